This is an optimization exercise on Yosys and OpenROAD, whose aim is a short achievable clock period and few clock cycles, not a production implementation. In this exercise RTL edits were held to simulation tests only and were not proved equivalent to the original. The runs stand in the order in which they began. Some may have run side by side, so a run need not build on the results above it, and the first need not be the original design. Not every run is shown, and edits may drop behaviour that the tests do not exercise. Power and IR drop assume default switching activity.

==> flow/design.v <==
`timescale 1ns / 1ps
module alu(
    output reg [15:0] out,
    output reg cout,
    input [3:0] op,
    input [3:0] logic_func,
    input [15:0] ina,
    input [15:0] inb,
    input [15:0] inc,
    input cin
    );
    integer i;
    always @(*) begin
        out = 16'b0;
        cout = cin;
        case(op)
            4'b0000 : {cout, out} = ina + inb + cin;
            4'b0001 : out = (ina << inb[3:0]) | ({16{cin}} >> -inb[3:0]);
            4'b0010 : {cout, out} = {1'b1, ina} - inb - ~cin;
            4'b0011 : out = (ina << inb[3:0]) | (ina >> -inb[3:0]);
            4'b0100 : for(i = 0; i < 16; i = i + 1) out[i] = logic_func[{ina[i], inb[i]}];
            4'b0101 : out = (|inc)    ? (ina) : (ina + inb);
            4'b0110 : out = (~|inc)   ? (ina) : (ina + inb);
            4'b0111 : out = (inc[15]) ? (ina) : (ina + inb);
        endcase
    end
endmodule
`timescale 1ns / 1ps
module reg16(
    output [15:0] outa,
    output [15:0] outb,
    output [15:0] outc,
    input [15:0] in,
    input [2:0] output_en,
    input write_en,
    input clk,
    input reset
    );
    reg [15:0] value;
    assign outa = output_en[0] ? value : 16'b0;
    assign outb = output_en[1] ? value : 16'b0;
    assign outc = output_en[2] ? value : 16'b0;
    always @(posedge clk) begin
        if(reset) begin
            value <= 16'b0;
        end else if(write_en) begin
            value <= in;
        end
    end
endmodule
`timescale 1ns / 1ps
module mem(
    output reg [7:0] data_out,
    output reg [31:0] io_outputs,
    input [7:0] data_in,
    input [31:0] io_inputs,
    input [15:0] addr,
    input write_en,
    input [7:0] mem_rdata,
    input clk,
    input reset
    );
    always @(posedge clk) begin
        if(reset) begin
            io_outputs <= 32'b0;
        end else if(write_en) begin
            case(addr)
                16'hfff8 : io_outputs[7:0] <= data_in;
                16'hfff9 : io_outputs[15:8] <= data_in;
                16'hfffa : io_outputs[23:16] <= data_in;
                16'hfffb : io_outputs[31:24] <= data_in;
                default : ;
            endcase
        end
    end
    always @(*) begin
        case(addr)
            16'hfff8 : data_out = io_outputs[7:0];
            16'hfff9 : data_out = io_outputs[15:8];
            16'hfffa : data_out = io_outputs[23:16];
            16'hfffb : data_out = io_outputs[31:24];
            16'hfffc : data_out = io_inputs[7:0];
            16'hfffd : data_out = io_inputs[15:8];
            16'hfffe : data_out = io_inputs[23:16];
            16'hffff : data_out = io_inputs[31:24];
            default  : data_out = mem_rdata;
        endcase
    end
endmodule
`timescale 1ns / 1ps
module cpu_ctl(
    output reg data_write_en,
    output reg [3:0] alu_op,
    output [3:0] alu_logic_func,
    output reg alu_cin,
    output reg [10:0] ctl_out,
    output reg [15:0] immediate,
    output reg [15:0] immediate2,
    output reg [15:0] write_en,
    output reg [47:0] output_en,
    input [7:0] data_in,
    input alu_cout,
    input clk,
    input reset
    );
    reg [31:0] insn;
    reg [15:0] mem_read_scratch;
    reg [7:0] insn_cycle;
    reg carry;
    assign alu_logic_func = insn[11:8];
    wire [15:0] reg_1, reg_2, reg_3;
    wire [47:0] out_1, out_2, out_3;
    wire insn_len_1, insn_len_2, insn_len_3, insn_len_4;
    assign reg_1 = 16'b1 << insn[3:0];
    assign reg_2 = 16'b1 << insn[15:12];
    assign reg_3 = 16'b1 << insn[11:8];
    assign out_1 = 48'b1 << (insn[3:0] * 3);
    assign out_2 = 48'b1 << (insn[15:12] * 3);
    assign out_3 = 48'b1 << (insn[11:8] * 3);
    function [1:0] insn_len;
        input [3:0] opcode;
        case(opcode)
            4'b0000: insn_len = 2'b00;
            4'b0001: insn_len = 2'b00;
            4'b0010: insn_len = 2'b01;
            4'b0011: insn_len = 2'b01;
            4'b0100: insn_len = 2'b01;
            4'b0101: insn_len = 2'b01;
            4'b0110: insn_len = 2'b01;
            4'b0111: insn_len = 2'b10;
            4'b1000: insn_len = 2'b10;
            4'b1001: insn_len = 2'b10;
            4'b1010: insn_len = 2'b11;
            4'b1011: insn_len = 2'b11;
            4'b1100: insn_len = 2'b11;
            4'b1101: insn_len = 2'b11;
            4'b1110: insn_len = 2'b11;
            4'b1111: insn_len = 2'b11;
        endcase
    endfunction
    reg [31:0] n_insn;
    reg [15:0] n_scratch;
    reg [7:0] n_cycle;
    reg n_carry;
    always @(*) begin
        n_insn = insn;
        n_cycle = insn_cycle;
        n_scratch = mem_read_scratch;
        n_carry = carry;
        case(n_cycle)
            8'b00 : begin
                n_insn[7:0] = data_in;
                n_cycle = (insn_len(n_insn[7:4]) == 2'b00) ? 8'b100 : 8'b01;
            end
            8'b01 : begin
                n_insn[15:8] = data_in;
                n_cycle = (insn_len(n_insn[7:4]) == 2'b01) ? 8'b100 : 8'b10;
            end
            8'b10 : begin
                n_insn[23:16] = data_in;
                n_cycle = (insn_len(n_insn[7:4]) == 2'b10) ? 8'b100 : 8'b11;
            end
            8'b11 : begin
                n_insn[31:24] = data_in;
                n_cycle = 8'b100;
            end
            default : case(n_insn[7:4])
                4'b0000 : begin
                    case(n_cycle)
                        8'b100  : n_cycle = 8'b101;
                        8'b101  : n_cycle = 8'b110;
                        default : n_cycle = 8'b00;
                    endcase
                end
                4'b0001 : begin
                    case(n_cycle)
                        8'b100  : n_cycle = 8'b111;
                        8'b111  : begin
                            n_scratch[7:0] = data_in;
                            n_cycle = 8'b1000;
                        end
                        8'b1000 : begin
                            n_scratch[15:8] = data_in;
                            n_cycle = 8'b1001;
                        end
                        default : n_cycle = 8'b00;
                    endcase
                end
                4'b0010 : begin
                    case(n_cycle)
                        8'b100  : n_cycle = 8'b1010;
                        default : n_cycle = 8'b00;
                    endcase
                end
                4'b0011 : begin
                    case(n_cycle)
                        8'b100  : n_cycle = 8'b1011;
                        default : begin
                            n_carry = alu_cout;
                            n_cycle = 8'b00;
                        end
                    endcase
                end
                4'b0100 : begin
                    case(n_cycle)
                        8'b100  : n_cycle = 8'b1100;
                        default : begin
                            n_carry = alu_cout;
                            n_cycle = 8'b00;
                        end
                    endcase
                end
                4'b0101 : begin
                    case(n_cycle)
                        8'b100  : n_cycle = 8'b1101;
                        default : n_cycle = 8'b00;
                    endcase
                end
                4'b0110 : begin
                    case(n_cycle)
                        8'b100  : n_cycle = 8'b1110;
                        default : n_cycle = 8'b00;
                    endcase
                end
                4'b0111 : begin
                    case(n_cycle)
                        8'b100  : n_cycle = 8'b1111;
                        default : n_cycle = 8'b00;
                    endcase
                end
                4'b1000 : begin
                    case(n_cycle)
                        8'b100  : n_cycle = 8'b10000;
                        default : n_cycle = 8'b00;
                    endcase
                end
                4'b1001 : begin
                    case(n_cycle)
                        8'b100   : n_cycle = 8'b10001;
                        8'b10001 : n_cycle = 8'b10010;
                        default  : n_cycle = 8'b00;
                    endcase
                end
                4'b1010 : begin
                    case(n_cycle)
                        8'b100  : n_cycle = 8'b10011;
                        default : n_cycle = 8'b00;
                    endcase
                end
                4'b1011 : begin
                    case(n_cycle)
                        8'b100  : n_cycle = 8'b10100;
                        default : n_cycle = 8'b00;
                    endcase
                end
                4'b1100 : begin
                    case(n_cycle)
                        8'b100  : n_cycle = 8'b10101;
                        default : n_cycle = 8'b00;
                    endcase
                end
                4'b1101 : begin
                    case(n_cycle)
                        8'b100  : n_cycle = 8'b10110;
                        default : n_cycle = 8'b00;
                    endcase
                end
                4'b1110 : begin
                    case(n_cycle)
                        8'b100   : n_cycle = 8'b10111;
                        8'b10111 : begin
                            n_scratch[7:0] = data_in;
                            n_cycle = 8'b11000;
                        end
                        8'b11000 : begin
                            n_scratch[15:8] = data_in;
                            n_cycle = 8'b11001;
                        end
                        default  : n_cycle = 8'b00;
                    endcase
                end
                4'b1111 : begin
                    case(n_cycle)
                        8'b100   : n_cycle = 8'b11010;
                        8'b11010 : n_cycle = 8'b11011;
                        default  : n_cycle = 8'b00;
                    endcase
                end
            endcase
        endcase
    end
    always @(posedge clk) begin
        if(reset) begin
            insn <= 32'b0;
            insn_cycle <= 8'b0;
            mem_read_scratch <= 16'b0;
            carry <= 1'b0;
        end else begin
            insn <= n_insn;
            insn_cycle <= n_cycle;
            mem_read_scratch <= n_scratch;
            carry <= n_carry;
        end
    end
    always @(*) begin
        write_en = 16'b0;
        data_write_en = 1'b0;
        alu_op = 4'b0;
        alu_cin = 1'b0;
        output_en = 48'b0;
        ctl_out = 11'b0;
        immediate = 16'b0;
        immediate2 = 16'b0;
        case(insn_cycle)
            8'b00, 8'b01, 8'b10, 8'b11 : begin
                write_en = 16'b1;
                data_write_en = 1'b0;
                alu_op = 4'b000;
                alu_cin = 1'b0;
                output_en = 48'b1;
                ctl_out = 11'b00010010101;
                immediate = 16'b1;
            end
            8'b100 : begin
                write_en = 16'b0;
                data_write_en = 1'b0;
            end
            8'b101 : begin
                write_en = 16'b0;
                data_write_en = 1'b1;
                alu_op = 4'b000;
                alu_cin = 1'b0;
                output_en = 48'b1000 | (out_1 << 1);
                ctl_out = 11'b01000100101;
                immediate = 16'hffff;
            end
            8'b110 : begin
                write_en = 16'b10;
                data_write_en = 1'b1;
                alu_op = 4'b000;
                alu_cin = 1'b0;
                output_en = 48'b1000 | (out_1 << 1);
                ctl_out = 11'b10010010101;
                immediate = 16'hfffe;
            end
            8'b111 : begin
                write_en = 16'b10;
                data_write_en = 1'b0;
                alu_op = 4'b000;
                alu_cin = 1'b0;
                output_en = 48'b1000;
                ctl_out = 11'b00010011001;
                immediate2 = 16'b1;
            end
            8'b1000 : begin
                write_en = 16'b10;
                data_write_en = 1'b0;
                alu_op = 4'b000;
                alu_cin = 1'b0;
                output_en = 48'b1000;
                ctl_out = 11'b00010011001;
                immediate2 = 16'b1;
            end
            8'b1001 : begin
                write_en = reg_1;
                data_write_en = 1'b0;
                ctl_out = 11'b00101000000;
                immediate = mem_read_scratch;
            end
            8'b1010 : begin
                write_en = reg_1;
                data_write_en = 1'b0;
                alu_op = 4'b100;
                output_en = out_1 | (out_2 << 1);
                ctl_out = 11'b00010000011;
            end
            8'b1011 : begin
                write_en = reg_2;
                data_write_en = 1'b0;
                alu_op = 4'b000;
                alu_cin = insn[3] ? carry : 1'b0;
                output_en = out_2 | (out_3 << 1);
                ctl_out = 11'b00010000011;
            end
            8'b1100 : begin
                write_en = reg_2;
                data_write_en = 1'b0;
                alu_op = 4'b010;
                alu_cin = insn[3] ? carry : 1'b1;
                output_en = out_2 | (out_3 << 1);
                ctl_out = 11'b00010000011;
            end
            8'b1101 : begin
                write_en = reg_2;
                data_write_en = 1'b0;
                alu_op = insn[3] ? 4'b001 : 4'b011;
                alu_cin = carry;
                output_en = out_2 | (out_3 << 1);
                ctl_out = 11'b00010000011;
            end
            8'b1110 : begin
                write_en = reg_1;
                data_write_en = 1'b0;
                alu_op = insn[3] ? 4'b001 : 4'b011;
                alu_cin = carry;
                output_en = out_1;
                ctl_out = 11'b00010000101;
                immediate = insn[11:8];
            end
            8'b1111 : begin
                write_en = reg_1;
                data_write_en = 1'b0;
                alu_op = 4'b000;
                alu_cin = 1'b0;
                output_en = out_1;
                ctl_out = 11'b00010000101;
                immediate = insn[23:8];
            end
            8'b10000 : begin
                write_en = reg_1;
                data_write_en = 1'b0;
                ctl_out = 11'b00101000000;
                immediate = insn[23:8];
            end
            8'b10001 : begin
                write_en = 16'h8000;
                data_write_en = 1'b0;
                output_en = 48'b10;
                ctl_out = 11'b00001000000;
            end
            8'b10010 : begin
                write_en = 16'b1;
                data_write_en = 1'b0;
                alu_op = 4'b000;
                alu_cin = 1'b0;
                output_en = out_1;
                ctl_out = 11'b00010000101;
                immediate = insn[23:8];
            end
            8'b10011 : begin
                write_en = reg_2;
                data_write_en = 1'b0;
                alu_op = 4'b100;
                output_en = out_2;
                ctl_out = 11'b00010000101;
                immediate = insn[31:16];
            end
            8'b10100 : begin
                write_en = 16'b1;
                data_write_en = 1'b0;
                alu_op = 4'b101;
                output_en = (out_2 << 2) | out_3;
                ctl_out = 11'b00010000101;
                immediate = insn[31:16];
            end
            8'b10101 : begin
                write_en = 16'b1;
                data_write_en = 1'b0;
                alu_op = 4'b110;
                output_en = (out_2 << 2) | out_3;
                ctl_out = 11'b00010000101;
                immediate = insn[31:16];
            end
            8'b10110 : begin
                write_en = 16'b1;
                data_write_en = 1'b0;
                alu_op = 4'b111;
                output_en = (out_2 << 2) | out_3;
                ctl_out = 11'b00010000101;
                immediate = insn[31:16];
            end
            8'b10111 : begin
                write_en = 16'b0;
                data_write_en = 1'b0;
                alu_op = 4'b000;
                alu_cin = 1'b0;
                output_en = out_3;
                ctl_out = 11'b00000101001;
                immediate2 = insn[31:16];
            end
            8'b11000 : begin
                write_en = 16'b0;
                data_write_en = 1'b0;
                alu_op = 4'b000;
                alu_cin = 1'b1;
                output_en = out_3;
                ctl_out = 11'b00000101001;
                immediate2 = insn[31:16];
            end
            8'b11001 : begin
                write_en = reg_2;
                data_write_en = 1'b0;
                ctl_out = 11'b00101000000;
                immediate = mem_read_scratch;
            end
            8'b11010 : begin
                write_en = 16'b0;
                data_write_en = 1'b1;
                alu_op = 4'b000;
                alu_cin = 1'b0;
                output_en = out_2 | (out_3 << 1);
                ctl_out = 11'b01000100101;
                immediate = insn[31:16];
            end
            8'b11011 : begin
                write_en = 16'b0;
                data_write_en = 1'b1;
                alu_op = 4'b000;
                alu_cin = 1'b1;
                output_en = out_2 | (out_3 << 1);
                ctl_out = 11'b10000100101;
                immediate = insn[31:16];
            end
            default : ;
        endcase
    end
endmodule
`timescale 1ns / 1ps
module cpu(
    output [31:0] io_outputs,
    output [15:0] mem_addr,
    output [7:0] mem_wdata,
    output mem_we,
    input [7:0] mem_rdata,
    input [31:0] io_inputs,
    input clk,
    input reset
    );
    wire [15:0] addr;
    wire [7:0] data_in, data_out;
    wire data_write_en;
    mem mem0(data_out, io_outputs, data_in, io_inputs, addr, data_write_en, mem_rdata, clk, reset);
    assign mem_addr = addr;
    assign mem_wdata = data_in;
    assign mem_we = data_write_en;
    wire [15:0] busa, busb, alua, alub, aluc, alu_out, reg_in, imm, imm2, write_en;
    wire [47:0] output_en;
    wire [10:0] ctl;
    wire [3:0] logic_func;
    wire [3:0] op;
    wire alu_cin, alu_cout;
    wire [15:0] outa [0:15];
    wire [15:0] outb [0:15];
    wire [15:0] outc [0:15];
    generate
        genvar i;
        for(i = 0; i < 16; i = i + 1) begin: cpu_regs
            reg16 register(outa[i], outb[i], outc[i], reg_in, output_en[(i*3)+2:(i*3)], write_en[i], clk, reset);
        end
    endgenerate
    reg [15:0] regs_a, regs_b, regs_c;
    integer k;
    always @(*) begin
        regs_a = 16'b0;
        regs_b = 16'b0;
        regs_c = 16'b0;
        for(k = 0; k < 16; k = k + 1) begin
            regs_a = regs_a | outa[k];
            regs_b = regs_b | outb[k];
            regs_c = regs_c | outc[k];
        end
    end
    alu alu0(alu_out, alu_cout, op, logic_func, alua, alub, aluc, alu_cin);
    cpu_ctl ctl0(data_write_en, op, logic_func, alu_cin, ctl, imm, imm2, write_en, output_en, data_out, alu_cout, clk, reset);
    assign busa = regs_a;
    assign busb = regs_b | (ctl[8] ? imm : 16'b0);
    assign aluc = regs_c;
    assign alua = ctl[0] ? busa : 16'b0;
    assign alub = (ctl[1] ? busb : 16'b0) | (ctl[2] ? imm : 16'b0) | (ctl[3] ? imm2 : 16'b0);
    assign addr = (ctl[4] ? busa : 16'b0) | (ctl[5] ? alu_out : 16'b0);
    assign reg_in = (ctl[6] ? busb : 16'b0) | (ctl[7] ? alu_out : 16'b0);
    assign data_in = (ctl[9] ? busb[7:0] : 8'b0) | (ctl[10] ? busb[15:8] : 8'b0);
endmodule
==> flow/config.mk <==
export PLATFORM = sky130hd
export DESIGN_NAME = cpu
export DESIGN_NICKNAME = cpu
export VERILOG_FILES = /design/flow/design.v
export SDC_FILE = /design/flow/constraint.sdc
export NUM_CORES = 4
export LEC_CHECK = 0
export CAP_MARGIN = 20
export CORE_MARGIN = 2
export CORE_UTILIZATION = 35
export SETUP_SLACK_MARGIN = 0.5
export SLEW_MARGIN = 20
==> flow/run.sh <==
#!/bin/bash
# synth_recipe.tcl (not shown) runs the flow's synth.tcl, then flattens the netlist and writes it again
# the make line also repeats each setting of config.mk as NAME=value (left out here)
make -C /OpenROAD-flow-scripts/flow DESIGN_CONFIG=/design/flow/config.mk WORK_HOME=/design/flow/orfs CLKGATE_MAP_FILE= SYNTH_SCRIPT=/design/flow/synth_recipe.tcl finish
==> flow/constraint.sdc <==
create_clock -name core_clock -period 12.0 [get_ports {clk}]
set_input_delay 2.4000 -clock core_clock [delete_from_list [all_inputs] [get_ports {clk}]]
set_output_delay 2.4000 -clock core_clock [all_outputs]
set_load 0.01 [all_outputs]
==> results of run 1 <==
## layout make-up
class	count	area, µm²	area share [%]
clock buffer	56	1170	3.53
timing repair buffer	328	2740	8.24
tap	1070	1340	4.03
antenna	32	80.1	0.241
sequential	344	6900	20.8
inverter	104	394	1.19
clock inverter	17	204	0.614
multi-input combinational	3036	20400	61.4
## stage by stage
step / setup slack, ns / hold slack [ns] / utilization, % / area (µm²) / total power, mW
after floorplan: 3.98 / 0.432 / - / 29100 / 3.69
after global placement: 1.32 / 0.461 / 38.6 / 31700 / 5.31
after detailed placement: 1.39 / 0.460 / 38.6 / 31700 / 5.25
after CTS: 0.751 / 0.468 / 40.3 / 33100 / 6.55
after global routing: 0.541 / 0.489 / 40.3 / 33100 / 6.89
final: 0.510 / 0.470 / 40.4 / 33200 / 6.79
## flip-flops by register name (all words and copies together) (netlist names), named ones only
signal	cells
ctl0.carry	1
cpu_regs.register.value	256
ctl0.insn_cycle	5
ctl0.insn	32
ctl0.mem_read_scratch	16
mem0.io_outputs	32
## report_power, final
| part | internal (mW) | total [mW] | leakage [nW] | switching, mW |
|---|---|---|---|---|
| Clock | 0.719 | 1.29 | 0.665 | 0.574 |
| Sequential | 1.20 | 1.40 | 2.78 | 0.196 |
| Combinational | 1.20 | 4.10 | 7.56 | 2.90 |
| Total | 3.12 | 6.79 | 11.0 | 3.67 |
## repair_timing
| item | 4_1_cts | 5_1_grt |
|---|---|---|
| hold endpoints to repair | 0 | 0 |
| gates resized for setup | 0 | 4 |
| endpoints found under the setup margin | 0 | 7 |
## synth_stat cells (19+ instances only)
library cell	count
mux2i_1	246
nor3_1	71
nor4_1	35
nand2b_1	31
nand3b_1	28
a211oi_1	177
buf_4	34
nor2_1	477
nand2_1	279
o221ai_1	26
clkbuf_1	188
inv_1	88
a31oi_1	44
a222oi_1	37
ha_1	48
or2_2	22
a21oi_1	198
a221oi_1	36
and3_1	31
a22oi_1	111
mux2_2	19
dfxtp_1	344
a21o_1	30
xnor2_1	21
o2111ai_1	20
o211ai_1	49
and4_1	34
o21ai_0	197
buf_2	81
a22o_1	53
nand3_1	105
nand4_1	56
o22ai_1	61
nor2b_1	37
and2_1	27
## worst max path at each step
stage / startpoint / end / slack, ns / depth (start not counted)
after floorplan: ctl0.insn_cycle[3]$_SDFF_PP0_ / mem_addr[12] / 3.98 / 29
final: ctl0.insn[2]$_SDFFE_PP0N_ / mem_addr[12] / 0.51 / 23
after global placement: ctl0.insn_cycle[3]$_SDFF_PP0_ / mem_addr[15] / 1.32 / 28
after CTS: ctl0.insn_cycle[3]$_SDFF_PP0_ / mem_addr[15] / 0.75 / 28
after detailed placement: ctl0.insn_cycle[3]$_SDFF_PP0_ / mem_addr[15] / 1.39 / 28
after global routing: ctl0.insn_cycle[4]$_SDFF_PP0_ / mem_addr[7] / 0.54 / 24
## cells by family (layout without fill, tap and decap cells)
logic type	Yosys count	after routing	synth area share [%]
AO/OA/AOI/OAI	1311	1311	32.5
buffers and inverters	435	505	6.85
flip-flops	344	344	23.7
XOR/XNOR	30	30	0.903
adder cells (fa/ha/maj)	54	54	2.45
AND/OR/NAND/NOR	1369	1369	23.9
multiplexers	272	272	9.74
other	0	32	0
## routing by layer
| layer | GRT usage (%) | share of wire [%] | vias up |
|---|---|---|---|
| li1 | - | - | 14704 |
| met2 | 70.8 | 39 | 3198 |
| met4 | 39.6 | 9.7 | 2 |
| met3 | 20.5 | 13 | 954 |
| met5 | 0.340 | 0.0044 | - |
| met1 | 61.4 | 38 | 18074 |
## critical path, stage by stage (launching register included)
cell and delay, ns:
dfxtp_1 0.53, nor2_1 1.05, nand3_1 0.42, o22ai_1 0.50, or2_1 0.61, a222oi_1 0.27, and4_1 0.38, a21oi_4 0.25
buf_4 0.51, ha_1 0.32, fa_1 0.24, nand2b_1 0.09, a221oi_1 0.43, o21ai_0 0.20, a21oi_1 0.23, o21ai_0 0.13
a21oi_1 0.32, o21a_1 0.16, o32a_1 0.12, and3_1 0.18, o211ai_1 0.14, a211oi_1 0.66, o22ai_1 0.18, clkdlybuf4s50_1 0.54
==> impl_metrics.csv, run 1 <==
group,metric,value,unit
logic_synthesis,yosysWarnings,5,
logic_synthesis,synth_area_leader_cell,"dfxtp_1",
die,die-area,0.0855,mm²
critical_path,timing.rr.start,"ctl0.insn[13]$_SDFFE_PP0P_",
global_routing,groute.usage.overall,50.7,%
clock_tree,cts_setup_buffers,0,
logic_synthesis,ys_seq_area_share,23.7,%
logic_synthesis,synth.distinct_cells,132,
clock_tree,clockBufferDepth,3,
critical_path,critical_path.max_fanout,40,
logic_synthesis,synth-edff-count,0,
sta,setup_viol,0,
route,vias_per_cell,7.41,
clock_tree,cts_tree,"yes",
job,max_cap_viol_count,0,
cells_and_area,nFillCells,8625,
cells_and_area,synthToLayoutAreaGrowth,14.1,%
die,initial_core_util,35.4,%
sta,period_needed,11.49,ns
route,dr_total_vias,36932,
critical_path,critPathCaptureType,"output port",
outcome,outcome,"timing/DRC/antenna clean",
route,drtAntennaViolNets,0,
logic_synthesis,synth_area_leaders,"dfxtp_1, mux2i_1, nor2_1",
clock_tree,cts_buffers,41,
logic_synthesis,mappedNetlistArea,0.0291,mm²
sta,fin_crit_sh,95.7,%
logic_synthesis,synthCells,3815,
pwr,p_leak,11.0,nW
sta,slew_headroom,12.4,%
sta,grt_setup_unrepaired,"no",
die,fp-row-count,105,
global_routing,grt_overflow,0,
sta,worst_pin_slew,1.31,ns
critical_path,crit_arrival,9.09,ns
sta,finalHoldViolations,0,
cells_and_area,drive_above_1_share,12.3,%
logic_synthesis,synth_top_area_share,23.7,%
worst_hold_path,hold_class,"flip-flop to flip-flop",
placement,gp_congestion,1.17,
placement,io_buffers,98,
critical_path,startpoint_type,"flip-flop",
global_routing,grt_pass1_vias,33185,
placement,dp.cells,4882,
logic_synthesis,async_flop_share,0,%
global_routing,grt_pass1_wl,299000,µm
sta,tns,0,ns
placement,dp_hpwl,174000,µm
logic_synthesis,synthFlopType,"dfxtp_1",
global_routing,antenna_found_initial,33,
clock_tree,htree_levels,2,
critical_path,r2r-end,"ctl0.insn[3]$_SDFFE_PP0N_",
worst_hold_path,worstHoldEndpoint,"ctl0.mem_read_scratch[12]$_SDFFE_PP0P_",
worst_hold_path,hold_depth,2,
pwr,max-vdd-ir-drop,0.000138,V
global_routing,grt_max_degree,90,
clock_tree,cts_sinks,344,
clock_tree,holdBufCountCts,0,
logic_synthesis,avgSynthCellArea,7.63,µm²
clock_tree,clockRootBuffer,"clkbuf_16",
die,pin_count,99,
cells_and_area,stdcell_count,4987,
logic_synthesis,synth-seq-cells,344,
critical_path,required,9.60,ns
clock_tree,clkTransAtPathRegs,0.06,ns
cells_and_area,mostFrequentLayoutCell,"nor2_1",
clock_tree,clock_latency,0.63,ns
cells_and_area,fin_nets,3950,
die,die_w,292,µm
route,routed_wl,225000,µm
die,coreArea,0.0822,mm²
cells_and_area,layout_common_cells,"nor2_1, dfxtp_1, nand2_1",
sta,fin_worst_skew,0.0491,ns
pwr,powerDensity,204,mW/mm²
route,drt_iter0_drc,6242,
critical_path,ff2ff_path_depth,27,
die,die_y,292,µm
worst_hold_path,hp-start,"ctl0.mem_read_scratch[12]$_SDFFE_PP0P_",
sta,fmax,87.0,MHz
route,firstDrtPassIters,10,
critical_path,criticalPathCategory,"flip-flop to output port",
route,wl_per_cell,45.1,µm
sta,final-max-slew-violation-count,0,
route,drt_drc_violations_left,0,
critical_path,rrSetupSlack,1.76,ns
Testbench counts, summed over its fixed seeds: cycles 343,385.
==> inputs of run 2 (changes only) <==
==> flow/design.v (replaced) <==
`timescale 1ns / 1ps
module cpu(
    output [31:0] io_outputs,
    output [15:0] mem_addr,
    output [7:0] mem_wdata,
    output mem_we,
    input [7:0] mem_rdata,
    input [31:0] io_inputs,
    input clk,
    input reset
    );
    localparam F0 = 0, F1 = 1, F2 = 2, F3 = 3, PU0 = 4, PU1 = 5, PO0 = 6, PO1 = 7,
               LD0 = 8, LD1 = 9, ST0 = 10, ST1 = 11, WT = 12;
    reg [12:0] st;
    reg [15:0] addr_q;
    reg we_q;
    reg [7:0] wd_q;
    reg [31:0] io_out;
    reg [7:0] b0, b1, b2, lo_q;
    reg [15:0] psave;
    reg taken_q;
    reg [15:0] R [1:15];
    reg carry;
    reg ex_v;
    reg [3:0] ex_dst;
    reg [2:0] ex_kind;       
    reg [3:0] ex_func;
    reg ex_cv;               
    reg ex_setc;             
    reg [15:0] opA, opB;
    assign io_outputs = io_out;
    assign mem_addr = addr_q;
    assign mem_we = we_q;
    assign mem_wdata = wd_q;
    wire gsel = &addr_q[15:3];
    reg [7:0] gbyte;
    always @(*) begin
        case({addr_q[2], addr_q[1:0]})
            3'd0: gbyte = io_out[7:0];
            3'd1: gbyte = io_out[15:8];
            3'd2: gbyte = io_out[23:16];
            3'd3: gbyte = io_out[31:24];
            3'd4: gbyte = io_inputs[7:0];
            3'd5: gbyte = io_inputs[15:8];
            3'd6: gbyte = io_inputs[23:16];
            default: gbyte = io_inputs[31:24];
        endcase
    end
    wire [7:0] rd = gsel ? gbyte : mem_rdata;
    wire [15:0] SP = R[1];
    wire [15:0] ainc1 = addr_q + 16'd1;
    wire [15:0] ainc3 = addr_q + 16'd3;
    function [15:0] rsel;
        input [3:0] s;
        input [15:0] r0;
        begin
            case(s)
                4'd0: rsel = r0;
                4'd1: rsel = R[1];
                4'd2: rsel = R[2];
                4'd3: rsel = R[3];
                4'd4: rsel = R[4];
                4'd5: rsel = R[5];
                4'd6: rsel = R[6];
                4'd7: rsel = R[7];
                4'd8: rsel = R[8];
                4'd9: rsel = R[9];
                4'd10: rsel = R[10];
                4'd11: rsel = R[11];
                4'd12: rsel = R[12];
                4'd13: rsel = R[13];
                4'd14: rsel = R[14];
                default: rsel = R[15];
            endcase
        end
    endfunction
    reg [15:0] zf, sf;
    integer k;
    always @(*) begin
        zf[0] = (ainc3 == 16'd0);
        sf[0] = ainc3[15];
        for(k = 1; k < 16; k = k + 1) begin
            zf[k] = (R[k] == 16'd0);
            sf[k] = R[k][15];
        end
    end
    wire czero = zf[rd[7:4]];
    wire csign = sf[rd[7:4]];
    wire taken_c = (b0[7:4] == 4'hb) ? czero : (b0[7:4] == 4'hc) ? ~czero : ~csign;
    wire cin_add = ex_cv ? carry : 1'b0;
    wire cin_sub = ex_cv ? carry : 1'b1;
    wire is_sub = (ex_kind == 3'd1);
    wire [15:0] addX = is_sub ? ~opB : opB;
    wire [16:0] sum = {1'b0, opA} + {1'b0, addX} + {15'b0, is_sub, is_sub ? cin_sub : cin_add};
    wire [3:0] sh = opB[3:0];
    wire [15:0] shl = opA << sh;
    wire [15:0] rot = shl | (opA >> (5'd16 - {1'b0, sh}));
    wire [15:0] cfill = {16{carry}} >> (~sh + 4'd1);
    wire [15:0] shc = shl | cfill;
    reg [15:0] lgc;
    integer j;
    always @(*) begin
        for(j = 0; j < 16; j = j + 1) lgc[j] = ex_func[{opA[j], opB[j]}];
    end
    reg [15:0] res;
    always @(*) begin
        case(ex_kind)
            3'd0, 3'd1: res = sum[15:0];
            3'd2: res = shc;
            3'd3: res = rot;
            default: res = lgc;
        endcase
    end
    reg [12:0] n_st;
    reg [15:0] n_addr;
    reg n_we;
    reg [7:0] n_wd;
    reg [7:0] n_b0, n_b1, n_b2, n_lo;
    reg [15:0] n_psave;
    reg n_taken;
    reg n_ex_v;
    reg [3:0] n_ex_dst, n_ex_func;
    reg [2:0] n_ex_kind;
    reg n_ex_cv, n_ex_setc;
    reg [15:0] n_opA, n_opB;
    reg w1_en;  reg [3:0] w1_dst; reg [15:0] w1_val;    
    reg sp_en;  reg [15:0] sp_val;                      
    reg r15_en; reg [15:0] r15_val;                     
    reg c_en;   reg c_val;
    reg [7:0] x;
    reg [15:0] xr0;
    reg hz;
    reg [15:0] tmp;
    always @(*) begin
        n_st = st;
        n_addr = addr_q;
        n_we = 1'b0;
        n_wd = wd_q;
        n_b0 = b0; n_b1 = b1; n_b2 = b2; n_lo = lo_q;
        n_psave = psave;
        n_taken = taken_q;
        n_ex_v = 1'b0;
        n_ex_dst = ex_dst; n_ex_func = ex_func; n_ex_kind = ex_kind;
        n_ex_cv = ex_cv; n_ex_setc = ex_setc;
        n_opA = opA; n_opB = opB;
        w1_en = 1'b0; w1_dst = 4'd0; w1_val = 16'd0;
        sp_en = 1'b0; sp_val = 16'd0;
        r15_en = 1'b0; r15_val = 16'd0;
        c_en = 1'b0; c_val = 1'b0;
        x = st[WT] ? b0 : rd;
        xr0 = st[WT] ? psave : ainc1;
        hz = 1'b0;
        tmp = 16'd0;
        if(st[F0] | st[WT]) begin
            n_b0 = x;
            if(x[7:5] == 3'b000) begin
                hz = ex_v & ((ex_dst == 4'd1) | (~x[4] & (ex_dst == x[3:0]) & (x[3:0] != 4'd0)));
                n_psave = xr0;
                if(hz) begin
                    n_st = 13'b0; n_st[WT] = 1'b1;
                end else if(~x[4]) begin
                    n_addr = SP - 16'd1;
                    n_we = 1'b1;
                    tmp = rsel(x[3:0], xr0); n_wd = tmp[7:0];
                    n_st = 13'b0; n_st[PU0] = 1'b1;
                end else begin
                    n_addr = SP;
                    n_st = 13'b0; n_st[PO0] = 1'b1;
                end
            end else begin
                n_addr = ainc1;
                n_st = 13'b0; n_st[F1] = 1'b1;
            end
        end
        if(st[F1]) begin
            n_b1 = rd;
            n_addr = ainc1;
            n_st = 13'b0; n_st[F2] = 1'b1;
            case(b0[7:4])
                4'h2: begin  
                    n_ex_v = 1'b1; n_ex_dst = b0[3:0]; n_ex_kind = 3'd4; n_ex_func = rd[3:0];
                    n_ex_setc = 1'b0; n_ex_cv = 1'b0;
                    n_opA = rsel(b0[3:0], ainc1); n_opB = rsel(rd[7:4], ainc1);
                    n_st = 13'b0; n_st[F0] = 1'b1;
                end
                4'h3, 4'h4, 4'h5: begin  
                    n_ex_v = 1'b1; n_ex_dst = rd[7:4];
                    n_ex_kind = (b0[7:4] == 4'h3) ? 3'd0 : (b0[7:4] == 4'h4) ? 3'd1 : (b0[3] ? 3'd2 : 3'd3);
                    n_ex_setc = (b0[7:4] != 4'h5); n_ex_cv = b0[3];
                    n_opA = rsel(rd[7:4], ainc1); n_opB = rsel(rd[3:0], ainc1);
                    n_st = 13'b0; n_st[F0] = 1'b1;
                end
                4'h6: begin  
                    n_ex_v = 1'b1; n_ex_dst = b0[3:0];
                    n_ex_kind = b0[3] ? 3'd2 : 3'd3;
                    n_ex_setc = 1'b0; n_ex_cv = 1'b0;
                    n_opA = rsel(b0[3:0], ainc1); n_opB = {12'b0, rd[3:0]};
                    n_st = 13'b0; n_st[F0] = 1'b1;
                end
                4'hb, 4'hc, 4'hd: begin  
                    n_taken = taken_c;
                    if(~taken_c & (rd[3:0] == 4'd0)) begin
                        n_addr = ainc3;
                        n_st = 13'b0; n_st[F0] = 1'b1;
                    end
                end
                default: ;
            endcase
        end
        if(st[F2]) begin
            n_b2 = rd;
            n_addr = ainc1;
            n_st = 13'b0; n_st[F3] = 1'b1;
            case(b0[7:4])
                4'h7: begin  
                    n_ex_v = 1'b1; n_ex_dst = b0[3:0]; n_ex_kind = 3'd0;
                    n_ex_setc = 1'b0; n_ex_cv = 1'b0;
                    n_opA = rsel(b0[3:0], ainc1); n_opB = {rd, b1};
                    n_st = 13'b0; n_st[F0] = 1'b1;
                end
                4'h8: begin  
                    if(b0[3:0] == 4'd0) n_addr = {rd, b1};
                    else begin w1_en = 1'b1; w1_dst = b0[3:0]; w1_val = {rd, b1}; end
                    n_st = 13'b0; n_st[F0] = 1'b1;
                end
                4'h9: begin  
                    r15_en = 1'b1; r15_val = ainc1;
                    n_addr = ((b0[3:0] == 4'd15) ? ainc1 : rsel(b0[3:0], ainc1)) + {rd, b1};
                    n_st = 13'b0; n_st[F0] = 1'b1;
                end
                default: ;
            endcase
        end
        if(st[F3]) begin
            n_addr = ainc1;
            n_st = 13'b0; n_st[F0] = 1'b1;
            n_psave = ainc1;
            case(b0[7:4])
                4'ha: begin  
                    n_ex_v = 1'b1; n_ex_dst = b1[7:4]; n_ex_kind = 3'd4; n_ex_func = b1[3:0];
                    n_ex_setc = 1'b0; n_ex_cv = 1'b0;
                    n_opA = rsel(b1[7:4], ainc1); n_opB = {rd, b2};
                end
                4'hb, 4'hc, 4'hd: begin
                    n_addr = taken_q ? rsel(b1[3:0], ainc1) + {rd, b2} : rsel(b1[3:0], ainc1);
                end
                4'he: begin  
                    n_addr = rsel(b1[3:0], ainc1) + {rd, b2};
                    n_st = 13'b0; n_st[LD0] = 1'b1;
                end
                4'hf: begin  
                    n_addr = rsel(b1[7:4], ainc1) + {rd, b2};
                    n_we = 1'b1;
                    tmp = rsel(b1[3:0], ainc1); n_wd = tmp[7:0];
                    n_st = 13'b0; n_st[ST0] = 1'b1;
                end
                default: ;
            endcase
        end
        if(st[PU0]) begin
            n_addr = ainc1;
            n_we = 1'b1;
            tmp = rsel(b0[3:0], psave); n_wd = tmp[15:8];
            n_st = 13'b0; n_st[PU1] = 1'b1;
        end
        if(st[PU1]) begin
            sp_en = 1'b1; sp_val = SP - 16'd2;
            n_addr = psave;
            n_st = 13'b0; n_st[F0] = 1'b1;
        end
        if(st[PO0] | st[LD0]) begin
            n_lo = rd;
            n_addr = ainc1;
            n_st = 13'b0; n_st[st[PO0] ? PO1 : LD1] = 1'b1;
        end
        if(st[PO1] | st[LD1]) begin
            if(st[PO1]) begin sp_en = 1'b1; sp_val = SP + 16'd2; end
            if((st[PO1] ? b0[3:0] : b1[7:4]) == 4'd0) n_addr = {rd, lo_q};
            else begin
                n_addr = psave;
                w1_en = 1'b1; w1_dst = st[PO1] ? b0[3:0] : b1[7:4]; w1_val = {rd, lo_q};
            end
            n_st = 13'b0; n_st[F0] = 1'b1;
        end
        if(st[ST0]) begin
            n_addr = ainc1;
            n_we = 1'b1;
            tmp = rsel(b1[3:0], psave); n_wd = tmp[15:8];
            n_st = 13'b0; n_st[ST1] = 1'b1;
        end
        if(st[ST1]) begin
            n_addr = psave;
            n_st = 13'b0; n_st[F0] = 1'b1;
        end
        if(ex_v) begin
            if(ex_kind[2:1] == 2'b00 && ex_setc) begin c_en = 1'b1; c_val = sum[16]; end
            if(ex_dst == 4'd0) begin
                n_addr = res;
                n_we = 1'b0;
                n_st = 13'b0; n_st[F0] = 1'b1;
            end
        end
    end
    integer i;
    always @(posedge clk) begin
        if(reset) begin
            st <= 13'b1;
            addr_q <= 16'd0;
            we_q <= 1'b0;
            wd_q <= 8'd0;
            b0 <= 8'd0; b1 <= 8'd0; b2 <= 8'd0; lo_q <= 8'd0;
            psave <= 16'd0;
            taken_q <= 1'b0;
            ex_v <= 1'b0;
            ex_dst <= 4'd0; ex_func <= 4'd0; ex_kind <= 3'd0; ex_cv <= 1'b0; ex_setc <= 1'b0;
            opA <= 16'd0; opB <= 16'd0;
            carry <= 1'b0;
            for(i = 1; i < 16; i = i + 1) R[i] <= 16'd0;
        end else begin
            st <= n_st;
            addr_q <= n_addr;
            we_q <= n_we;
            wd_q <= n_wd;
            b0 <= n_b0; b1 <= n_b1; b2 <= n_b2; lo_q <= n_lo;
            psave <= n_psave;
            taken_q <= n_taken;
            ex_v <= n_ex_v;
            ex_dst <= n_ex_dst; ex_func <= n_ex_func; ex_kind <= n_ex_kind;
            ex_cv <= n_ex_cv; ex_setc <= n_ex_setc;
            opA <= n_opA; opB <= n_opB;
            if(c_en) carry <= c_val;
            for(i = 1; i < 16; i = i + 1) begin
                if(ex_v && ex_dst == i) R[i] <= res;
                else if(w1_en && w1_dst == i) R[i] <= w1_val;
                else if(i == 15 && r15_en) R[i] <= r15_val;
                else if(i == 1 && sp_en) R[i] <= sp_val;
            end
        end
    end
    always @(posedge clk) begin
        if(reset) io_out <= 32'd0;
        else if(we_q && addr_q[15:2] == 14'h3ffe) begin
            case(addr_q[1:0])
                2'd0: io_out[7:0] <= wd_q;
                2'd1: io_out[15:8] <= wd_q;
                2'd2: io_out[23:16] <= wd_q;
                default: io_out[31:24] <= wd_q;
            endcase
        end
    end
endmodule
==> impl_metrics.csv, run 2 <==
group,metric,value,unit
clock_tree,clock_latency,0.73,ns
clock_tree,htree_levels,2,
critical_path,critPathTopFamily,"compound AO/OA/AOI/OAI gates",
clock_tree,clkTransAtPathRegs,0.07,ns
clock_tree,clockRootBuffer,"clkbuf_16",
logic_synthesis,yosys-top-cells-count,"nor2_1, nand2_1, clkbuf_1",
logic_synthesis,avgSynthCellArea,6.81,µm²
critical_path,worst-path-stages,18,
sta,grt_setup_unrepaired,"no",
pwr,p_leak,15.4,nW
cells_and_area,layout_common_cells,"nor2_1, nand2_1, a21oi_1",
cells_and_area,synthToLayoutAreaGrowth,14.4,%
die,coreArea,0.112,mm²
critical_path,required,12.61,ns
sta,worst_slack,4.51,ns
logic_synthesis,mappedNetlistArea,0.0396,mm²
worst_hold_path,hold_class,"flip-flop to flip-flop",
cells_and_area,fin_nets,5822,
critical_path,ff2ff_path_depth,18,
sta,fin_worst_skew,0.0620,ns
critical_path,crit_arrival,8.10,ns
sta,fin_crit_sh,62.4,%
pwr,max-vdd-ir-drop,0.000113,V
route,drt_drc_violations_left,0,
route,vias_per_cell,7.86,
logic_synthesis,synthCells,5818,
global_routing,groute.usage.overall,57.3,%
cells_and_area,drive_above_1_share,11.6,%
sta,tns,0,ns
cells_and_area,mostFrequentLayoutCell,"nor2_1",
sta,final-max-slew-violation-count,0,
critical_path,endpoint,"addr_q[4]$_SDFF_PP0_",
placement,dp.cells,7130,
logic_synthesis,synth.distinct_cells,105,
logic_synthesis,synth_area_leader_cell,"dfxtp_1",
critical_path,cp_cell_sequence,"buf_4 > nand2b_1 > nor2_2 > buf_4 > a222oi_1 > o2111ai_1 > o22ai_1 > inv_1 > ha_1 > a21boi_0 > nor2_1 > a221oi_1 > o21ai_0 > a31oi_1 > o2111ai_1 > o2111ai_1 > a21oi_1 > o211a_1",
logic_synthesis,synth-edff-count,0,
placement,dp_hpwl,249000,µm
clock_tree,cts_tree,"yes",
critical_path,critPathCaptureType,"flip-flop",
cells_and_area,biggestRegsByFlops,"R: 240 flops, io_out: 32 flops",
global_routing,grt_max_degree,97,
critical_path,timing.rr.start,"b1[2]$_SDFFE_PP0P_",
clock_tree,cts_resized,0,
clock_tree,cts_buffers,52,
placement,gp_congestion,1.16,
outcome,outcome,"timing/DRC/antenna clean",
clock_tree,cts_setup_buffers,0,
cells_and_area,top_register,"R",
critical_path,crit_buf_inv,3,
die,fp-row-count,123,
die,pin_count,99,
critical_path,rrSetupSlack,4.51,ns
critical_path,criticalPathCategory,"flip-flop to flip-flop",
sta,setup_viol,0,
logic_synthesis,synthFlopType,"dfxtp_1",
critical_path,cp_slowest_cell,"o22ai_1",
cells_and_area,nFillCells,11944,
placement,pre_cts_slack,4.48,ns
logic_synthesis,async_flop_share,0,%
die,die_y,340,µm
logic_synthesis,synth_top_area_share,20.5,%
critical_path,startpoint_type,"flip-flop",
global_routing,grt_overflow,0,
cells_and_area,stdcell_count,7276,
logic_synthesis,synth-seq-cells,406,
global_routing,antenna_found_initial,58,
critical_path,worstSetupStartpoint,"b1[2]$_SDFFE_PP0P_",
critical_path,critical_path.max_fanout,30,
cells_and_area,multi_input_area,0.0293,mm²
pwr,p_total,5.80,mW
logic_synthesis,yosysWarnings,2,
route,routed_wl,348000,µm
die,die_w,340,µm
critical_path,cpPeakStageDelay,1.08,ns
route,wl_per_cell,47.8,µm
logic_synthesis,synth_area_leaders,"dfxtp_1, nor2_1, a22oi_1",
pwr,powerDensity,128,mW/mm²
placement,dpl_cell_area,0.0432,mm²
critical_path,r2r-end,"addr_q[4]$_SDFF_PP0_",
clock_tree,cts_sinks,406,
cells_and_area,fin_area,0.0453,mm²
sta,finalHoldViolations,0,
cells_and_area,largest_reg_flops,240,
route,drtAntennaViolNets,0,
clock_tree,holdBufCountCts,0,
route,dr_total_vias,57180,
sta,slew_headroom,4.24,%
logic_synthesis,yosysMostFrequentCell,"nor2_1",
global_routing,grt_pass1_wl,459000,µm
sta,period_needed,7.49,ns
route,firstDrtPassIters,12,
die,initial_core_util,35.3,%
cells_and_area,regArea,0.00814,mm²
placement,io_buffers,98,
logic_synthesis,ys_seq_area_share,20.5,%
critical_path,cpMostUsedCell,"o2111ai_1",
sta,fmax,134,MHz
sta,worst_pin_slew,1.42,ns
clock_tree,clockBufferDepth,3,
global_routing,grt_pass1_vias,50511,
route,drt_iter0_drc,11722,
die,die-area,0.116,mm²
job,max_cap_viol_count,0,
run 2: worst min path at each step:
stage | startpoint | end | cells after the start
after detailed placement | io_out[16]$_SDFFE_PP0P_ | io_out[16]$_SDFFE_PP0P_ | 2
final | io_out[31]$_SDFFE_PP0P_ | io_out[31]$_SDFFE_PP0P_ | 2
after CTS | io_out[16]$_SDFFE_PP0P_ | io_out[16]$_SDFFE_PP0P_ | 2
after floorplan | lo_q[5]$_SDFFE_PP0N_ | lo_q[5]$_SDFFE_PP0N_ | 2
after global placement | io_out[16]$_SDFFE_PP0P_ | io_out[16]$_SDFFE_PP0P_ | 2
after global routing | io_out[29]$_SDFFE_PP0P_ | io_out[29]$_SDFFE_PP0P_ | 2
run 2: logic make-up (layout without fill, tap and decap cells):
| kind of cell | count (synthesis) | count (layout) | share of synthesized area, % |
|---|---|---|---|
| multiplexers | 131 | 131 | 4.15 |
| flip-flops | 406 | 406 | 20.5 |
| AO/OA/AOI/OAI | 2242 | 2242 | 38.6 |
| buffers and inverters | 722 | 636 | 7.16 |
| XOR/XNOR | 120 | 120 | 2.65 |
| other | 0 | 44 | 0 |
| adder cells (fa/ha/maj) | 93 | 93 | 3.03 |
| AND/OR/NAND/NOR | 2104 | 2104 | 23.9 |
run 2: metal layers:
layer  wire (µm)  part of all wire [%]  GRT usage, %
met1      123000                    35          66.6
met2      130000                    37          75.8
met3       56800                    16          30.9
met4       37100                    11          47.2
met5         607                  0.17          5.31
run 2: worst min-delay path: stages (launching register included):
cell and delay, ns:
dfxtp_1 0.32, nand2_1 0.06, a21oi_1 0.05
run 2: power breakdown:
| group | switching [mW] | internal, mW |
|---|---|---|
| logic | 1.83 | 0.640 |
| clock network | 0.778 | 1.03 |
| registers | 0.127 | 1.39 |
run 2: metrics by stage:
step / utilization, % / hold slack, ns
4_1_cts: 40.1 / 0.474
2_1_floorplan: - / 0.445
3_3_place_gp: 38.5 / 0.456
5_1_grt: 40.3 / 0.496
6_report: 40.3 / 0.475
3_5_place_dp: 38.5 / 0.466
run 2: layout make-up:
type	instances	share of cell area [%]
sequential	406	18.0
multi-input combinational	4690	64.6
inverter	70	0.580
timing repair buffer	468	8.36
tap	1500	4.14
antenna	44	0.243
clock buffer	66	3.19
clock inverter	32	0.947
Testbench counts for the RTL of run 2, summed over its fixed seeds: cycles 220,471.
==> inputs of run 3 (changes only) <==
==> flow/design.v (replaced) <==
`timescale 1ns / 1ps
module cpu_alu(
    output [15:0] res,
    output cout,
    input [15:0] a,
    input [15:0] b,
    input [4:0] kind,
    input sub,
    input cin,
    input carry,
    input [3:0] func
    );
    function [16:0] ks17;
        input [16:0] x;
        input [16:0] y;
        input ci;
        reg [16:0] g, p, G, P;
        integer d, i;
        begin
            g = x & y; p = x ^ y;
            G = g; P = p;
            G[0] = g[0] | (p[0] & ci);
            for(d = 1; d < 17; d = d * 2)
                for(i = 16; i >= d; i = i - 1) begin
                    G[i] = G[i] | (P[i] & G[i-d]);
                    P[i] = P[i] & P[i-d];
                end
            ks17 = p ^ {G[15:0], ci};
        end
    endfunction
    wire [15:0] addX = sub ? ~b : b;
    wire [15:0] cs_t = a ^ addX ^ {14'b0, sub, 1'b0};
    wire [15:0] cs_c = (a & addX) | ({14'b0, sub, 1'b0} & (a ^ addX));
    wire [16:0] sum = ks17({1'b0, cs_t}, {cs_c, 1'b0}, cin);
    wire [3:0] sh = b[3:0];
    wire [15:0] shl = a << sh;
    wire [15:0] rot = shl | (a >> (5'd16 - {1'b0, sh}));
    wire [15:0] cfill = {16{carry}} >> (~sh + 4'd1);
    wire [15:0] shc = shl | cfill;
    reg [15:0] lgc;
    integer j;
    always @(*) begin
        for(j = 0; j < 16; j = j + 1) lgc[j] = func[{a[j], b[j]}];
    end
    assign res = (kind[0] ? sum[15:0] : 16'd0) | (kind[1] ? shc : 16'd0) |
                 (kind[2] ? rot : 16'd0) | (kind[3] ? lgc : 16'd0) |
                 (kind[4] ? b : 16'd0);
    assign cout = sum[16];
endmodule
`timescale 1ns / 1ps
module cpu_add8(
    output [7:0] s,
    output co,
    input [7:0] a,
    input [7:0] b,
    input ci
    );
    reg [7:0] G, P;
    wire [7:0] g = a & b;
    wire [7:0] p = a ^ b;
    integer d, i;
    always @(*) begin
        G = g; P = p;
        G[0] = g[0] | (p[0] & ci);
        for(d = 1; d < 8; d = d * 2)
            for(i = 7; i >= d; i = i - 1) begin
                G[i] = G[i] | (P[i] & G[i-d]);
                P[i] = P[i] & P[i-d];
            end
    end
    assign s = p ^ {G[6:0], ci};
    assign co = G[7];
endmodule
module cpu_add16(
    output [16:0] s,
    input [15:0] a,
    input [15:0] b
    );
    reg [15:0] G, P;
    wire [15:0] g = a & b;
    wire [15:0] p = a ^ b;
    integer d, i;
    always @(*) begin
        G = g; P = p;
        for(d = 1; d < 16; d = d * 2)
            for(i = 15; i >= d; i = i - 1) begin
                G[i] = G[i] | (P[i] & G[i-d]);
                P[i] = P[i] & P[i-d];
            end
    end
    assign s = {G[15], p ^ {G[14:0], 1'b0}};
endmodule
`timescale 1ns / 1ps
module cpu_nxt(
    output [15:0] addr_d,
    output [12:0] st_d,
    output we_d,
    input reset,
    input ex_r0,
    input [15:0] res,
    input late_a,
    input [15:0] n_late,
    input late_h,
    input use_gq,
    input [7:0] hsum_m,
    input [7:0] hsum_g,
    input [7:0] lo8,
    input xpush,
    input xpop,
    input xwait,
    input bskip,
    input [15:0] spm1,
    input [15:0] sp,
    input [15:0] ainc3,
    input [15:0] n_addr,
    input [12:0] n_st,
    input n_we
    );
    wire [15:0] a1 = late_a ? n_late : n_addr;
    wire [15:0] a2 = xpush ? spm1 : xpop ? sp : bskip ? ainc3 : a1;
    wire s_r = ~reset & ex_r0;
    wire s_hm = ~reset & ~ex_r0 & late_h & ~use_gq;
    wire s_hg = ~reset & ~ex_r0 & late_h & use_gq;
    wire s_o = ~reset & ~ex_r0 & ~late_h;
    assign addr_d = ({16{s_r}} & res) | ({16{s_hm}} & {hsum_m, lo8}) |
                    ({16{s_hg}} & {hsum_g, lo8}) | ({16{s_o}} & a2);
    wire [12:0] s2 = xpush ? 13'b0000000010000 : xpop ? 13'b0000001000000 :
                     xwait ? 13'b1000000000000 : bskip ? 13'b0000000000001 : n_st;
    assign st_d = (reset | ex_r0) ? 13'b0000000000001 : s2;
    assign we_d = ~reset & ~ex_r0 & (n_we | xpush);
endmodule
`timescale 1ns / 1ps
module cpu(
    output [31:0] io_outputs,
    output [15:0] mem_addr,
    output [7:0] mem_wdata,
    output mem_we,
    input [7:0] mem_rdata,
    input [31:0] io_inputs,
    input clk,
    input reset
    );
    localparam F0 = 0, F1 = 1, F2 = 2, F3 = 3, PU0 = 4, PU1 = 5, PO0 = 6, PO1 = 7,
               LD0 = 8, LD1 = 9, ST0 = 10, ST1 = 11, WT = 12;
    reg [12:0] st;
    reg [15:0] addr_q;
    reg we_q;
    reg [7:0] wd_q;
    reg [31:0] io_out;
    reg [7:0] b0, b1, b2, lo_q, hi_q;
    reg [15:0] psave;
    reg taken_q;
    reg [15:0] R [1:15];
    reg carry;
    reg ex_v;                
    reg ex_r0;               
    reg [15:1] ex_we;        
    reg [4:0] ex_kind;       
    reg ex_sub;
    reg [3:0] ex_func;
    reg ex_cv;               
    reg ex_setc;             
    reg [15:0] ex_asel, ex_bsel;     
    reg ex_bimm;             
    reg [15:0] ex_imm, ex_pc;
    reg [15:0] base_q;       
    assign io_outputs = io_out;
    assign mem_addr = addr_q;
    assign mem_we = we_q;
    assign mem_wdata = wd_q;
    wire gsel = &addr_q[15:3];
    reg [7:0] gbyte;
    always @(*) begin
        case({addr_q[2], addr_q[1:0]})
            3'd0: gbyte = io_out[7:0];
            3'd1: gbyte = io_out[15:8];
            3'd2: gbyte = io_out[23:16];
            3'd3: gbyte = io_out[31:24];
            3'd4: gbyte = io_inputs[7:0];
            3'd5: gbyte = io_inputs[15:8];
            3'd6: gbyte = io_inputs[23:16];
            default: gbyte = io_inputs[31:24];
        endcase
    end
    wire [7:0] rdd = gsel ? gbyte : mem_rdata;
    reg [7:0] gq;
    reg use_gq;
    wire [7:0] rd = use_gq ? gq : mem_rdata;
    wire fetch = st[F0] | st[F1] | st[F2] | st[F3];
    wire fstall = gsel & ~use_gq & fetch;
    wire [15:0] SP = R[1];
    wire [16:0] ainc1_w, ainc2_w, ainc3_w, spm1_w, spm2_w, spp2_w;
    cpu_add16 adda1(.s(ainc1_w), .a(addr_q), .b(16'd1));
    cpu_add16 adda2(.s(ainc2_w), .a(addr_q), .b(16'd2));
    cpu_add16 adda3(.s(ainc3_w), .a(addr_q), .b(16'd3));
    cpu_add16 adds1(.s(spm1_w), .a(R[1]), .b(16'hffff));
    cpu_add16 adds2(.s(spm2_w), .a(R[1]), .b(16'hfffe));
    cpu_add16 adds3(.s(spp2_w), .a(R[1]), .b(16'd2));
    wire [15:0] ainc1 = ainc1_w[15:0];
    wire [15:0] ainc2 = ainc2_w[15:0];
    wire [15:0] ainc3 = ainc3_w[15:0];
    function [15:0] rsel;
        input [3:0] s;
        input [15:0] r0;
        begin
            case(s)
                4'd0: rsel = r0;
                4'd1: rsel = R[1];
                4'd2: rsel = R[2];
                4'd3: rsel = R[3];
                4'd4: rsel = R[4];
                4'd5: rsel = R[5];
                4'd6: rsel = R[6];
                4'd7: rsel = R[7];
                4'd8: rsel = R[8];
                4'd9: rsel = R[9];
                4'd10: rsel = R[10];
                4'd11: rsel = R[11];
                4'd12: rsel = R[12];
                4'd13: rsel = R[13];
                4'd14: rsel = R[14];
                default: rsel = R[15];
            endcase
        end
    endfunction
    function [15:0] rsel1h;
        input [15:0] s;
        input [15:0] r0;
        integer n;
        begin
            rsel1h = s[0] ? r0 : 16'd0;
            for(n = 1; n < 16; n = n + 1)
                rsel1h = rsel1h | (s[n] ? R[n] : 16'd0);
        end
    endfunction
    function [15:0] dec16;
        input [3:0] s;
        begin
            dec16 = 16'd1 << s;
        end
    endfunction
    reg [15:0] zf, sf;
    integer k;
    always @(*) begin
        zf[0] = (addr_q == 16'hfffe);
        sf[0] = addr_q[15] ^ (&addr_q[14:1]);
        for(k = 1; k < 16; k = k + 1) begin
            zf[k] = (R[k] == 16'd0);
            sf[k] = R[k][15];
        end
    end
    wire [15:0] tk_all = (b0[7:4] == 4'hb) ? zf : (b0[7:4] == 4'hc) ? ~zf : ~sf;
    wire taken_c = tk_all[b1[7:4]];
    wire isbr = (b0[7:4] == 4'hb) | (b0[7:4] == 4'hc) | (b0[7:4] == 4'hd);
    wire [15:0] opA = rsel1h(ex_asel, ex_pc);
    wire [15:0] opB = ex_bimm ? ex_imm : rsel1h(ex_bsel, ex_pc);
    wire [15:0] res;
    wire cout;
    cpu_alu alu0(.res(res), .cout(cout), .a(opA), .b(opB), .kind(ex_kind), .sub(ex_sub),
                 .cin(ex_cv ? carry : ex_sub), .carry(carry), .func(ex_func));
    reg [12:0] n_st;
    reg [15:0] n_addr;           
    reg late_a;                  
    reg [15:0] n_late;
    reg late_h;                  
    reg [7:0] lo8;               
    reg n_we;
    reg [7:0] n_wd;
    reg [7:0] n_b0, n_b1, n_b2, n_lo, n_hi;
    reg [15:0] n_psave;
    reg n_taken;
    reg n_ex_v, n_ex_r0, n_ex_sub, n_ex_cv, n_ex_setc, n_ex_bimm;
    reg [15:1] n_ex_we;
    reg [4:0] n_ex_kind;
    reg [3:0] n_ex_func;
    reg [15:0] n_ex_asel, n_ex_bsel, n_ex_imm;
    reg [15:0] n_base;
    reg [8:0] lsum;
    reg [7:0] hsum;
    reg sp_en;  reg [15:0] sp_val;                      
    reg r15_en;                                         
    reg c_en;   reg c_val;
    wire [7:0] x = st[WT] ? b0 : rd;
    wire [15:0] xr0 = st[WT] ? psave : ainc1;
    reg [15:0] xv;
    wire [3:0] qsel = st[F1] ? b0[3:0] : (st[F2] & (b0[7:4] == 4'hf)) ? b1[7:4] : b1[3:0];
    wire [15:0] qv = rsel(qsel, st[F3] ? ainc1 : ainc2);
    wire [8:0] lsum_call;
    cpu_add8 addc(.s(lsum_call[7:0]), .co(lsum_call[8]), .a(base_q[7:0]), .b(b1), .ci(1'b0));
    wire [7:0] hsum_w;
    wire [8:0] lsum_f3;
    cpu_add8 addf(.s(lsum_f3[7:0]), .co(lsum_f3[8]), .a(base_q[7:0]), .b(b2), .ci(1'b0));
    wire [8:0] lsum_x = st[F2] ? lsum_call : lsum_f3;
    wire [7:0] hsum_g;
    cpu_add8 addh(.s(hsum_w), .co(), .a(base_q[15:8]), .b(mem_rdata), .ci(lsum_x[8]));
    cpu_add8 addg(.s(hsum_g), .co(), .a(base_q[15:8]), .b(gq), .ci(lsum_x[8]));
    always @(*) begin
        n_st = st;
        n_addr = addr_q;
        late_a = 1'b0;
        n_late = 16'd0;
        late_h = 1'b0;
        lo8 = 8'd0;
        n_we = 1'b0;
        n_wd = wd_q;
        n_b0 = b0; n_b1 = b1; n_b2 = b2; n_lo = lo_q; n_hi = hi_q;
        n_psave = psave;
        n_taken = taken_q;
        n_ex_v = 1'b0; n_ex_r0 = 1'b0; n_ex_we = 15'd0;
        n_ex_kind = ex_kind; n_ex_sub = ex_sub; n_ex_func = ex_func;
        n_ex_cv = ex_cv; n_ex_setc = 1'b0;
        n_ex_asel = ex_asel; n_ex_bsel = ex_bsel; n_ex_bimm = ex_bimm;
        n_ex_imm = ex_imm;
        n_base = base_q;
        lsum = 9'd0; hsum = 8'd0;
        sp_en = 1'b0; sp_val = 16'd0;
        r15_en = 1'b0;
        c_en = 1'b0; c_val = 1'b0;
        xv = rsel(b0[3:0], psave);
        if(st[F0] | st[WT]) begin
            n_b0 = x;
            n_psave = xr0;
            if(st[WT]) begin n_wd = xv[7:0]; n_hi = xv[15:8]; end
            n_addr = ainc1;
            n_st = 13'b0; n_st[F1] = 1'b1;
        end
        if(st[F1]) begin
            n_b1 = rd;
            n_addr = ainc1;
            n_st = 13'b0; n_st[F2] = 1'b1;
            n_ex_bimm = 1'b0;
            n_ex_cv = b0[3];
            n_ex_sub = 1'b0;
            case(b0[7:4])
                4'h2: begin  
                    n_ex_v = 1'b1; n_ex_r0 = (b0[3:0] == 4'd0); n_ex_we = dec16(b0[3:0]) >> 1;
                    n_ex_kind = 5'b01000; n_ex_func = rd[3:0];
                    n_ex_asel = dec16(b0[3:0]); n_ex_bsel = dec16(rd[7:4]);
                    n_st = 13'b0; n_st[F0] = 1'b1;
                end
                4'h3, 4'h4: begin  
                    n_ex_v = 1'b1; n_ex_r0 = (rd[7:4] == 4'd0); n_ex_we = dec16(rd[7:4]) >> 1;
                    n_ex_kind = 5'b00001; n_ex_sub = b0[6]; n_ex_setc = 1'b1;
                    n_ex_asel = dec16(rd[7:4]); n_ex_bsel = dec16(rd[3:0]);
                    n_st = 13'b0; n_st[F0] = 1'b1;
                end
                4'h5: begin  
                    n_ex_v = 1'b1; n_ex_r0 = (rd[7:4] == 4'd0); n_ex_we = dec16(rd[7:4]) >> 1;
                    n_ex_kind = b0[3] ? 5'b00010 : 5'b00100;
                    n_ex_asel = dec16(rd[7:4]); n_ex_bsel = dec16(rd[3:0]);
                    n_st = 13'b0; n_st[F0] = 1'b1;
                end
                4'h6: begin  
                    n_ex_v = 1'b1; n_ex_r0 = (b0[3:0] == 4'd0); n_ex_we = dec16(b0[3:0]) >> 1;
                    n_ex_kind = b0[3] ? 5'b00010 : 5'b00100;
                    n_ex_asel = dec16(b0[3:0]); n_ex_bimm = 1'b1; n_ex_imm = {12'b0, rd[3:0]};
                    n_st = 13'b0; n_st[F0] = 1'b1;
                end
                4'h9: begin  
                    n_base = (b0[3:0] == 4'd15) ? ainc2 : qv;
                end
                4'h8: begin  
                    n_base = 16'd0;
                end
                default: ;
            endcase
        end
        if(st[F2]) begin
            n_b2 = rd;
            n_addr = ainc1;
            n_st = 13'b0; n_st[F3] = 1'b1;
            n_base = qv;
            n_taken = taken_c;
            if(isbr & ~taken_c & (b1[3:0] == 4'd0)) begin
                n_addr = ainc2;
                n_st = 13'b0; n_st[F0] = 1'b1;
            end
            case(b0[7:4])
                4'h7: begin  
                    n_ex_v = 1'b1; n_ex_r0 = (b0[3:0] == 4'd0); n_ex_we = dec16(b0[3:0]) >> 1;
                    n_ex_kind = 5'b00001; n_ex_sub = 1'b0; n_ex_cv = 1'b0;
                    n_ex_asel = dec16(b0[3:0]); n_ex_bimm = 1'b1; n_ex_imm = {rd, b1};
                    n_st = 13'b0; n_st[F0] = 1'b1;
                end
                4'h8: begin  
                    if(b0[3:0] == 4'd0) begin late_h = 1'b1; lo8 = lsum_call[7:0]; end
                    else begin
                        n_ex_v = 1'b1; n_ex_we = dec16(b0[3:0]) >> 1;
                        n_ex_kind = 5'b10000; n_ex_bimm = 1'b1; n_ex_imm = {rd, b1};
                    end
                    n_st = 13'b0; n_st[F0] = 1'b1;
                end
                4'h9: begin  
                    r15_en = 1'b1;
                    late_h = 1'b1; lo8 = lsum_call[7:0];
                    n_st = 13'b0; n_st[F0] = 1'b1;
                end
                default: ;
            endcase
        end
        if(st[F3]) begin
            hsum = hsum_w;
            n_addr = ainc1;
            n_st = 13'b0; n_st[F0] = 1'b1;
            n_psave = ainc1;
            case(b0[7:4])
                4'ha: begin  
                    n_ex_v = 1'b1; n_ex_r0 = (b1[7:4] == 4'd0); n_ex_we = dec16(b1[7:4]) >> 1;
                    n_ex_kind = 5'b01000; n_ex_func = b1[3:0];
                    n_ex_asel = dec16(b1[7:4]); n_ex_bimm = 1'b1; n_ex_imm = {rd, b2};
                end
                4'hb, 4'hc, 4'hd: begin
                    if(taken_q) begin late_h = 1'b1; lo8 = lsum_f3[7:0]; end
                    else n_addr = base_q;
                end
                4'he: begin  
                    late_h = 1'b1; lo8 = lsum_f3[7:0];
                    n_st = 13'b0; n_st[LD0] = 1'b1;
                end
                4'hf: begin  
                    late_h = 1'b1; lo8 = lsum_f3[7:0];
                    n_we = 1'b1;
                    n_wd = qv[7:0]; n_hi = qv[15:8];
                    n_st = 13'b0; n_st[ST0] = 1'b1;
                end
                default: ;
            endcase
        end
        if(st[PU0]) begin
            n_addr = ainc1;
            n_we = 1'b1;
            n_wd = hi_q;
            n_st = 13'b0; n_st[PU1] = 1'b1;
        end
        if(st[PU1]) begin
            sp_en = 1'b1; sp_val = spm2_w[15:0];
            n_addr = psave;
            n_st = 13'b0; n_st[F0] = 1'b1;
        end
        if(st[PO0] | st[LD0]) begin
            n_lo = rdd;
            n_addr = ainc1;
            n_st = 13'b0; n_st[st[PO0] ? PO1 : LD1] = 1'b1;
        end
        if(st[PO1] | st[LD1]) begin
            if(st[PO1]) begin sp_en = 1'b1; sp_val = spp2_w[15:0]; end
            n_addr = psave;
            n_ex_v = 1'b1; n_ex_we = dec16(st[PO1] ? b0[3:0] : b1[7:4]) >> 1;
            n_ex_r0 = ((st[PO1] ? b0[3:0] : b1[7:4]) == 4'd0);
            n_ex_kind = 5'b10000; n_ex_bimm = 1'b1; n_ex_imm = {rdd, lo_q};
            n_st = 13'b0; n_st[F0] = 1'b1;
        end
        if(st[ST0]) begin
            n_addr = ainc1;
            n_we = 1'b1;
            n_wd = hi_q;
            n_st = 13'b0; n_st[ST1] = 1'b1;
        end
        if(st[ST1]) begin
            n_addr = psave;
            n_st = 13'b0; n_st[F0] = 1'b1;
        end
        if(fstall) begin
            n_st = st; n_addr = addr_q; late_a = 1'b0; late_h = 1'b0; n_we = 1'b0;
            n_b0 = b0; n_b1 = b1; n_b2 = b2; n_psave = psave; n_taken = taken_q;
            n_base = base_q;
            n_ex_v = 1'b0; n_ex_r0 = 1'b0; n_ex_we = 15'd0; n_ex_setc = 1'b0;
            r15_en = 1'b0;
        end
        if(ex_v & ex_setc) begin c_en = 1'b1; c_val = cout; end
    end
    wire [15:0] ex_we16 = {ex_we, 1'b0};
    wire f0ok = st[F0] & ~fstall;
    wire xpush = st[WT] & (b0[7:4] == 4'h0);
    wire xpop = (st[WT] & (b0[7:4] == 4'h1)) | (f0ok & (rd[7:4] == 4'h1) & ~(ex_v & ex_we[1]));
    wire xwait = f0ok & ((rd[7:4] == 4'h0) | ((rd[7:4] == 4'h1) & ex_v & ex_we[1]));
    wire bskip = 1'b0;
    wire [15:0] addr_d;
    wire [12:0] st_d;
    wire we_d;
    cpu_nxt nxt0(.addr_d(addr_d), .st_d(st_d), .we_d(we_d),
                 .reset(reset), .ex_r0(ex_r0), .res(res), .late_a(late_a), .n_late(n_late),
                 .late_h(late_h), .use_gq(use_gq), .hsum_m(hsum_w), .hsum_g(hsum_g), .lo8(lo8),
                 .xpush(xpush), .xpop(xpop), .xwait(xwait), .bskip(bskip),
                 .spm1(spm1_w[15:0]), .sp(SP), .ainc3(ainc3), .n_addr(n_addr), .n_st(n_st), .n_we(n_we));
    integer i;
    always @(posedge clk) begin
        st <= st_d;
        addr_q <= addr_d;
        we_q <= we_d;
        wd_q <= n_wd;
        b0 <= n_b0; b1 <= n_b1; b2 <= n_b2; lo_q <= n_lo; hi_q <= n_hi;
        psave <= n_psave;
        taken_q <= n_taken;
        ex_kind <= n_ex_kind; ex_sub <= n_ex_sub; ex_func <= n_ex_func;
        ex_cv <= n_ex_cv; ex_setc <= n_ex_setc;
        ex_asel <= n_ex_asel; ex_bsel <= n_ex_bsel; ex_bimm <= n_ex_bimm;
        ex_imm <= n_ex_imm; ex_pc <= ainc1;
        base_q <= n_base;
        gq <= gbyte;
        if(reset) begin
            ex_v <= 1'b0; ex_r0 <= 1'b0; ex_we <= 15'd0;
            use_gq <= 1'b0;
            carry <= 1'b0;
            for(i = 1; i < 16; i = i + 1) R[i] <= 16'd0;
        end else begin
            ex_v <= n_ex_v; ex_r0 <= n_ex_r0; ex_we <= n_ex_we;
            use_gq <= fstall & ~ex_r0;
            if(c_en) carry <= c_val;
            for(i = 1; i < 16; i = i + 1) begin
                if(ex_we[i]) R[i] <= res;
                else if(i == 15 && r15_en) R[i] <= ainc1;
                else if(i == 1 && sp_en) R[i] <= sp_val;
            end
        end
    end
    always @(posedge clk) begin
        if(reset) io_out <= 32'd0;
        else if(we_q && addr_q[15:2] == 14'h3ffe) begin
            case(addr_q[1:0])
                2'd0: io_out[7:0] <= wd_q;
                2'd1: io_out[15:8] <= wd_q;
                2'd2: io_out[23:16] <= wd_q;
                default: io_out[31:24] <= wd_q;
            endcase
        end
    end
endmodule
==> flow/flow/run.sh (new file) <==
#!/bin/bash
set -uo pipefail
W=$PWD
MARGIN=${MARGIN:-8.2}
make -C "$FLOW_HOME" DESIGN_CONFIG=$W/config.mk WORK_HOME=$W/orfs CLKGATE_MAP_FILE= \
  SYNTH_SCRIPT=$W/synth_recipe.tcl ADDER_MAP_FILE= SETUP_SLACK_MARGIN=$MARGIN finish > $W/make_finish.log 2>&1
R=$W/orfs/results/$FLOW_PLATFORM/cpu/base/6_final.odb
if [[ -f $R ]]; then
  : # left out here: write the final layout as DEF
fi
==> flow/standard.sh (new file) <==
#!/bin/bash
# synth_recipe.tcl (not shown) runs the flow's synth.tcl, then flattens the netlist and writes it again
# the make line also repeats each setting of config.mk as NAME=value (left out here)
make -C /OpenROAD-flow-scripts/flow DESIGN_CONFIG=/design/flow/config.mk WORK_HOME=/design/flow/orfs CLKGATE_MAP_FILE= SYNTH_SCRIPT=/design/flow/synth_recipe.tcl "${@:-finish}"
--- a/flow/config.mk
+++ b/flow/config.mk
@@ -9,4 +9,6 @@
 export CORE_MARGIN = 2
-export CORE_UTILIZATION = 35
-export SETUP_SLACK_MARGIN = 0.5
+export CORE_UTILIZATION = 25
+export SETUP_SLACK_MARGIN = 5
 export SLEW_MARGIN = 20
+export SYNTH_HIERARCHICAL = 1
+export SYNTH_MINIMUM_KEEP_SIZE = 0
removed: flow/run.sh
==> impl_metrics.csv, run 3 <==
group,metric,value,unit
cells_and_area,layout_common_cells,"nor2_1, nand2_1, conb_1",
route,firstDrtPassIters,10,
placement,io_buffers,98,
clock_tree,cts_buffers,59,
sta,fin_hold_ws,0.448,ns
sta,worst_slack,7.58,ns
route,dr_total_vias,48264,
sta,setup_viol,0,
route,drt_iter0_drc,7742,
pwr,power_frac_comb,50.9,%
clock_tree,clock_latency,0.70,ns
sta,tns,0,ns
critical_path,crit_buf_inv,3,
critical_path,cp_slowest_cell,"edfxtp_1",
outcome,violations,"slew limit",
clock_tree,htree_levels,2,
sta,worst_pin_slew,1.55,ns
die,die_w,405,µm
pwr,swShare,45.5,%
route,routed_wl,259000,µm
job,max_cap_viol_count,0,
pwr,p_seq_share,26.0,%
critical_path,critPathTopFamily,"compound AO/OA/AOI/OAI gates",
logic_synthesis,avgSynthCellArea,8.00,µm²
cells_and_area,top_register,"R",
sta,fmax,226,MHz
sta,fin_worst_skew,0.0218,ns
placement,gp_congestion,1.08,
clock_tree,clockRootBuffer,"clkbuf_16",
placement,dp_hpwl,174000,µm
sta,grt_setup_unrepaired,"yes",
critical_path,cp_cell_sequence,"buf_6 > a22o_1 > a221oi_1 > nand4_1 > buf_6 > mux2_4 > xor2_4 > and3_4 > nor3_4 > o21ai_2 > a211oi_4 > o31ai_4 > a32o_1 > a21o_1 > buf_12 > nand2_1 > a21oi_1 > a221o_1",
cells_and_area,stdcell_count,7704,
sta,finalHoldViolations,0,
cells_and_area,synthToLayoutAreaGrowth,29.9,%
die,initial_core_util,25.1,%
pwr,intPower,4.46,mW
clock_tree,clkTransAtPathRegs,0.06,ns
critical_path,critical_path.max_fanout,16,
pwr,p_clk_share,23.1,%
placement,pre_cts_slack,6.53,ns
critical_path,cpMostUsedCell,"buf_6",
placement,dp.cells,7317,
critical_path,crit_arrival,5.00,ns
sta,final-max-slew-violation-count,17,
critical_path,required,12.59,ns
pwr,max-vdd-ir-drop,0.000123,V
die,coreArea,0.160,mm²
route,drtAntennaViolNets,0,
route,wl_per_cell,33.6,µm
critical_path,startpoint_type,"flip-flop",
logic_synthesis,mappedNetlistArea,0.0401,mm²
cells_and_area,biggestRegsByFlops,"R: 240 flops, io_out: 32 flops",
critical_path,criticalPathCategory,"flip-flop to flip-flop",
sta,slew_headroom,-3.54,%
cells_and_area,fin_nets,5604,
global_routing,grt_pass1_wl,353000,µm
die,fp-row-count,147,
route,vias_per_cell,6.26,
die,pin_count,99,
worst_hold_path,hold_class,"flip-flop to flip-flop",
global_routing,grt_pass1_vias,43950,
pwr,powerDensity,157,mW/mm²
global_routing,groute.usage.overall,30.1,%
global_routing,grt_max_degree,107,
pwr,switchingPower,3.72,mW
critical_path,cpPeakStageDelay,0.38,ns
die,die_y,405,µm
critical_path,worst-path-stages,18,
outcome,outcome,"complete, but fails checks",
global_routing,grt_overflow,0,
critical_path,critPathCaptureType,"flip-flop",
critical_path,ff2ff_path_depth,18,
route,drt_drc_violations_left,0,
pwr,p_leak,18.5,nW
worst_hold_path,hold_depth,2,
clock_tree,clockBufferDepth,3,
clock_tree,cts_tree,"yes",
logic_synthesis,synthCells,5020,
logic_synthesis,yosysWarnings,12,
cells_and_area,nFillCells,16816,
clock_tree,cts_sinks,487,
cells_and_area,drive_above_1_share,20.5,%
sta,fin_crit_sh,36.8,%
sta,period_needed,4.42,ns
cells_and_area,mostFrequentLayoutCell,"nor2_1",
global_routing,antenna_found_initial,16,
die,die-area,0.164,mm²
cells_and_area,fin_util,32.6,%
cells_and_area,largest_reg_flops,240,
-- run 3: final timing paths --
check                                           start            endpoint  slack [ns]
worst max register to register  ex_bsel[11]$_DFFE_PP_  addr_q[15]$_DFF_P_        7.58
worst min-delay path                lo_q[2]$_DFFE_PP_   ex_imm[2]$_DFF_P_        0.45
worst max-delay path            ex_bsel[11]$_DFFE_PP_  addr_q[15]$_DFF_P_        7.58
worst min register to register      lo_q[2]$_DFFE_PP_   ex_imm[2]$_DFF_P_        0.45
-- run 3: metrics by stage --
step           cell area [µm²]  total power, mW
2_1_floorplan            41700             3.72
3_3_place_gp             45000             5.02
3_5_place_dp             45000             5.04
4_1_cts                  50700             7.63
5_1_grt                  52100             8.28
6_report                 52100             8.17
-- run 3: cell type report --
type | count | area [µm²] | share of cell area (%)
Tap cell | 2086 | 2610 | 5.01
Clock inverter | 30 | 308 | 0.590
Timing Repair Buffer | 558 | 5660 | 10.9
Antenna cell | 12 | 30.0 | 0.0576
Multi-Input combinational cell | 4335 | 30700 | 59.0
Inverter | 120 | 469 | 0.900
Timing Repair inverter | 1 | 5.00 | 0.00960
Clock buffer | 75 | 1640 | 3.14
Sequential cell | 487 | 10700 | 20.5
-- run 3: tightest hold or removal path: stages (launching register included) --
cell and delay [ns]:
edfxtp_1 0.32, nand2_1 0.04, o21ai_0 0.06
-- run 3: what timing repair did --
item	4_1_cts	5_1_grt
setup buffers	199	50
endpoints found under the setup margin	442	325
pin swaps	109	95
hold buffers	0	0
resized for setup	471	207
cloned	19	2
-- run 3: layer usage --
layer / vias up / GRT usage (%) / part of all wire (%)
li1: 19797 / - / -
met1: 23288 / 37.0 / 37
met2: 3948 / 42.3 / 39
met3: 1221 / 12.1 / 14
met4: 10 / 21.6 / 9.7
met5: - / 0 / 0.046
-- run 3: power by group through the flow --
stage	Sequential [mW]	Clock [mW]	Combinational, mW
finish	2.12	1.89	4.16
floorplan	1.94	0	1.78
CTS	2.08	1.89	3.66
detailed placement	2.14	0	2.90
global route	2.11	1.95	4.22
global placement	2.13	0	2.88
Testbench counts for the RTL of run 3, summed over its fixed seeds: cycles 227,257.
==> inputs of run 4 (changes only) <==
--- a/flow/design.v
+++ b/flow/design.v
@@ -6,2 +6,3 @@
     input [15:0] b,
+    input [15:0] bx,         
     input [4:0] kind,
@@ -30,3 +31,3 @@
     endfunction
-    wire [15:0] addX = sub ? ~b : b;
+    wire [15:0] addX = bx;
     wire [15:0] cs_t = a ^ addX ^ {14'b0, sub, 1'b0};
@@ -73,7 +74,9 @@
 endmodule
-module cpu_add16(
+module cpu_add16 #(
+    parameter [15:0] B = 16'd0
+    )(
     output [16:0] s,
-    input [15:0] a,
-    input [15:0] b
+    input [15:0] a
     );
+    wire [15:0] b = B;
     reg [15:0] G, P;
@@ -92,2 +95,25 @@
 endmodule
+module cpu_add8z(
+    output [7:0] s,
+    output co,
+    input [7:0] a,
+    input [7:0] b
+    );
+    reg [7:0] G, P;
+    wire [7:0] g = a & b;
+    wire [7:0] p = a ^ b;
+    wire ci = 1'b0;
+    integer d, i;
+    always @(*) begin
+        G = g; P = p;
+        G[0] = g[0] | (p[0] & ci);
+        for(d = 1; d < 8; d = d * 2)
+            for(i = 7; i >= d; i = i - 1) begin
+                G[i] = G[i] | (P[i] & G[i-d]);
+                P[i] = P[i] & P[i-d];
+            end
+    end
+    assign s = p ^ {G[6:0], ci};
+    assign co = G[7];
+endmodule
 `timescale 1ns / 1ps
@@ -100,4 +126,4 @@
     input [15:0] res,
-    input late_a,
-    input [15:0] n_late,
+    input fast_r0,
+    input [15:0] fast_val,
     input late_h,
@@ -110,6 +136,4 @@
     input xwait,
-    input bskip,
     input [15:0] spm1,
     input [15:0] sp,
-    input [15:0] ainc3,
     input [15:0] n_addr,
@@ -118,14 +142,16 @@
     );
-    wire [15:0] a1 = late_a ? n_late : n_addr;
-    wire [15:0] a2 = xpush ? spm1 : xpop ? sp : bskip ? ainc3 : a1;
+    wire [15:0] a1 = n_addr;
+    wire [15:0] a2 = xpush ? spm1 : xpop ? sp : a1;
+    wire jr = ex_r0 | fast_r0;
     wire s_r = ~reset & ex_r0;
-    wire s_hm = ~reset & ~ex_r0 & late_h & ~use_gq;
-    wire s_hg = ~reset & ~ex_r0 & late_h & use_gq;
-    wire s_o = ~reset & ~ex_r0 & ~late_h;
-    assign addr_d = ({16{s_r}} & res) | ({16{s_hm}} & {hsum_m, lo8}) |
-                    ({16{s_hg}} & {hsum_g, lo8}) | ({16{s_o}} & a2);
+    wire s_f = ~reset & ~ex_r0 & fast_r0;
+    wire s_hm = ~reset & ~jr & late_h & ~use_gq;
+    wire s_hg = ~reset & ~jr & late_h & use_gq;
+    wire s_o = ~reset & ~jr & ~late_h;
+    wire [15:0] early = ({16{s_hg}} & {hsum_g, lo8}) | ({16{s_o}} & a2) | ({16{s_f}} & fast_val);
+    assign addr_d = ({16{s_hm}} & {hsum_m, lo8}) | ({16{s_r}} & res) | early;
     wire [12:0] s2 = xpush ? 13'b0000000010000 : xpop ? 13'b0000001000000 :
-                     xwait ? 13'b1000000000000 : bskip ? 13'b0000000000001 : n_st;
-    assign st_d = (reset | ex_r0) ? 13'b0000000000001 : s2;
-    assign we_d = ~reset & ~ex_r0 & (n_we | xpush);
+                     xwait ? 13'b1000000000000 : n_st;
+    assign st_d = (reset | jr) ? 13'b0000000000001 : s2;
+    assign we_d = ~reset & ~jr & (n_we | xpush);
 endmodule
@@ -153,2 +179,3 @@
     reg [15:0] R [1:15];
+    reg [15:1] zfq;          
     reg carry;
@@ -157,2 +184,7 @@
     reg [15:1] ex_we;        
+    reg e2_v, e2_r0, e2_sub, e2_cv, e2_setc;
+    reg [15:1] e2_we;
+    reg [4:0] e2_kind;
+    reg [3:0] e2_func;
+    reg [15:0] e2_a, e2_b, e2_bx;
     reg [4:0] ex_kind;       
@@ -192,8 +224,8 @@
     wire [16:0] ainc1_w, ainc2_w, ainc3_w, spm1_w, spm2_w, spp2_w;
-    cpu_add16 adda1(.s(ainc1_w), .a(addr_q), .b(16'd1));
-    cpu_add16 adda2(.s(ainc2_w), .a(addr_q), .b(16'd2));
-    cpu_add16 adda3(.s(ainc3_w), .a(addr_q), .b(16'd3));
-    cpu_add16 adds1(.s(spm1_w), .a(R[1]), .b(16'hffff));
-    cpu_add16 adds2(.s(spm2_w), .a(R[1]), .b(16'hfffe));
-    cpu_add16 adds3(.s(spp2_w), .a(R[1]), .b(16'd2));
+    cpu_add16 #(.B(16'd1)) adda1(.s(ainc1_w), .a(addr_q));
+    cpu_add16 #(.B(16'd2)) adda2(.s(ainc2_w), .a(addr_q));
+    cpu_add16 #(.B(16'd3)) adda3(.s(ainc3_w), .a(addr_q));
+    cpu_add16 #(.B(16'hffff)) adds1(.s(spm1_w), .a(R[1]));
+    cpu_add16 #(.B(16'hfffe)) adds2(.s(spm2_w), .a(R[1]));
+    cpu_add16 #(.B(16'd2)) adds3(.s(spp2_w), .a(R[1]));
     wire [15:0] ainc1 = ainc1_w[15:0];
@@ -247,3 +279,3 @@
         for(k = 1; k < 16; k = k + 1) begin
-            zf[k] = (R[k] == 16'd0);
+            zf[k] = zfq[k];
             sf[k] = R[k][15];
@@ -255,11 +287,20 @@
     wire [15:0] opA = rsel1h(ex_asel, ex_pc);
-    wire [15:0] opB = ex_bimm ? ex_imm : rsel1h(ex_bsel, ex_pc);
+    wire [15:0] opB = (ex_bimm ? ex_imm : 16'd0) | rsel1h(ex_bsel, ex_pc);
+    reg [15:0] opBx;
+    integer m;
+    always @(*) begin
+        opBx = (ex_bimm ? ex_imm ^ {16{ex_sub}} : 16'd0) | (ex_bsel[0] ? ex_pc ^ {16{ex_sub}} : 16'd0);
+        for(m = 1; m < 16; m = m + 1)
+            opBx = opBx | (ex_bsel[m] ? R[m] ^ {16{ex_sub}} : 16'd0);
+    end
     wire [15:0] res;
     wire cout;
-    cpu_alu alu0(.res(res), .cout(cout), .a(opA), .b(opB), .kind(ex_kind), .sub(ex_sub),
-                 .cin(ex_cv ? carry : ex_sub), .carry(carry), .func(ex_func));
+    cpu_alu alu0(.res(res), .cout(cout), .a(e2_a), .b(e2_b), .bx(e2_bx), .kind(e2_kind), .sub(e2_sub),
+                 .cin(e2_cv ? carry : e2_sub), .carry(carry), .func(e2_func));
+    wire fast_r0 = ex_v & ex_r0 & ((ex_kind[3] & (ex_func == 4'b1010)) | ex_kind[4]);
+    wire jr = e2_r0 | fast_r0;
+    wire [15:0] pend = {(ex_v ? ex_we : 15'd0) | (e2_v ? e2_we : 15'd0), 1'b0};
+    wire fhold = st[F1] & (b0[7:4] == 4'h9) & pend[b0[3:0]];
     reg [12:0] n_st;
     reg [15:0] n_addr;           
-    reg late_a;                  
-    reg [15:0] n_late;
     reg late_h;                  
@@ -288,6 +329,6 @@
     wire [8:0] lsum_call;
-    cpu_add8 addc(.s(lsum_call[7:0]), .co(lsum_call[8]), .a(base_q[7:0]), .b(b1), .ci(1'b0));
+    cpu_add8z addc(.s(lsum_call[7:0]), .co(lsum_call[8]), .a(base_q[7:0]), .b(b1));
     wire [7:0] hsum_w;
     wire [8:0] lsum_f3;
-    cpu_add8 addf(.s(lsum_f3[7:0]), .co(lsum_f3[8]), .a(base_q[7:0]), .b(b2), .ci(1'b0));
+    cpu_add8z addf(.s(lsum_f3[7:0]), .co(lsum_f3[8]), .a(base_q[7:0]), .b(b2));
     wire [8:0] lsum_x = st[F2] ? lsum_call : lsum_f3;
@@ -299,4 +340,2 @@
         n_addr = addr_q;
-        late_a = 1'b0;
-        n_late = 16'd0;
         late_h = 1'b0;
@@ -462,4 +501,4 @@
         end
-        if(fstall) begin
-            n_st = st; n_addr = addr_q; late_a = 1'b0; late_h = 1'b0; n_we = 1'b0;
+        if(fstall | fhold) begin
+            n_st = st; n_addr = addr_q; late_h = 1'b0; n_we = 1'b0;
             n_b0 = b0; n_b1 = b1; n_b2 = b2; n_psave = psave; n_taken = taken_q;
@@ -469,3 +508,6 @@
         end
-        if(ex_v & ex_setc) begin c_en = 1'b1; c_val = cout; end
+        if(e2_v & e2_setc) begin c_en = 1'b1; c_val = cout; end
+        if(jr) begin
+            n_ex_v = 1'b0; n_ex_r0 = 1'b0; n_ex_we = 15'd0; r15_en = 1'b0; sp_en = 1'b0;
+        end
     end
@@ -473,6 +515,6 @@
     wire f0ok = st[F0] & ~fstall;
-    wire xpush = st[WT] & (b0[7:4] == 4'h0);
-    wire xpop = (st[WT] & (b0[7:4] == 4'h1)) | (f0ok & (rd[7:4] == 4'h1) & ~(ex_v & ex_we[1]));
-    wire xwait = f0ok & ((rd[7:4] == 4'h0) | ((rd[7:4] == 4'h1) & ex_v & ex_we[1]));
-    wire bskip = 1'b0;
+    wire wthz = pend[1] | (~b0[4] & pend[b0[3:0]]);
+    wire xpush = st[WT] & (b0[7:4] == 4'h0) & ~wthz;
+    wire xpop = (st[WT] & (b0[7:4] == 4'h1) & ~wthz) | (f0ok & (rd[7:4] == 4'h1) & ~pend[1]);
+    wire xwait = (f0ok & ((rd[7:4] == 4'h0) | ((rd[7:4] == 4'h1) & pend[1]))) | (st[WT] & wthz);
     wire [15:0] addr_d;
@@ -481,6 +523,6 @@
     cpu_nxt nxt0(.addr_d(addr_d), .st_d(st_d), .we_d(we_d),
-                 .reset(reset), .ex_r0(ex_r0), .res(res), .late_a(late_a), .n_late(n_late),
+                 .reset(reset), .ex_r0(e2_r0), .res(res), .fast_r0(fast_r0), .fast_val(opB),
                  .late_h(late_h), .use_gq(use_gq), .hsum_m(hsum_w), .hsum_g(hsum_g), .lo8(lo8),
-                 .xpush(xpush), .xpop(xpop), .xwait(xwait), .bskip(bskip),
-                 .spm1(spm1_w[15:0]), .sp(SP), .ainc3(ainc3), .n_addr(n_addr), .n_st(n_st), .n_we(n_we));
+                 .xpush(xpush), .xpop(xpop), .xwait(xwait),
+                 .spm1(spm1_w[15:0]), .sp(SP), .n_addr(n_addr), .n_st(n_st), .n_we(n_we));
     integer i;
@@ -496,3 +538,3 @@
         ex_cv <= n_ex_cv; ex_setc <= n_ex_setc;
-        ex_asel <= n_ex_asel; ex_bsel <= n_ex_bsel; ex_bimm <= n_ex_bimm;
+        ex_asel <= n_ex_asel; ex_bsel <= n_ex_bimm ? 16'd0 : n_ex_bsel; ex_bimm <= n_ex_bimm;
         ex_imm <= n_ex_imm; ex_pc <= ainc1;
@@ -500,4 +542,8 @@
         gq <= gbyte;
+        e2_kind <= ex_kind; e2_sub <= ex_sub; e2_func <= ex_func;
+        e2_cv <= ex_cv; e2_setc <= ex_setc;
+        e2_a <= opA; e2_b <= opB; e2_bx <= opBx;
         if(reset) begin
             ex_v <= 1'b0; ex_r0 <= 1'b0; ex_we <= 15'd0;
+            e2_v <= 1'b0; e2_r0 <= 1'b0; e2_we <= 15'd0;
             use_gq <= 1'b0;
@@ -505,10 +551,12 @@
             for(i = 1; i < 16; i = i + 1) R[i] <= 16'd0;
+            zfq <= {15{1'b1}};
         end else begin
             ex_v <= n_ex_v; ex_r0 <= n_ex_r0; ex_we <= n_ex_we;
-            use_gq <= fstall & ~ex_r0;
+            e2_v <= ex_v; e2_r0 <= ex_r0 & ~fast_r0; e2_we <= ex_we;
+            use_gq <= fstall & ~jr;
             if(c_en) carry <= c_val;
             for(i = 1; i < 16; i = i + 1) begin
-                if(ex_we[i]) R[i] <= res;
-                else if(i == 15 && r15_en) R[i] <= ainc1;
-                else if(i == 1 && sp_en) R[i] <= sp_val;
+                if(e2_we[i]) begin R[i] <= res; zfq[i] <= (res == 16'd0); end
+                else if(i == 15 && r15_en) begin R[i] <= ainc1; zfq[i] <= (ainc1 == 16'd0); end
+                else if(i == 1 && sp_en) begin R[i] <= sp_val; zfq[i] <= (sp_val == 16'd0); end
             end
==> flow/flow/run.sh (replaced) <==
#!/bin/bash
set -uo pipefail
W=$PWD
MARGIN=${MARGIN:-8.4}
make -C "$FLOW_HOME" DESIGN_CONFIG=$W/config.mk WORK_HOME=$W/orfs CLKGATE_MAP_FILE= \
  SYNTH_SCRIPT=$W/synth_recipe.tcl ADDER_MAP_FILE= SETUP_SLACK_MARGIN=$MARGIN \
  BUFFER_PORTS_ARGS="-buffer_cell sky130_fd_sc_hd__buf_4" finish > $W/make_finish.log 2>&1
R=$W/orfs/results/$FLOW_PLATFORM/cpu/base/6_final.odb
if [[ -f $R ]]; then
  : # left out here: write the final layout as DEF
fi
--- a/flow/config.mk
+++ b/flow/config.mk
@@ -9,3 +9,3 @@
 export CORE_MARGIN = 2
-export CORE_UTILIZATION = 25
+export CORE_UTILIZATION = 20
 export SETUP_SLACK_MARGIN = 5
==> impl_metrics.csv, run 4 <==
group,metric,value,unit
sta,fmax,265,MHz
logic_synthesis,mappedNetlistArea,0.0411,mm²
critical_path,cpMostUsedCell,"nor2_4",
route,wl_per_cell,34.5,µm
cells_and_area,biggestRegsByFlops,"R: 240 flops, io_out: 32 flops",
clock_tree,cts_buffers,71,
sta,tns,0,ns
sta,fin_hold_ws,0.387,ns
cells_and_area,nFillCells,22259,
pwr,powerDensity,182,mW/mm²
critical_path,criticalPathCategory,"input port to flip-flop",
route,drtAntennaViolNets,0,
cells_and_area,layout_common_cells,"nor2_1, dfxtp_1, nand2_1",
critical_path,r2r-end,"addr_q[11]$_DFF_P_",
critical_path,startpoint_type,"input port",
global_routing,antenna_found_initial,28,
worst_hold_path,hp-start,"ex_setc$_SDFF_PN0_",
critical_path,ff2ff_path_depth,15,
global_routing,grt_pass1_wl,370000,µm
critical_path,rrSetupSlack,8.32,ns
placement,dp_hpwl,183000,µm
logic_synthesis,avgSynthCellArea,8.11,µm²
clock_tree,clockRootBuffer,"clkbuf_16",
outcome,outcome,"timing/DRC/antenna clean",
die,die_w,457,µm
critical_path,timing.rr.start,"b0[0]$_DFFE_PP_",
global_routing,grt_max_degree,96,
cells_and_area,regArea,0.0124,mm²
route,drt_iter0_drc,9102,
logic_synthesis,yosysWarnings,17,
placement,gp_congestion,1.08,
sta,period_needed,3.77,ns
sta,finalHoldViolations,0,
clock_tree,clock_latency,0.73,ns
cells_and_area,multi_input_area,0.0276,mm²
critical_path,cpPeakStageDelay,0.31,ns
route,firstDrtPassIters,13,
global_routing,grt_pass1_vias,44565,
global_routing,groute.usage.overall,24.8,%
clock_tree,holdBufCountCts,0,
route,dr_total_vias,49071,
critical_path,cp_cell_sequence,"buf_8 > mux2i_4 > inv_4 > nor2_4 > nand2_4 > o22a_1 > nor2_4 > buf_12 > buf_16 > mux2_4 > o211ai_1 > nand4_1",
sta,fin_crit_sh,31.4,%
route,routed_wl,274000,µm
logic_synthesis,synthCells,5072,
sta,grt_setup_unrepaired,"yes",
clock_tree,htree_levels,3,
route,drt_drc_violations_left,0,
clock_tree,clockBufferDepth,3,
critical_path,cp_slowest_cell,"mux2_4",
cells_and_area,mostFrequentLayoutCell,"nor2_1",
cells_and_area,top_register,"R",
clock_tree,cts_tree,"yes",
cells_and_area,synthToLayoutAreaGrowth,23.1,%
cells_and_area,largest_reg_flops,240,
die,pin_count,99,
worst_hold_path,hold_class,"flip-flop to flip-flop",
die,die-area,0.209,mm²
worst_hold_path,worstHoldEndpoint,"e2_setc$_DFF_P_",
cells_and_area,fin_nets,5189,
sta,setup_viol,0,
pwr,p_leak,16.9,nW
job,max_cap_viol_count,0,
sta,slew_headroom,8.32,%
sta,final-max-slew-violation-count,0,
sta,worst_pin_slew,1.37,ns
sta,fin_worst_skew,0.0474,ns
route,vias_per_cell,6.20,
critical_path,critPathCaptureType,"flip-flop",
cells_and_area,drive_above_1_share,19.4,%
pwr,max-vdd-ir-drop,0.000127,V
clock_tree,cts_sinks,579,
critical_path,crit_arrival,4.35,ns
die,initial_core_util,20.1,%
global_routing,grt_overflow,0,
critical_path,required,12.58,ns
die,fp-row-count,166,
placement,io_buffers,98,
die,die_y,457,µm
critical_path,critical_path.max_fanout,8,
clock_tree,clkTransAtPathRegs,0.07,ns
worst_hold_path,hold_depth,0,
die,coreArea,0.204,mm²
run 4: critical path, delay by kind of cell:
family,cells,cell delay (ns)
compound gates,2,0.43
buf+inv,4,0.47
mux,2,0.51
simple gates,4,0.53
run 4: through the flow:
stage	utilization, %	worst slack [ns]	power, mW	area (µm²)	std cells
2_1_floorplan	-	7.94	4.28	41200	5072
3_3_place_gp	22.0	7.10	6.11	45000	7574
3_5_place_dp	22.0	7.10	6.13	45000	7576
4_1_cts	24.3	8.24	8.72	49700	7847
5_1_grt	24.7	8.22	9.20	50600	7903
6_report	24.8	8.23	9.19	50600	7917
run 4: how the worst max path moves through the flow:
stage / startpoint / endpoint / cells after the start
final: mem_rdata[7] / addr_q[11]$_DFF_P_ / 12
after floorplan: mem_rdata[5] / addr_q[15]$_DFF_P_ / 10
after CTS: addr_q[2]$_DFF_P_ / mem_addr[2] / 2
after global placement: b0[4]$_DFFE_PP_ / addr_q[3]$_DFF_P_ / 11
after global routing: mem_rdata[7] / addr_q[11]$_DFF_P_ / 12
after detailed placement: b0[4]$_DFFE_PP_ / addr_q[3]$_DFF_P_ / 11
run 4: layout make-up:
type / instances / share of cell area, %
clock inverters: 43 / 0.994
well taps: 2688 / 6.65
clock buffers: 86 / 3.76
diodes: 26 / 0.129
inverters: 86 / 0.660
repair buffers: 484 / 8.74
flip-flops and latches: 579 / 24.6
multi-input cells: 3925 / 54.5
run 4: layer usage:
metal  vias up  routed length [µm]  global-route usage (%)
met1     23955              103000                    30.5
li1      19634                   -                       -
met2      4275              106000                    34.2
met3      1183               41300                    11.5
met5         -                 681                    1.31
met4        24               23400                    15.9
run 4: timing repair:
action | 4_1_cts | 5_1_grt
gates resized for setup | 284 | 125
gates cloned | 8 | 1
setup endpoints to repair | 321 | 133
setup buffers | 134 | 43
pin swaps | 48 | 63
run 4: where the power goes:
group          leakage (nW)  internal [mW]  total, mW  switching, mW
sequential             4.84           2.19       2.99          0.793
combinational          10.9           1.18       3.87           2.69
clock                  1.16           1.32       2.34           1.02
total                  16.9           4.69       9.19           4.50
Testbench counts for the RTL of run 4, summed over its fixed seeds: cycles 227,344.

## separate check: timing with driven ports
The flow's constraints put no driver on any port. The routed layouts listed below were extracted and timed again, unchanged, in two steps. Step 1 (the two cells are an assumption about what drives the block):
set clk [get_ports {clk}]
set_driving_cell -lib_cell sky130_fd_sc_hd__clkbuf_16 $clk
set_driving_cell -lib_cell sky130_fd_sc_hd__buf_2 [delete_from_list [all_inputs] $clk]
Step 2 moves the port delays by t, midway between the first and last clock arrival at a register: inputs arrive t later, outputs are due t later. That takes back most of the time a late clock gives input paths. Three values: ideal, step 1, step 2; two values: the first two.
run	shift t [ns]	slack for setup (ns)	worst setup path at the end
run 1	0.676	0.510 / 0.435 / 1.111	register to output
run 2	0.779	4.513 / 4.513 / 4.308	input to register
run 3	0.778	7.582 / 7.582 / 7.124	input to register
run 4	0.777	8.229 / 8.186 / 7.433	input to register
For run 4, which loses most, drivers alone change the setup slack by -0.043 ns; drivers and shift together by -0.796 ns.
